This is an optimization exercise on Yosys and OpenROAD, whose aim is small area, a short achievable clock period and few clock cycles, not a production implementation. At most, simulation tests tie the RTL to the original design; equivalence was not proved. Order is by start time. A run may have started before the one above it ended, and the first run may already hold edits. The series may have gaps, and a smaller design here may also do less where the tests do not look. No functional check of the RTL was part of run 4.

==> flow/design.v <==
module kmeans_distance_unit (
    input  [7:0] x1, y1, z1,
    input  [7:0] x2, y2, z2,
    output [17:0] dist2
);
    wire [8:0] dx = (x1 > x2) ? (x1 - x2) : (x2 - x1);
    wire [8:0] dy = (y1 > y2) ? (y1 - y2) : (y2 - y1);
    wire [8:0] dz = (z1 > z2) ? (z1 - z2) : (z2 - z1);
    assign dist2 = dx*dx + dy*dy + dz*dz;
endmodule
module kmeans_point_memory #(
    parameter N = 32
)(
    input clk,
    input  [4:0] raddr,
    output [7:0] x, y, z,
    output [1:0] label,
    input        pwe,
    input  [4:0] paddr,
    input  [7:0] px, py, pz,
    input        we,
    input  [4:0] waddr,
    input  [1:0] wlabel,
    output [2*N-1:0] labels
);
    reg [7:0] x_mem [0:N-1];
    reg [7:0] y_mem [0:N-1];
    reg [7:0] z_mem [0:N-1];
    reg [1:0] label_mem [0:N-1];
    assign x = x_mem[raddr];
    assign y = y_mem[raddr];
    assign z = z_mem[raddr];
    assign label = label_mem[raddr];
    genvar g;
    generate
        for (g = 0; g < N; g = g + 1) begin : g_lab
            assign labels[2*g+1:2*g] = label_mem[g];
        end
    endgenerate
    always @(posedge clk) begin
        if (pwe) begin
            x_mem[paddr] <= px;
            y_mem[paddr] <= py;
            z_mem[paddr] <= pz;
        end
        if (we)
            label_mem[waddr] <= wlabel;
    end
endmodule
module kmeans_fsm #(
    parameter N = 32,
    parameter ITER = 10
)(
    input clk,
    input rst,
    input start,
    input ld,
    input [17:0] d0, d1, d2,
    input [7:0]  x, y, z,
    input [1:0]  mem_label,
    output [4:0] idx,
    output        we,
    output [4:0]  waddr,
    output reg [1:0] wlabel,
    output reg [15:0] sumx0, sumx1, sumx2,
    output reg [15:0] sumy0, sumy1, sumy2,
    output reg [15:0] sumz0, sumz1, sumz2,
    output reg [5:0]  cnt0,  cnt1,  cnt2,
    output init_centroids,
    output update_centroids,
    output busy,
    output reg done
);
    localparam IDLE   = 2'd3,
               ASSIGN = 2'd0,
               ACCUM  = 2'd1,
               UPDATE = 2'd2;
    reg [1:0] phase;
    reg [4:0] i;
    reg [3:0] iter;
    assign busy = (phase != IDLE);
    assign idx = i;
    assign we = (phase == ASSIGN);
    assign waddr = i;
    assign init_centroids = (phase == IDLE) && start;
    assign update_centroids = (phase == UPDATE);
    always @(*) begin
        if (d0 <= d1 && d0 <= d2) wlabel = 2'd0;
        else if (d1 <= d2)        wlabel = 2'd1;
        else                      wlabel = 2'd2;
    end
    always @(posedge clk or posedge rst) begin
        if (rst) begin
            phase <= IDLE;
            i <= 0;
            iter <= 0;
            done <= 0;
            sumx0 <= 0; sumx1 <= 0; sumx2 <= 0;
            sumy0 <= 0; sumy1 <= 0; sumy2 <= 0;
            sumz0 <= 0; sumz1 <= 0; sumz2 <= 0;
            cnt0  <= 0; cnt1  <= 0; cnt2  <= 0;
        end else begin
            case (phase)
            IDLE: begin
                if (start) begin
                    phase <= ASSIGN;
                    i <= 0;
                    iter <= 0;
                    done <= 0;
                end else if (ld)
                    done <= 0;
            end
            ASSIGN: begin
                if (i == N-1) begin
                    i <= 0;
                    phase <= ACCUM;
                end else
                    i <= i + 1;
            end
            ACCUM: begin
                case (mem_label)
                    2'd0: begin
                        sumx0 <= sumx0 + x;
                        sumy0 <= sumy0 + y;
                        sumz0 <= sumz0 + z;
                        cnt0  <= cnt0 + 1;
                    end
                    2'd1: begin
                        sumx1 <= sumx1 + x;
                        sumy1 <= sumy1 + y;
                        sumz1 <= sumz1 + z;
                        cnt1  <= cnt1 + 1;
                    end
                    2'd2: begin
                        sumx2 <= sumx2 + x;
                        sumy2 <= sumy2 + y;
                        sumz2 <= sumz2 + z;
                        cnt2  <= cnt2 + 1;
                    end
                    default: ;
                endcase
                if (i == N-1) begin
                    i <= 0;
                    phase <= UPDATE;
                end else
                    i <= i + 1;
            end
            UPDATE: begin
                sumx0 <= 0; sumx1 <= 0; sumx2 <= 0;
                sumy0 <= 0; sumy1 <= 0; sumy2 <= 0;
                sumz0 <= 0; sumz1 <= 0; sumz2 <= 0;
                cnt0  <= 0; cnt1  <= 0; cnt2  <= 0;
                if (iter == ITER-1) begin
                    done <= 1;
                    phase <= IDLE;
                end else begin
                    iter <= iter + 1;
                    phase <= ASSIGN;
                end
            end
            endcase
        end
    end
endmodule
module kmeans_top #(
    parameter N    = 32,
    parameter ITER = 10
)(
    input clk,
    input rst,
    input        ld_valid,
    input  [4:0] ld_addr,
    input  [7:0] ld_x,
    input  [7:0] ld_y,
    input  [7:0] ld_z,
    input  start,
    output busy,
    output done,
    output [2*N-1:0] labels,
    output [71:0]    centroids
);
    wire [4:0] idx;
    wire [7:0] x, y, z;
    wire [1:0] mem_label;
    wire        we;
    wire [4:0]  waddr;
    wire [1:0]  wlabel;
    reg [7:0] cx0, cy0, cz0;
    reg [7:0] cx1, cy1, cz1;
    reg [7:0] cx2, cy2, cz2;
    wire [17:0] d0, d1, d2;
    wire [15:0] sumx0, sumx1, sumx2;
    wire [15:0] sumy0, sumy1, sumy2;
    wire [15:0] sumz0, sumz1, sumz2;
    wire [5:0]  cnt0,  cnt1,  cnt2;
    wire init_centroids;
    wire update_centroids;
    wire ld = ld_valid && !busy;
    assign centroids = {cz2, cy2, cx2, cz1, cy1, cx1, cz0, cy0, cx0};
    kmeans_point_memory #(N) PM (
        .clk(clk),
        .raddr(idx),
        .x(x), .y(y), .z(z),
        .label(mem_label),
        .pwe(ld),
        .paddr(ld_addr),
        .px(ld_x), .py(ld_y), .pz(ld_z),
        .we(we),
        .waddr(waddr),
        .wlabel(wlabel),
        .labels(labels)
    );
    kmeans_distance_unit DU0(x,y,z, cx0,cy0,cz0, d0);
    kmeans_distance_unit DU1(x,y,z, cx1,cy1,cz1, d1);
    kmeans_distance_unit DU2(x,y,z, cx2,cy2,cz2, d2);
    kmeans_fsm #(N,ITER) FSM (
        clk, rst,
        start, ld,
        d0,d1,d2,
        x,y,z,
        mem_label,
        idx,
        we, waddr, wlabel,
        sumx0,sumx1,sumx2,
        sumy0,sumy1,sumy2,
        sumz0,sumz1,sumz2,
        cnt0,cnt1,cnt2,
        init_centroids,
        update_centroids,
        busy,
        done
    );
    always @(posedge clk or posedge rst) begin
        if (rst) begin
            cx0 <= 12; cy0 <= 50; cz0 <= 10;
            cx1 <= 50; cy1 <= 50; cz1 <= 51;
            cx2 <= 90; cy2 <= 21; cz2 <= 71;
        end else if (init_centroids) begin
            cx0 <= 12; cy0 <= 50; cz0 <= 10;
            cx1 <= 50; cy1 <= 50; cz1 <= 51;
            cx2 <= 90; cy2 <= 21; cz2 <= 71;
        end else if (update_centroids) begin
            if (cnt0 != 0) begin
                cx0 <= sumx0 / cnt0;
                cy0 <= sumy0 / cnt0;
                cz0 <= sumz0 / cnt0;
            end
            if (cnt1 != 0) begin
                cx1 <= sumx1 / cnt1;
                cy1 <= sumy1 / cnt1;
                cz1 <= sumz1 / cnt1;
            end
            if (cnt2 != 0) begin
                cx2 <= sumx2 / cnt2;
                cy2 <= sumy2 / cnt2;
                cz2 <= sumz2 / cnt2;
            end
        end
    end
endmodule
==> flow/run.sh <==
#!/bin/bash
# synth_recipe.tcl (not shown) runs the flow's synth.tcl, then flattens the netlist and writes it again
# the make line also repeats each setting of config.mk as NAME=value (left out here)
make -C /OpenROAD-flow-scripts/flow DESIGN_CONFIG=/design/flow/config.mk WORK_HOME=/design/flow/orfs CLKGATE_MAP_FILE= SYNTH_SCRIPT=/design/flow/synth_recipe.tcl finish
==> flow/config.mk <==
export PLATFORM = sky130hd
export DESIGN_NAME = kmeans_top
export DESIGN_NICKNAME = kmeans_top
export VERILOG_FILES = /design/flow/design.v
export SDC_FILE = /design/flow/constraint.sdc
export NUM_CORES = 4
export LEC_CHECK = 0
export CAP_MARGIN = 20
export CORE_MARGIN = 2
export CORE_UTILIZATION = 40
export SLEW_MARGIN = 20
==> flow/constraint.sdc <==
create_clock -name core_clock -period 32.0 [get_ports {clk}]
set_input_delay 6.4000 -clock core_clock [delete_from_list [all_inputs] [get_ports {clk}]]
set_output_delay 6.4000 -clock core_clock [all_outputs]
set_load 0.01 [all_outputs]
==> results of run 1 <==
[layer usage]
metal  vias up  GRT usage
met5         -          0
met3       429     0.0348
met1     45400      0.305
li1      43200          -
met2      2241      0.387
met4         6     0.0710
[flip-flops by register name, summed over array words and instances, names as in the netlist, 16 cells and up]
| signal | flops |
|---|---|
| FSM.sumx0 | 16 |
| FSM.sumx1 | 16 |
| FSM.sumx2 | 16 |
| FSM.sumy0 | 16 |
| FSM.sumy1 | 16 |
| FSM.sumy2 | 16 |
| FSM.sumz0 | 16 |
| FSM.sumz1 | 16 |
| FSM.sumz2 | 16 |
| PM.label_mem | 64 |
| PM.x_mem | 256 |
| PM.y_mem | 256 |
| PM.z_mem | 256 |
[metrics by stage]
stage | cells | hold WS [ns] | setup WS, ns | util
6_report | 15800 | 0.542 | 1.96 | 0.451
5_1_grt | 15800 | 0.581 | -0.150 | 0.451
4_1_cts | 15700 | 0.534 | 0.0290 | 0.445
3_5_place_dp | 15500 | 0.511 | -0.587 | 0.428
3_3_place_gp | 15500 | 0.513 | 0.0417 | 0.428
2_1_floorplan | 11700 | 0.495 | 1.96 | -
[how the worst min path moves through the flow]
stage / startpoint / end / slack, ns
6_report: FSM.done / FSM.done / 0.54
3_3_place_gp: FSM.done / FSM.done / 0.51
5_1_grt: FSM.done / FSM.done / 0.58
3_5_place_dp: FSM.done / FSM.done / 0.51
2_1_floorplan: FSM.iter[1] / FSM.iter[1] / 0.50
4_1_cts: FSM.done / FSM.done / 0.53
[what timing repair did]
item                                   in CTS  in global routing
setup endpoints to repair                   4                 17
resized for setup                          18                285
cloned                                      0                  1
buffers inserted                            0                 77
pin swaps                                   0                 38
endpoints found under the hold margin       0                  0
[cells by family (layout without fill, tap and decap cells)]
logic type / count (synthesis) / after routing
mux: 574 / 574
flops: 1078 / 1078
buf+inv: 1489 / 1853
xor+xnor: 549 / 549
simple gates: 3435 / 3435
fa+ha+maj: 1762 / 1762
other cells: 0 / 7
compound gates: 2821 / 2822
[worst min-delay path, cell delays in order, from the launching register on]
cell and delay (ns):
dfrtp_1 0.38, nand2_1 0.06, o21ai_0 0.06
[placed cells by master (no fill, tap or decap), types with 151 or more instances in the layout]
master,instances
a21o_1,210
a21oi_1,542
buf_4,325
clkdlybuf4s50_1,164
dfrtp_1,210
edfxtp_1,832
fa_1,498
ha_1,1262
inv_1,1098
mux2_2,174
mux2i_1,171
mux4_2,208
nand2_1,664
nand3_1,255
nor2_1,1036
nor3_1,422
o21a_1,379
o21ai_0,455
or2_2,151
xnor2_1,373
xor2_1,174
[cell type report]
type	instances	area (um^2)
fillers	26300	153000
diodes	7	17.5
inverters	1116	4200
repair buffers	508	4370
clock buffers	140	3100
clock inverters	89	1370
multi-input cells	9142	77000
flip-flops and latches	1078	31200
well taps	3724	4660
==> run notes, run 1 <==
Critical R2R Launch FSM.cnt2[5]; sequential fraction of the synthesis area 0.278; later-pin clock latency in the skew report 0.86 ns; final instance area 126000 um^2; initial antenna violation count 13; R2R setup slack 1.96 ns; status finished clean; Synth Instances 11700; largest delay contributor family on the critical path compound AO/OA/AOI/OAI gates; FFs w/ async S/R, synth 0.228; most used flip-flop cell after synthesis edfxtp_1; syn_nets 13500; IO Count 171; WP data required 32.65 ns; Num CTS Buffers 120; Top cell by count, worst path o21a_1; worst hold stages 2; antenna-violating nets left 0; first-pass GRT wire length 521 mm; largest family of logic cells by synthesized area adder cells; R2R Path End cx2[0]; period utilisation layout 0.939; Worst setup startpoint FSM.cnt2[5]; Avg Cell Area, Syn 9.58 um^2; Placed Area 120000 um^2; GRT Util Overall 0.230; Hold Vio Cnt, Final 0; cell area after synthesis 112000 um^2; fin nets 13800; Setup crit start kind flop; layout cells sized above 1 0.129; CTS tree done; R2R depth 141; max capacitance violation total 0; Commonest cells post-synth 1262 x ha_1, 1114 x inv_1, 1089 x nor2_1, 832 x edfxtp_1, 677 x nand2_1; Bufs and invs on worst path 8; clk sink count 1078; crit path to cx2[0]; setup TNS after final layout 0 ns; Yosys top cell by area edfxtp_1; met1 wire length 148 mm; Pre-antenna DRT Iters 6; top layer in use met5; Detail Placement HPWL 250 mm; CTS Buffer Depth 3; Core Area 279000 um^2; Post-route DRC 0; Post-Synth XOR/XNOR Area 0.0431; most numerous cell in the Yosys netlist ha_1; post-synthesis mux area share 0.0766; wire per inst 21.3 um; vias per inst 5.77; Area Overhead vs Synth 12.3%; Rows 194; Synth cell types 132; PortBufs 170; Initial Util 0.402; Hold Path Class reg2reg; Worst-path clk slew 0.06 ns; CTS root buf clkbuf_16; slowest stage delay, CP 0.58 ns; Final Wtd Congestion 0.914; crit end category flop; Slew Limit Fails 0; Synth Area in Simple Gates 0.149; Synth Area in Adders 0.230; Synth top area share 0.223; number of enable flip-flop cells after synthesis 832; hold buffer count at cts 0; Max Clock Freq 33.3 MHz; CP max FO 14; Worst-Margin Slew 1.18 ns; metal3 WL 19.2 mm; DRT Wirelength 336 mm; die span in y 533 um; Die ar. 285000 um^2; total number of vias 91300; fin crit period 30.04 ns; Slew HR 0.205; final setup fails 0; Synth Warn # 3; largest net degree at the start of global routing 129; top cells by area, synth edfxtp_1 22%, ha_1 14%, fa_1 8.9%; DR iter-0 viols 6326; Die Width 533 um; Compound-Gate Fraction of Synth Area 0.173; Worst path slowest cell dfrtp_4; met2 wire length 158 mm; crit path DAT 30.69 ns; vias in the first global route 91200; Worst Skew 0.118 ns; CTS H-Tree Depth 3; Levels on crit path 141; Seq cells post-synth 1078; CP Class reg2reg; gr ovfl total 0
Testbench counts, summed over its fixed seeds: cycles 87,424.
Power of run 1 is left out: the tool's default activity adds up to more than one toggle a clock period on the data nets, which glitch-free logic cannot reach.
==> run 2, diff against run 1 <==
==> flow/design.v (replaced) <==
module kmeans_distance_unit (
    input  [7:0] px, py, pz,
    input  [7:0] qx, qy, qz,
    output [17:0] dist2
);
    wire [8:0] tx = {1'b0, px} - {1'b0, qx};
    wire [8:0] ty = {1'b0, py} - {1'b0, qy};
    wire [8:0] tz = {1'b0, pz} - {1'b0, qz};
    wire w1, w2, w3, w4, w5, w6, w7, w8, w9, w10, w11, w12, w13, w14, w15, w16, w17, w18, w19, w20, w21, w22, w23, w24, w25, w26, w27, w28, w29, w30, w31, w32, w33, w34, w35, w36, w37, w38, w39, w40, w41, w42, w43, w44, w45, w46, w47, w48, w49, w50, w51, w52, w53, w54, w55, w56, w57, w58, w59, w60, w61, w62, w63, w64, w65, w66, w67, w68, w69, w70, w71, w72, w73, w74, w75, w76, w77, w78, w79, w80, w81, w82, w83, w84, w85, w86, w87, w88, w89, w90, w91, w92, w93, w94, w95, w96, w97, w98, w99, w100, w101, w102, w103, w104, w105, w106, w107, w108, w109, w110, w111, w112, w113, w114, w115, w116, w117, w118, w119, w120, w121, w122, w123, w124, w125, w126, w127, w128, w129, w130, w131, w132, w133, w134, w135, w136, w137, w138, w139, w140, w141, w142, w143, w144, w145, w146, w147, w148, w149, w150, w151, w152, w153, w154, w155, w156, w157, w158, w159, w160, w161, w162, w163, w164, w165, w166, w167, w168, w169, w170, w171, w172, w173, w174, w175, w176, w177, w178, w179, w180, w181, w182, w183, w184, w185, w186, w187, w188, w189, w190, w191, w192, w193, w194, w195, w196, w197, w198, w199, w200, w201, w202, w203, w204, w205, w206, w207, w208, w209, w210, w211, w212, w213, w214, w215, w216, w217, w218, w219, w220, w221, w222, w223, w224;
    assign w1 = (tx[0] & tx[7]) ^ (tx[1] & tx[6]) ^ (tx[2] & tx[5]);
    assign w2 = ((tx[0] & tx[7]) & (tx[1] & tx[6])) | ((tx[0] & tx[7]) & (tx[2] & tx[5])) | ((tx[1] & tx[6]) & (tx[2] & tx[5]));
    assign w3 = (tx[1] & tx[7]) ^ (tx[2] & tx[6]);
    assign w4 = (tx[1] & tx[7]) & (tx[2] & tx[6]);
    assign w5 = (tx[2] & tx[7]) ^ (tx[3] & tx[6]) ^ (tx[4] & tx[5]);
    assign w6 = ((tx[2] & tx[7]) & (tx[3] & tx[6])) | ((tx[2] & tx[7]) & (tx[4] & tx[5])) | ((tx[3] & tx[6]) & (tx[4] & tx[5]));
    assign w7 = tx[5] ^ ~(tx[8] & tx[1]) ^ (ty[2] & ty[7]);
    assign w8 = (tx[5] & ~(tx[8] & tx[1])) | (tx[5] & (ty[2] & ty[7])) | (~(tx[8] & tx[1]) & (ty[2] & ty[7]));
    assign w9 = (tx[0] & tx[5]) ^ (tx[1] & tx[4]) ^ (tx[2] & tx[3]);
    assign w10 = ((tx[0] & tx[5]) & (tx[1] & tx[4])) | ((tx[0] & tx[5]) & (tx[2] & tx[3])) | ((tx[1] & tx[4]) & (tx[2] & tx[3]));
    assign w11 = tx[3] ^ (ty[0] & ty[5]);
    assign w12 = tx[3] & (ty[0] & ty[5]);
    assign w13 = (tx[0] & tx[6]) ^ (tx[1] & tx[5]) ^ (tx[2] & tx[4]);
    assign w14 = ((tx[0] & tx[6]) & (tx[1] & tx[5])) | ((tx[0] & tx[6]) & (tx[2] & tx[4])) | ((tx[1] & tx[5]) & (tx[2] & tx[4]));
    assign w15 = (tx[3] & tx[4]) ^ tx[4] ^ (ty[0] & ty[7]);
    assign w16 = ((tx[3] & tx[4]) & tx[4]) | ((tx[3] & tx[4]) & (ty[0] & ty[7])) | (tx[4] & (ty[0] & ty[7]));
    assign w17 = (ty[1] & ty[6]) ^ (ty[2] & ty[5]) ^ (ty[3] & ty[4]);
    assign w18 = ((ty[1] & ty[6]) & (ty[2] & ty[5])) | ((ty[1] & ty[6]) & (ty[3] & ty[4])) | ((ty[2] & ty[5]) & (ty[3] & ty[4]));
    assign w19 = ty[4] ^ (tz[0] & tz[7]);
    assign w20 = ty[4] & (tz[0] & tz[7]);
    assign w21 = (tx[3] & tx[5]) ^ ~(tx[8] & tx[0]) ^ (ty[1] & ty[7]);
    assign w22 = ((tx[3] & tx[5]) & ~(tx[8] & tx[0])) | ((tx[3] & tx[5]) & (ty[1] & ty[7])) | (~(tx[8] & tx[0]) & (ty[1] & ty[7]));
    assign w23 = (ty[2] & ty[6]) ^ (ty[3] & ty[5]) ^ ~(ty[8] & ty[0]);
    assign w24 = ((ty[2] & ty[6]) & (ty[3] & ty[5])) | ((ty[2] & ty[6]) & ~(ty[8] & ty[0])) | ((ty[3] & ty[5]) & ~(ty[8] & ty[0]));
    assign w25 = (tz[1] & tz[7]) ^ (tz[2] & tz[6]) ^ (tz[3] & tz[5]);
    assign w26 = ((tz[1] & tz[7]) & (tz[2] & tz[6])) | ((tz[1] & tz[7]) & (tz[3] & tz[5])) | ((tz[2] & tz[6]) & (tz[3] & tz[5]));
    assign w27 = ~(tz[8] & tz[0]) ^ 1'b1;
    assign w28 = ~(tz[8] & tz[0]) & 1'b1;
    assign w29 = (ty[3] & ty[6]) ^ (ty[4] & ty[5]) ^ ty[5];
    assign w30 = ((ty[3] & ty[6]) & (ty[4] & ty[5])) | ((ty[3] & ty[6]) & ty[5]) | ((ty[4] & ty[5]) & ty[5]);
    assign w31 = ~(ty[8] & ty[1]) ^ (tz[2] & tz[7]) ^ (tz[3] & tz[6]);
    assign w32 = (~(ty[8] & ty[1]) & (tz[2] & tz[7])) | (~(ty[8] & ty[1]) & (tz[3] & tz[6])) | ((tz[2] & tz[7]) & (tz[3] & tz[6]));
    assign w33 = (tz[4] & tz[5]) ^ tz[5] ^ ~(tz[8] & tz[1]);
    assign w34 = ((tz[4] & tz[5]) & tz[5]) | ((tz[4] & tz[5]) & ~(tz[8] & tz[1])) | (tz[5] & ~(tz[8] & tz[1]));
    assign w35 = 1'b1 ^ w5 ^ w7;
    assign w36 = (1'b1 & w5) | (1'b1 & w7) | (w5 & w7);
    assign w37 = (tx[3] & tx[7]) ^ (tx[4] & tx[6]) ^ ~(tx[8] & tx[2]);
    assign w38 = ((tx[3] & tx[7]) & (tx[4] & tx[6])) | ((tx[3] & tx[7]) & ~(tx[8] & tx[2])) | ((tx[4] & tx[6]) & ~(tx[8] & tx[2]));
    assign w39 = (ty[3] & ty[7]) ^ (ty[4] & ty[6]) ^ ~(ty[8] & ty[2]);
    assign w40 = ((ty[3] & ty[7]) & (ty[4] & ty[6])) | ((ty[3] & ty[7]) & ~(ty[8] & ty[2])) | ((ty[4] & ty[6]) & ~(ty[8] & ty[2]));
    assign w41 = (tz[3] & tz[7]) ^ (tz[4] & tz[6]) ^ ~(tz[8] & tz[2]);
    assign w42 = ((tz[3] & tz[7]) & (tz[4] & tz[6])) | ((tz[3] & tz[7]) & ~(tz[8] & tz[2])) | ((tz[4] & tz[6]) & ~(tz[8] & tz[2]));
    assign w43 = (tx[4] & tx[7]) ^ (tx[5] & tx[6]) ^ tx[6];
    assign w44 = ((tx[4] & tx[7]) & (tx[5] & tx[6])) | ((tx[4] & tx[7]) & tx[6]) | ((tx[5] & tx[6]) & tx[6]);
    assign w45 = ~(tx[8] & tx[3]) ^ (ty[4] & ty[7]) ^ (ty[5] & ty[6]);
    assign w46 = (~(tx[8] & tx[3]) & (ty[4] & ty[7])) | (~(tx[8] & tx[3]) & (ty[5] & ty[6])) | ((ty[4] & ty[7]) & (ty[5] & ty[6]));
    assign w47 = ty[6] ^ ~(ty[8] & ty[3]) ^ (tz[4] & tz[7]);
    assign w48 = (ty[6] & ~(ty[8] & ty[3])) | (ty[6] & (tz[4] & tz[7])) | (~(ty[8] & ty[3]) & (tz[4] & tz[7]));
    assign w49 = (tx[0] & tx[3]) ^ (tx[1] & tx[2]) ^ tx[2];
    assign w50 = ((tx[0] & tx[3]) & (tx[1] & tx[2])) | ((tx[0] & tx[3]) & tx[2]) | ((tx[1] & tx[2]) & tx[2]);
    assign w51 = (ty[0] & ty[3]) ^ (ty[1] & ty[2]);
    assign w52 = (ty[0] & ty[3]) & (ty[1] & ty[2]);
    assign w53 = (tx[0] & tx[4]) ^ (tx[1] & tx[3]) ^ (ty[0] & ty[4]);
    assign w54 = ((tx[0] & tx[4]) & (tx[1] & tx[3])) | ((tx[0] & tx[4]) & (ty[0] & ty[4])) | ((tx[1] & tx[3]) & (ty[0] & ty[4]));
    assign w55 = (ty[1] & ty[4]) ^ (ty[2] & ty[3]) ^ ty[3];
    assign w56 = ((ty[1] & ty[4]) & (ty[2] & ty[3])) | ((ty[1] & ty[4]) & ty[3]) | ((ty[2] & ty[3]) & ty[3]);
    assign w57 = (tz[0] & tz[5]) ^ (tz[1] & tz[4]) ^ (tz[2] & tz[3]);
    assign w58 = ((tz[0] & tz[5]) & (tz[1] & tz[4])) | ((tz[0] & tz[5]) & (tz[2] & tz[3])) | ((tz[1] & tz[4]) & (tz[2] & tz[3]));
    assign w59 = (ty[0] & ty[6]) ^ (ty[1] & ty[5]) ^ (ty[2] & ty[4]);
    assign w60 = ((ty[0] & ty[6]) & (ty[1] & ty[5])) | ((ty[0] & ty[6]) & (ty[2] & ty[4])) | ((ty[1] & ty[5]) & (ty[2] & ty[4]));
    assign w61 = (tz[0] & tz[6]) ^ (tz[1] & tz[5]) ^ (tz[2] & tz[4]);
    assign w62 = ((tz[0] & tz[6]) & (tz[1] & tz[5])) | ((tz[0] & tz[6]) & (tz[2] & tz[4])) | ((tz[1] & tz[5]) & (tz[2] & tz[4]));
    assign w63 = w13 ^ w10;
    assign w64 = w13 & w10;
    assign w65 = (tz[1] & tz[6]) ^ (tz[2] & tz[5]) ^ (tz[3] & tz[4]);
    assign w66 = ((tz[1] & tz[6]) & (tz[2] & tz[5])) | ((tz[1] & tz[6]) & (tz[3] & tz[4])) | ((tz[2] & tz[5]) & (tz[3] & tz[4]));
    assign w67 = tz[4] ^ w1 ^ w15;
    assign w68 = (tz[4] & w1) | (tz[4] & w15) | (w1 & w15);
    assign w69 = w17 ^ w19 ^ w14;
    assign w70 = (w17 & w19) | (w17 & w14) | (w19 & w14);
    assign w71 = w3 ^ w2 ^ w21;
    assign w72 = (w3 & w2) | (w3 & w21) | (w2 & w21);
    assign w73 = w23 ^ w25 ^ w27;
    assign w74 = (w23 & w25) | (w23 & w27) | (w25 & w27);
    assign w75 = w16 ^ w18 ^ w20;
    assign w76 = (w16 & w18) | (w16 & w20) | (w18 & w20);
    assign w77 = w4 ^ w29 ^ w31;
    assign w78 = (w4 & w29) | (w4 & w31) | (w29 & w31);
    assign w79 = w33 ^ w35 ^ w22;
    assign w80 = (w33 & w35) | (w33 & w22) | (w35 & w22);
    assign w81 = w24 ^ w26 ^ w28;
    assign w82 = (w24 & w26) | (w24 & w28) | (w26 & w28);
    assign w83 = w6 ^ w8 ^ w37;
    assign w84 = (w6 & w8) | (w6 & w37) | (w8 & w37);
    assign w85 = w39 ^ w41 ^ w30;
    assign w86 = (w39 & w41) | (w39 & w30) | (w41 & w30);
    assign w87 = w32 ^ w34 ^ w36;
    assign w88 = (w32 & w34) | (w32 & w36) | (w34 & w36);
    assign w89 = (tz[5] & tz[6]) ^ tz[6] ^ ~(tz[8] & tz[3]);
    assign w90 = ((tz[5] & tz[6]) & tz[6]) | ((tz[5] & tz[6]) & ~(tz[8] & tz[3])) | (tz[6] & ~(tz[8] & tz[3]));
    assign w91 = w43 ^ w45 ^ w47;
    assign w92 = (w43 & w45) | (w43 & w47) | (w45 & w47);
    assign w93 = w38 ^ w40 ^ w42;
    assign w94 = (w38 & w40) | (w38 & w42) | (w40 & w42);
    assign w95 = (tx[5] & tx[7]) ^ ~(tx[8] & tx[4]) ^ (ty[5] & ty[7]);
    assign w96 = ((tx[5] & tx[7]) & ~(tx[8] & tx[4])) | ((tx[5] & tx[7]) & (ty[5] & ty[7])) | (~(tx[8] & tx[4]) & (ty[5] & ty[7]));
    assign w97 = ~(ty[8] & ty[4]) ^ (tz[5] & tz[7]) ^ ~(tz[8] & tz[4]);
    assign w98 = (~(ty[8] & ty[4]) & (tz[5] & tz[7])) | (~(ty[8] & ty[4]) & ~(tz[8] & tz[4])) | ((tz[5] & tz[7]) & ~(tz[8] & tz[4]));
    assign w99 = w44 ^ w46 ^ w48;
    assign w100 = (w44 & w46) | (w44 & w48) | (w46 & w48);
    assign w101 = (tx[6] & tx[7]) ^ tx[7] ^ ~(tx[8] & tx[5]);
    assign w102 = ((tx[6] & tx[7]) & tx[7]) | ((tx[6] & tx[7]) & ~(tx[8] & tx[5])) | (tx[7] & ~(tx[8] & tx[5]));
    assign w103 = (ty[6] & ty[7]) ^ ty[7] ^ ~(ty[8] & ty[5]);
    assign w104 = ((ty[6] & ty[7]) & ty[7]) | ((ty[6] & ty[7]) & ~(ty[8] & ty[5])) | (ty[7] & ~(ty[8] & ty[5]));
    assign w105 = (tz[6] & tz[7]) ^ tz[7] ^ ~(tz[8] & tz[5]);
    assign w106 = ((tz[6] & tz[7]) & tz[7]) | ((tz[6] & tz[7]) & ~(tz[8] & tz[5])) | (tz[7] & ~(tz[8] & tz[5]));
    assign w107 = (tx[0] & tx[1]) ^ tx[1] ^ (ty[0] & ty[1]);
    assign w108 = ((tx[0] & tx[1]) & tx[1]) | ((tx[0] & tx[1]) & (ty[0] & ty[1])) | (tx[1] & (ty[0] & ty[1]));
    assign w109 = ty[2] ^ (tz[0] & tz[3]) ^ (tz[1] & tz[2]);
    assign w110 = (ty[2] & (tz[0] & tz[3])) | (ty[2] & (tz[1] & tz[2])) | ((tz[0] & tz[3]) & (tz[1] & tz[2]));
    assign w111 = (ty[1] & ty[3]) ^ (tz[0] & tz[4]) ^ (tz[1] & tz[3]);
    assign w112 = ((ty[1] & ty[3]) & (tz[0] & tz[4])) | ((ty[1] & ty[3]) & (tz[1] & tz[3])) | ((tz[0] & tz[4]) & (tz[1] & tz[3]));
    assign w113 = w53 ^ w50;
    assign w114 = w53 & w50;
    assign w115 = tz[3] ^ w9 ^ w11;
    assign w116 = (tz[3] & w9) | (tz[3] & w11) | (w9 & w11);
    assign w117 = w55 ^ w57 ^ w54;
    assign w118 = (w55 & w57) | (w55 & w54) | (w57 & w54);
    assign w119 = w12 ^ w59 ^ w61;
    assign w120 = (w12 & w59) | (w12 & w61) | (w59 & w61);
    assign w121 = w63 ^ w56 ^ w58;
    assign w122 = (w63 & w56) | (w63 & w58) | (w56 & w58);
    assign w123 = w65 ^ w67 ^ w69;
    assign w124 = (w65 & w67) | (w65 & w69) | (w67 & w69);
    assign w125 = w60 ^ w62 ^ w64;
    assign w126 = (w60 & w62) | (w60 & w64) | (w62 & w64);
    assign w127 = w71 ^ w73 ^ w75;
    assign w128 = (w71 & w73) | (w71 & w75) | (w73 & w75);
    assign w129 = w66 ^ w68 ^ w70;
    assign w130 = (w66 & w68) | (w66 & w70) | (w68 & w70);
    assign w131 = w77 ^ w79 ^ w81;
    assign w132 = (w77 & w79) | (w77 & w81) | (w79 & w81);
    assign w133 = w72 ^ w74 ^ w76;
    assign w134 = (w72 & w74) | (w72 & w76) | (w74 & w76);
    assign w135 = w83 ^ w85 ^ w87;
    assign w136 = (w83 & w85) | (w83 & w87) | (w85 & w87);
    assign w137 = w78 ^ w80 ^ w82;
    assign w138 = (w78 & w80) | (w78 & w82) | (w80 & w82);
    assign w139 = w89 ^ w91 ^ w93;
    assign w140 = (w89 & w91) | (w89 & w93) | (w91 & w93);
    assign w141 = w84 ^ w86 ^ w88;
    assign w142 = (w84 & w86) | (w84 & w88) | (w86 & w88);
    assign w143 = w95 ^ w97 ^ w99;
    assign w144 = (w95 & w97) | (w95 & w99) | (w97 & w99);
    assign w145 = w90 ^ w92 ^ w94;
    assign w146 = (w90 & w92) | (w90 & w94) | (w92 & w94);
    assign w147 = w101 ^ w103 ^ w105;
    assign w148 = (w101 & w103) | (w101 & w105) | (w103 & w105);
    assign w149 = w96 ^ w98 ^ w100;
    assign w150 = (w96 & w98) | (w96 & w100) | (w98 & w100);
    assign w151 = ~(tx[8] & tx[6]) ^ ~(ty[8] & ty[6]) ^ ~(tz[8] & tz[6]);
    assign w152 = (~(tx[8] & tx[6]) & ~(ty[8] & ty[6])) | (~(tx[8] & tx[6]) & ~(tz[8] & tz[6])) | (~(ty[8] & ty[6]) & ~(tz[8] & tz[6]));
    assign w153 = w102 ^ w104 ^ w106;
    assign w154 = (w102 & w104) | (w102 & w106) | (w104 & w106);
    assign w155 = tx[8] ^ ~(tx[8] & tx[7]) ^ ty[8];
    assign w156 = (tx[8] & ~(tx[8] & tx[7])) | (tx[8] & ty[8]) | (~(tx[8] & tx[7]) & ty[8]);
    assign w157 = ~(ty[8] & ty[7]) ^ tz[8] ^ ~(tz[8] & tz[7]);
    assign w158 = (~(ty[8] & ty[7]) & tz[8]) | (~(ty[8] & ty[7]) & ~(tz[8] & tz[7])) | (tz[8] & ~(tz[8] & tz[7]));
    assign w159 = ty[1] ^ (tz[0] & tz[1]);
    assign w160 = ty[1] & (tz[0] & tz[1]);
    assign w161 = (tx[0] & tx[2]) ^ (ty[0] & ty[2]) ^ (tz[0] & tz[2]);
    assign w162 = ((tx[0] & tx[2]) & (ty[0] & ty[2])) | ((tx[0] & tx[2]) & (tz[0] & tz[2])) | ((ty[0] & ty[2]) & (tz[0] & tz[2]));
    assign w163 = tz[2] ^ w49 ^ w51;
    assign w164 = (tz[2] & w49) | (tz[2] & w51) | (w49 & w51);
    assign w165 = w52 ^ w111 ^ w113;
    assign w166 = (w52 & w111) | (w52 & w113) | (w111 & w113);
    assign w167 = w115 ^ w117 ^ w112;
    assign w168 = (w115 & w117) | (w115 & w112) | (w117 & w112);
    assign w169 = w119 ^ w121 ^ w116;
    assign w170 = (w119 & w121) | (w119 & w116) | (w121 & w116);
    assign w171 = w123 ^ w125 ^ w120;
    assign w172 = (w123 & w125) | (w123 & w120) | (w125 & w120);
    assign w173 = w127 ^ w129 ^ w124;
    assign w174 = (w127 & w129) | (w127 & w124) | (w129 & w124);
    assign w175 = w131 ^ w133 ^ w128;
    assign w176 = (w131 & w133) | (w131 & w128) | (w133 & w128);
    assign w177 = w135 ^ w137 ^ w132;
    assign w178 = (w135 & w137) | (w135 & w132) | (w137 & w132);
    assign w179 = w139 ^ w141 ^ w136;
    assign w180 = (w139 & w141) | (w139 & w136) | (w141 & w136);
    assign w181 = w143 ^ w145 ^ w140;
    assign w182 = (w143 & w145) | (w143 & w140) | (w145 & w140);
    assign w183 = w147 ^ w149 ^ w144;
    assign w184 = (w147 & w149) | (w147 & w144) | (w149 & w144);
    assign w185 = w151 ^ w153 ^ w148;
    assign w186 = (w151 & w153) | (w151 & w148) | (w153 & w148);
    assign w187 = w155 ^ w157 ^ w152;
    assign w188 = (w155 & w157) | (w155 & w152) | (w157 & w152);
    assign w189 = 1'b1 ^ w156;
    assign w190 = 1'b1 & w156;
    assign w191 = tx[0] ^ ty[0];
    assign w192 = tx[0] & ty[0];
    assign w193 = tz[1] ^ w107;
    assign w194 = tz[1] & w107;
    assign w195 = w108 ^ w161 ^ w160;
    assign w196 = (w108 & w161) | (w108 & w160) | (w161 & w160);
    assign w197 = w109 ^ w163 ^ w162;
    assign w198 = (w109 & w163) | (w109 & w162) | (w163 & w162);
    assign w199 = w110 ^ w165 ^ w164;
    assign w200 = (w110 & w165) | (w110 & w164) | (w165 & w164);
    assign w201 = w114 ^ w167 ^ w166;
    assign w202 = (w114 & w167) | (w114 & w166) | (w167 & w166);
    assign w203 = w118 ^ w169 ^ w168;
    assign w204 = (w118 & w169) | (w118 & w168) | (w169 & w168);
    assign w205 = w122 ^ w171 ^ w170;
    assign w206 = (w122 & w171) | (w122 & w170) | (w171 & w170);
    assign w207 = w126 ^ w173 ^ w172;
    assign w208 = (w126 & w173) | (w126 & w172) | (w173 & w172);
    assign w209 = w130 ^ w175 ^ w174;
    assign w210 = (w130 & w175) | (w130 & w174) | (w175 & w174);
    assign w211 = w134 ^ w177 ^ w176;
    assign w212 = (w134 & w177) | (w134 & w176) | (w177 & w176);
    assign w213 = w138 ^ w179 ^ w178;
    assign w214 = (w138 & w179) | (w138 & w178) | (w179 & w178);
    assign w215 = w142 ^ w181 ^ w180;
    assign w216 = (w142 & w181) | (w142 & w180) | (w181 & w180);
    assign w217 = w146 ^ w183 ^ w182;
    assign w218 = (w146 & w183) | (w146 & w182) | (w183 & w182);
    assign w219 = w150 ^ w185 ^ w184;
    assign w220 = (w150 & w185) | (w150 & w184) | (w185 & w184);
    assign w221 = w154 ^ w187 ^ w186;
    assign w222 = (w154 & w187) | (w154 & w186) | (w187 & w186);
    assign w223 = w158 ^ w189 ^ w188;
    assign w224 = (w158 & w189) | (w158 & w188) | (w189 & w188);
    wire [17:0] ra = {w223, w221, w219, w217, w215, w213, w211, w209, w207, w205, w203, w201, w199, w197, w195, w159, w192, tz[0]};
    wire [17:0] rb = {w222, w220, w218, w216, w214, w212, w210, w208, w206, w204, w202, w200, w198, w196, w194, w193, 1'b0, w191};
    assign dist2 = ra + rb;
endmodule
module kmeans_dist3 (
    input  [23:0] p,
    input  [71:0] c,
    output [53:0] d
);
    kmeans_distance_unit DU0(p[7:0], p[15:8], p[23:16], c[7:0],   c[15:8],  c[23:16], d[17:0]);
    kmeans_distance_unit DU1(p[7:0], p[15:8], p[23:16], c[31:24], c[39:32], c[47:40], d[35:18]);
    kmeans_distance_unit DU2(p[7:0], p[15:8], p[23:16], c[55:48], c[63:56], c[71:64], d[53:36]);
endmodule
module kmeans_argmin3 (
    input  [53:0] d,
    output [1:0]  label
);
    wire [17:0] d0 = d[17:0], d1 = d[35:18], d2 = d[53:36];
    wire le01 = d0 <= d1;
    wire le02 = d0 <= d2;
    wire le12 = d1 <= d2;
    assign label = (le01 && le02) ? 2'd0 : (le12 ? 2'd1 : 2'd2);
endmodule
module kmeans_point_memory #(
    parameter P = 4,
    parameter R = 8
)(
    input clk,
    input shift,
    output [24*P-1:0] head,
    output [24*P-1:0] tail,
    input         pwe,
    input  [4:0]  paddr,
    input  [23:0] pdata
);
    genvar b, r;
    generate
        for (b = 0; b < P; b = b + 1) begin : g_bank
            wire [24*R-1:0] rows;
            for (r = 0; r < R; r = r + 1) begin : g_row
                reg [23:0] q;
                always @(posedge clk) begin
                    if (shift)
                        q <= rows[24*((r + 1) % R) +: 24];
                    else if (pwe && paddr == r * P + b)
                        q <= pdata;
                end
                assign rows[24*r +: 24] = q;
            end
            assign head[24*b +: 24] = rows[0 +: 24];
            assign tail[24*b +: 24] = rows[24*(R-1) +: 24];
        end
    endgenerate
endmodule
module kmeans_acc_div (
    input clk,
    input acc,
    input first,
    input [9:0] add,
    input div,
    input [5:0] n,
    output [3:0] q
);
    reg [12:0] sum;
    wire [12:0] r7 = sum;
    wire [6:0]  t7 = {1'b0, r7[12:7]} - {1'b0, n};
    wire [12:0] r6 = t7[6] ? r7 : {t7[5:0], r7[6:0]};
    wire [6:0]  t6 = {1'b0, r6[11:6]} - {1'b0, n};
    wire [12:0] r5 = t6[6] ? r6 : {1'b0, t6[5:0], r6[5:0]};
    wire [6:0]  t5 = {1'b0, r5[10:5]} - {1'b0, n};
    wire [12:0] r4 = t5[6] ? r5 : {2'b0, t5[5:0], r5[4:0]};
    wire [6:0]  t4 = {1'b0, r4[9:4]} - {1'b0, n};
    wire [12:0] r3 = t4[6] ? r4 : {3'b0, t4[5:0], r4[3:0]};
    assign q = {~t7[6], ~t6[6], ~t5[6], ~t4[6]};
    always @(posedge clk) begin
        if (acc)
            sum <= (first ? 13'd0 : sum) + {3'b0, add};
        else if (div)
            sum <= {r3[8:0], 4'b0};
    end
endmodule
module kmeans_top #(
    parameter N    = 32,
    parameter ITER = 10
)(
    input clk,
    input rst,
    input        ld_valid,
    input  [4:0] ld_addr,
    input  [7:0] ld_x,
    input  [7:0] ld_y,
    input  [7:0] ld_z,
    input  start,
    output busy,
    output done,
    output [2*N-1:0] labels,
    output [71:0]    centroids
);
    localparam P  = 4;           
    localparam R  = N / P;       
    reg busy_r, done_r;
    reg s1;                      
    reg [2:0] row;
    reg v2, first2, last2;       
    reg d1, d2;                  
    reg [3:0] iter;
    assign busy = busy_r;
    assign done = done_r;
    wire ld = ld_valid && !busy_r;
    wire go = start && !busy_r;
    reg        ldv_q;
    reg [4:0]  lda_q;
    reg [23:0] ldd_q;
    always @(posedge clk or posedge rst)
        if (rst) ldv_q <= 1'b0;
        else     ldv_q <= ld;
    always @(posedge clk)
        if (ld) begin
            lda_q <= ld_addr;
            ldd_q <= {ld_z, ld_y, ld_x};
        end
    wire [24*P-1:0] head, tail;
    kmeans_point_memory #(.P(P), .R(R)) PM (
        .clk(clk), .shift(s1), .head(head), .tail(tail),
        .pwe(ldv_q), .paddr(lda_q), .pdata(ldd_q)
    );
    wire [71:0] cvec;
    assign centroids = cvec;
    wire [2*P-1:0] lab;          
    wire [2*P-1:0] lab_prev;     
    genvar l, r;
    generate
        for (l = 0; l < P; l = l + 1) begin : g_lane
            wire [53:0] d;
            reg  [53:0] d_q;
            kmeans_dist3 DU (.p(head[24*l +: 24]), .c(cvec), .d(d));
            always @(posedge clk)
                if (s1) d_q <= d;
            kmeans_argmin3 AM (.d(d_q), .label(lab[2*l +: 2]));
            wire [2*R-1:0] lrows;
            for (r = 0; r < R; r = r + 1) begin : g_lrow
                reg [1:0] q;
                always @(posedge clk)
                    if (v2) q <= (r == R - 1) ? lab[2*l +: 2] : lrows[2*(r + 1) +: 2];
                assign lrows[2*r +: 2] = q;
                assign labels[2*(r*P + l) +: 2] = q;
            end
            assign lab_prev[2*l +: 2] = lrows[1:0];
        end
    endgenerate
    genvar k, c;
    wire [8:0] cdiff;
    generate
        for (k = 0; k < 3; k = k + 1) begin : g_cl
            wire [P-1:0] m;
            for (l = 0; l < P; l = l + 1) begin : g_m
                assign m[l] = (lab[2*l +: 2] == k);
            end
            reg [2:0] pc;
            integer j;
            always @(*) begin
                pc = 0;
                for (j = 0; j < P; j = j + 1) pc = pc + m[j];
            end
            reg [5:0] cnt;
            always @(posedge clk)
                if (v2) cnt <= (first2 ? 6'd0 : cnt) + pc;
            for (c = 0; c < 3; c = c + 1) begin : g_co
                reg [9:0] s;
                integer jj;
                always @(*) begin
                    s = 0;
                    for (jj = 0; jj < P; jj = jj + 1)
                        s = s + (m[jj] ? tail[24*jj + 8*c +: 8] : 8'd0);
                end
                wire [3:0] q;
                kmeans_acc_div AD (
                    .clk(clk), .acc(v2), .first(first2), .add(s),
                    .div(d1), .n(cnt), .q(q)
                );
                localparam [71:0] INIT = {8'd71, 8'd21, 8'd90, 8'd51, 8'd50, 8'd50, 8'd10, 8'd50, 8'd12};
                wire upd = (d1 || d2) && cnt != 0;
                reg [7:0] cr;
                always @(posedge clk) begin
                    if (go)
                        cr <= INIT[24*k + 8*c +: 8];
                    else if (upd) begin
                        if (d1) cr[7:4] <= q;
                        else    cr[3:0] <= q;
                    end
                end
                assign cvec[24*k + 8*c +: 8] = cr;
                assign cdiff[3*k + c] = upd && (q != (d1 ? cr[7:4] : cr[3:0]));
            end
        end
    endgenerate
    wire lab_chg_row = (lab != lab_prev);
    reg  lab_chg, cen_chg;
    wire lab_chg_all = lab_chg || lab_chg_row || iter == 0;
    wire pass_end = v2 && last2;
    wire fin_lab = pass_end && !lab_chg_all;
    wire cen_chg_all = cen_chg || (cdiff != 0);
    wire fin_div = d2 && (!cen_chg_all || iter == ITER - 1);
    always @(posedge clk) begin
        if (v2) lab_chg <= (first2 ? 1'b0 : lab_chg) || lab_chg_row;
        cen_chg <= d1 && (cdiff != 0);
    end
    always @(posedge clk or posedge rst) begin
        if (rst) begin
            busy_r <= 1'b0;
            done_r <= 1'b0;
            s1 <= 1'b0;
            row <= 0;
            v2 <= 1'b0;
            first2 <= 1'b0;
            last2 <= 1'b0;
            d1 <= 1'b0;
            d2 <= 1'b0;
            iter <= 4'd0;
        end else begin
            v2 <= s1;
            first2 <= (row == 0);
            last2 <= (row == R - 1);
            d1 <= pass_end && !fin_lab;
            d2 <= d1;
            if (go) begin
                busy_r <= 1'b1;
                done_r <= 1'b0;
                s1 <= 1'b1;
                row <= 0;
                iter <= 4'd0;
            end else if (ld) begin
                done_r <= 1'b0;
            end
            if (s1) begin
                row <= row + 1'b1;
                if (row == R - 1) s1 <= 1'b0;
            end
            if (fin_lab) begin
                busy_r <= 1'b0;
                done_r <= 1'b1;
            end
            if (d2) begin
                if (fin_div) begin
                    busy_r <= 1'b0;
                    done_r <= 1'b1;
                end else begin
                    iter <= iter + 1'b1;
                    s1 <= 1'b1;
                    row <= 0;
                end
            end
        end
    end
endmodule
==> run 2 against run 1 <==
  * Synthesized area is 15% higher
  * First-iteration DRC count is 60% higher
  * Sequential share of layout area is 2.2 points higher
  * Synthesized cell count is 15% higher
  * Count of clock-buffer cells in the layout is 57 higher
  * Non-clock buffer count is 132 lower
  * Global-route usage is 3.8 points higher
  * Fmax grew to 3.3 times the previous value
  * Highest routed layer unchanged
==> run notes, run 2 <==
cts repair resizes 0 (was 18); total number of vias 97200 (was 91300); hold buffer count at cts 0 (unchanged); CTS H-Tree Depth 4 (was 3); CP Class reg2reg (unchanged); setup TNS after final layout 0 ns (unchanged); Yosys top cell by area edfxtp_1 (unchanged); FFs w/ async S/R, synth 0.0123 (was 0.228); Die ar. 326000 um^2 (was 285000 um^2); die span in y 571 um (was 533 um); RSZ-0062 raised after global routing no; layout cells sized above 1 0.0524 (was 0.129); Num CTS Buffers 158 (was 120); wire per inst 24.3 um (was 21.3 um); Synth cell types 87 (was 132); WP data required 32.71 ns (was 32.65 ns); vias per inst 5.37 (was 5.77); Synth Warn # 3 (unchanged); largest net degree at the start of global routing 213 (was 129); period utilisation layout 0.288 (was 0.939); commonest non-fill, non-tap cell in the layout nand2_1 (was ha_1); CP max FO 14 (unchanged); fin nets 16200 (was 13800); Slew HR 0.210 (was 0.205); initial antenna violation count 33 (was 13); slowest stage delay, CP 0.56 ns (was 0.58 ns); Synth Instances 13400 (was 11700); PortBufs 170 (unchanged); Setup crit start kind flop (unchanged); first-pass GRT wire length 640 mm (was 521 mm); gr ovfl total 0 (unchanged); Setup Buffers After CTS 0 (unchanged); later-pin clock latency in the skew report 0.88 ns (was 0.86 ns); Pre-antenna DRT Iters 6 (unchanged); Core Area 321000 um^2 (was 279000 um^2); top cells by area, synth edfxtp_1 28%, fa_1 21%, ha_1 12% (was edfxtp_1 22%, ha_1 14%, fa_1 8.9%); most used flip-flop cell after synthesis edfxtp_1 (unchanged); Final Wtd Congestion 1.02 (was 0.914); most numerous cell in the Yosys netlist nand2_1 (was ha_1); Initial Util 0.401 (was 0.402); fin crit period 9.20 ns (was 30.04 ns); Die Width 571 um (was 533 um); clk sink count 1302 (was 1078); max reg flops 768; largest registers PM.g_bank.g_row.q (768), g_lane.d_q (216), g_cl.g_co.AD.sum (117) (was PM.x_mem (256), PM.y_mem (256), PM.z_mem (256)); vias in the first global route 94700 (was 91200); DR iter-0 viols 10100 (was 6326); Commonest cells post-synth 2305 x nand2_1, 1856 x inv_1, 1334 x nor2_1, 1332 x fa_1, 1238 x ha_1 (was 1262 x ha_1, 1114 x inv_1, 1089 x nor2_1, 832 x edfxtp_1, 677 x nand2_1); IO Count 171 (unchanged); Worst Skew 0.0724 ns (was 0.118 ns); Rows 208 (was 194); final instance area 142000 um^2 (was 126000 um^2); number of enable flip-flop cells after synthesis 1213 (was 832); max capacitance violation total 0 (unchanged); Post-route DRC 0 (unchanged); Slew Limit Fails 0 (unchanged); Worst path slowest cell inv_1 (was dfrtp_4); Area Overhead vs Synth 10.1% (was 12.3%); commonest non-fill, non-tap cells in the layout 2304 x nand2_1, 1856 x inv_1, 1332 x fa_1 (was 1262 x ha_1, 1098 x inv_1, 1036 x nor2_1); CTS tree done (unchanged); crit path DAT 9.91 ns (was 30.69 ns); Hold Path Class reg2reg (unchanged); final setup fails 0 (unchanged); crit end category flop (unchanged); Seq cells post-synth 1302 (was 1078); Hold Vio Cnt, Final 0 (unchanged); antenna-violating nets left 0 (unchanged); Synth top area share 0.283 (was 0.223); Max Clock Freq 109 MHz (was 33.3 MHz); DRT Wirelength 439 mm (was 336 mm); Placed Area 136000 um^2 (was 120000 um^2); Worst-Margin Slew 1.18 ns (about the same); Detail Placement HPWL 336 mm (was 250 mm); Worst-path clk slew 0.06 ns (about the same); Top reg by flops PM.g_bank.g_row.q; GRT Util Overall 0.269 (was 0.230); cell area after synthesis 129000 um^2 (was 112000 um^2); Avg Cell Area, Syn 9.59 um^2 (was 9.58 um^2); sequential fraction of the synthesis area 0.297 (was 0.278); syn_nets 16000 (was 13500); status finished clean (unchanged); CTS root buf clkbuf_16 (unchanged); CTS Buffer Depth 4 (was 3)
-- run 2: cell types whose count changed after synthesis, sizes merged, moves of 115 or more --
cell,before,now
nand2,679,2305
fa,498,1332
inv,1115,1859
edfxtp,832,1213
o21a,382,78
nor3,444,168
nor2,1092,1334
o21ai,502,264
mux4,208,0
dfrtp,216,16
nand3,266,93
xnor2,374,527
o31ai,148,25
xor2,175,290
-- run 2: worst paths after layout --
check / start / to / slack [ns] / depth (start not counted)
min: g_lane[0].g_lrow[7].q[0] / g_lane[0].g_lrow[6].q[0] / 0.44 / 0
max: g_cl[1].cnt[2] / iter[1] / 22.80 / 33
max in group asynchronous: rst / s1 / 25.23 / 2
min in group asynchronous: rst / ldv_q / 6.08 / 2
max reg2reg: g_cl[1].cnt[2] / iter[1] / 22.80 / 33
min reg2reg: g_lane[0].g_lrow[7].q[0] / g_lane[0].g_lrow[6].q[0] / 0.44 / 0
-- run 2: through the flow --
stage               utilization  hold WS [ns]  setup WS, ns  instances
finish                    0.442         0.442         22.80      18100
global placement          0.426         0.428         22.73      17800
detailed placement        0.426         0.431         22.80      17800
global route              0.442         0.450         21.99      18100
floorplan                     -         0.374         23.80      13400
CTS                       0.442         0.441         22.72      18100
-- run 2: cell type report --
type	instances	area (um^2)
Antenna cell	27	67.6
Fill cell	30900	179000
Clock buffer	197	4280
Sequential cell	1302	38300
Inverter	1861	6990
Timing Repair Buffer	376	3300
Multi-Input combinational cell	9945	82500
Clock inverter	86	896
Tap cell	4305	5390
-- run 2: per-layer routing --
| metal | wire [um] | GRT usage | vias up |
|---|---|---|---|
| li1 | - | - | 44400 |
| met1 | 183000 | 0.365 | 47800 |
| met5 | 25 | 0 | - |
| met2 | 185000 | 0.392 | 4149 |
| met3 | 45000 | 0.0703 | 817 |
| met4 | 26300 | 0.141 | 6 |
-- run 2: kinds of logic (layout without fill, tap and decap cells) --
family | count (synthesis) | after routing | synth area share
DFF | 1302 | 1302 | 0.297
xor gates and xnor gates | 817 | 817 | 0.0556
other | 0 | 27 | 0
and+or+nand+nor | 4696 | 4696 | 0.156
muxes | 189 | 189 | 0.0159
buffers and inverters | 2174 | 2520 | 0.0637
AOI/OAI and AO/OA | 1673 | 1673 | 0.0841
adders and majority gates | 2570 | 2570 | 0.328
-- run 2: worst max-delay path, delay by kind of cell, from the launching register on --
family / cells / cell delay, ns
xor gates and xnor gates: 1 / 0.20
adders and majority gates: 4 / 1.76
buffers and inverters: 3 / 0.88
AOI/OAI and AO/OA: 15 / 3.56
DFF: 1 / 0.42
and+or+nand+nor: 8 / 1.66
muxes: 2 / 0.59
Testbench counts for the RTL of run 2, summed over its fixed seeds: cycles 8,852.
Power of run 2 is left out for the same reason.
==> run 3, diff against run 2 <==
--- a/flow/design.v
+++ b/flow/design.v
@@ -338,2 +338,3 @@
     reg d1, d2;                  
+    reg pw;                      
     reg [3:0] iter;
@@ -354,2 +355,33 @@
         end
+    reg        pv2;              
+    reg [4:0]  lda_q2;
+    reg [23:0] ldd_q2;
+    reg        pre_first;        
+    reg [N-1:0] loaded;
+    reg        dup;
+    always @(posedge clk or posedge rst)
+        if (rst) pv2 <= 1'b0;
+        else     pv2 <= ldv_q;
+    always @(posedge clk)
+        if (ldv_q) begin
+            lda_q2 <= lda_q;
+            ldd_q2 <= ldd_q;
+        end
+    always @(posedge clk or posedge rst)
+        if (rst) begin
+            loaded <= 0;
+            dup <= 1'b0;
+            pre_first <= 1'b1;
+        end else begin
+            if (go) begin
+                loaded <= 0;
+                dup <= 1'b0;
+            end else if (ld) begin
+                loaded[ld_addr] <= 1'b1;
+                if (loaded[ld_addr]) dup <= 1'b1;
+            end
+            if (s1 || d1) pre_first <= 1'b1;
+            else if (pv2) pre_first <= 1'b0;
+        end
+    wire use_pre = (&loaded) && !dup;
     wire [24*P-1:0] head, tail;
@@ -368,5 +400,11 @@
             reg  [53:0] d_q;
-            kmeans_dist3 DU (.p(head[24*l +: 24]), .c(cvec), .d(d));
+            wire [23:0] pin;
+            if (l == 0) begin : g_pin
+                assign pin = busy_r ? head[23:0] : ldd_q;
+            end else begin : g_pin
+                assign pin = head[24*l +: 24];
+            end
+            kmeans_dist3 DU (.p(pin), .c(cvec), .d(d));
             always @(posedge clk)
-                if (s1) d_q <= d;
+                if (s1 || (l == 0 && ldv_q)) d_q <= d;
             kmeans_argmin3 AM (.d(d_q), .label(lab[2*l +: 2]));
@@ -377,2 +415,3 @@
                     if (v2) q <= (r == R - 1) ? lab[2*l +: 2] : lrows[2*(r + 1) +: 2];
+                    else if (pv2 && lda_q2 == r * P + l) q <= lab[1:0];
                 assign lrows[2*r +: 2] = q;
@@ -384,3 +423,4 @@
     genvar k, c;
-    wire [8:0] cdiff;
+    wire acc = v2 || pv2;
+    wire first = v2 ? first2 : pre_first;
     generate
@@ -389,3 +429,3 @@
             for (l = 0; l < P; l = l + 1) begin : g_m
-                assign m[l] = (lab[2*l +: 2] == k);
+                assign m[l] = (lab[2*l +: 2] == k) && (v2 || (l == 0 && pv2));
             end
@@ -399,3 +439,3 @@
             always @(posedge clk)
-                if (v2) cnt <= (first2 ? 6'd0 : cnt) + pc;
+                if (acc) cnt <= (first ? 6'd0 : cnt) + pc;
             for (c = 0; c < 3; c = c + 1) begin : g_co
@@ -406,3 +446,3 @@
                     for (jj = 0; jj < P; jj = jj + 1)
-                        s = s + (m[jj] ? tail[24*jj + 8*c +: 8] : 8'd0);
+                        s = s + (m[jj] ? ((jj == 0 && !v2) ? ldd_q2[8*c +: 8] : tail[24*jj + 8*c +: 8]) : 8'd0);
                 end
@@ -410,3 +450,3 @@
                 kmeans_acc_div AD (
-                    .clk(clk), .acc(v2), .first(first2), .add(s),
+                    .clk(clk), .acc(acc), .first(first), .add(s),
                     .div(d1), .n(cnt), .q(q)
@@ -417,3 +457,3 @@
                 always @(posedge clk) begin
-                    if (go)
+                    if (go || ld)
                         cr <= INIT[24*k + 8*c +: 8];
@@ -425,3 +465,2 @@
                 assign cvec[24*k + 8*c +: 8] = cr;
-                assign cdiff[3*k + c] = upd && (q != (d1 ? cr[7:4] : cr[3:0]));
             end
@@ -430,3 +469,3 @@
     wire lab_chg_row = (lab != lab_prev);
-    reg  lab_chg, cen_chg;
+    reg  lab_chg;
     wire lab_chg_all = lab_chg || lab_chg_row || iter == 0;
@@ -434,7 +473,5 @@
     wire fin_lab = pass_end && !lab_chg_all;
-    wire cen_chg_all = cen_chg || (cdiff != 0);
-    wire fin_div = d2 && (!cen_chg_all || iter == ITER - 1);
+    wire fin_div = d2 && iter == ITER - 1;
     always @(posedge clk) begin
         if (v2) lab_chg <= (first2 ? 1'b0 : lab_chg) || lab_chg_row;
-        cen_chg <= d1 && (cdiff != 0);
     end
@@ -451,2 +488,3 @@
             d2 <= 1'b0;
+            pw <= 1'b0;
             iter <= 4'd0;
@@ -456,3 +494,4 @@
             last2 <= (row == R - 1);
-            d1 <= pass_end && !fin_lab;
+            pw <= go && use_pre;
+            d1 <= (pass_end && !fin_lab) || pw;
             d2 <= d1;
@@ -461,3 +500,3 @@
                 done_r <= 1'b0;
-                s1 <= 1'b1;
+                s1 <= !use_pre;
                 row <= 0;
==> run 3 against run 2 <==
  * Still clean
  * Global-route usage is 1.4 points lower
  * Sequential cell count is 64 higher
  * Synthesized cell count is 3.6% higher
  * Synthesized area is 3.2% higher
  * Via count is 1.4% higher
  * Clock skew is 0.017 ns higher
  * Register-to-register slack better by 0.56 ns
  * Critical path depth is 32 lower
  * Worst hold slack better by 0.0098 ns
  * Sequential share of layout area is 0.43 points higher
  * Critical path type is now reg2out
  * Highest routed layer unchanged
==> run notes, run 3 <==
antenna-violating nets left 0 (unchanged); DRT Wirelength 431 mm (was 439 mm); WP data required 25.60 ns (was 32.71 ns); fin crit period 9.25 ns (was 9.20 ns); crit end category primary output (was flop); CTS H-Tree Depth 4 (unchanged); max capacitance violation total 0 (unchanged); vias in the first global route 97400 (was 94700); Area Overhead vs Synth 9.85% (was 10.1%); Hold Vio Cnt, Final 0 (unchanged); Hold Path Class reg2reg (unchanged); period utilisation layout 0.289 (was 0.288); clk sink count 1366 (was 1302); Pre-antenna DRT Iters 7 (was 6); CP Class reg2out (was reg2reg); crit path DAT 2.85 ns (was 9.91 ns); Synth Warn # 3 (unchanged); Setup Buffers After CTS 0 (unchanged); commonest non-fill, non-tap cell in the layout nand2_1 (unchanged); Yosys top cell by area edfxtp_1 (unchanged); Commonest cells post-synth 2441 x nand2_1, 1949 x inv_1, 1332 x fa_1, 1243 x ha_1, 1242 x edfxtp_1 (was 2305 x nand2_1, 1856 x inv_1, 1334 x nor2_1, 1332 x fa_1, 1238 x ha_1); commonest non-fill, non-tap cells in the layout 2441 x nand2_1, 1948 x inv_1, 1332 x fa_1 (was 2304 x nand2_1, 1856 x inv_1, 1332 x fa_1); fin nets 16700 (was 16200); Worst path slowest cell clkdlybuf4s50_1 (was inv_1); most used flip-flop cell after synthesis edfxtp_1 (unchanged); hold slack final 0.451 ns (was 0.442 ns); total number of vias 98500 (was 97200); Bufs and invs on worst path 1 (was 3); vias per inst 5.30 (was 5.37); Worst-Margin Slew 1.21 ns (was 1.18 ns); Setup crit start kind flop (unchanged); CP cell instances clkdlybuf4s50_1; Synth cell types 95 (was 87); sequential fraction of the synthesis area 0.301 (was 0.297); Worst Skew 0.0890 ns (was 0.0724 ns); pre-CTS setup slack 23.25 ns (was 22.80 ns); later-pin clock latency in the skew report 0.88 ns (about the same); syn_nets 16500 (was 16000); CP max FO 4 (was 14); CTS Buffer Depth 4 (unchanged); Top reg by flops PM.g_bank.g_row.q (unchanged); DR iter-0 viols 8317 (was 10100); slowest stage delay, CP 1.21 ns (was 0.56 ns); Post-route DRC 0 (unchanged); IO Count 171 (unchanged); Filler cells 31900 (was 30900); Die Width 580 um (was 571 um); setup TNS after final layout 0 ns (unchanged); gr ovfl total 0 (unchanged); GRT Util Overall 0.254 (was 0.269); Synth Instances 13900 (was 13400); Slew Limit Fails 0 (unchanged); layout cells sized above 1 0.0511 (was 0.0524); first-pass GRT wire length 639 mm (was 640 mm); largest delay contributor family on the critical path buffers and inverters (was compound AO/OA/AOI/OAI gates); FFs w/ async S/R, synth 0.0381 (was 0.0123); Die ar. 337000 um^2 (was 326000 um^2); PortBufs 170 (unchanged); cts repair resizes 0 (unchanged); Max Clock Freq 108 MHz (was 109 MHz); cell area after synthesis 133000 um^2 (was 129000 um^2); initial antenna violation count 24 (was 33); number of enable flip-flop cells after synthesis 1242 (was 1213); max reg flops 768 (unchanged); Worst-path clk slew 0.06 ns (about the same); Rows 211 (was 208); wire per inst 23.2 um (was 24.3 um); largest registers PM.g_bank.g_row.q (768), g_lane.d_q (216), g_cl.g_co.AD.sum (117) (unchanged); top cells by area, synth edfxtp_1 28%, fa_1 20%, ha_1 12% (was edfxtp_1 28%, fa_1 21%, ha_1 12%); Final WS setup 22.75 ns (was 22.80 ns); Core Area 331000 um^2 (was 321000 um^2); Slew HR 0.187 (was 0.210); CTS tree done (unchanged); die span in y 580 um (was 571 um); Num CTS Buffers 168 (was 158); CTS root buf clkbuf_16 (unchanged); Seq cells post-synth 1366 (was 1302); status finished clean (unchanged); most numerous cell in the Yosys netlist nand2_1 (unchanged); Initial Util 0.402 (was 0.401); Synth top area share 0.281 (was 0.283); hold buffer count at cts 0 (unchanged); largest net degree at the start of global routing 113 (was 213); Detail Placement HPWL 337 mm (was 336 mm); RSZ-0062 raised after global routing no (unchanged); Avg Cell Area, Syn 9.56 um^2 (was 9.59 um^2); Final Wtd Congestion 1.00 (was 1.02); final setup fails 0 (unchanged)
==> run 3: changes by cell type after synthesis, moves of 41 or more <==
cell,delta
o21ai_1,-41
o21ai_0,+82
nor2b_1,-43
nand3_1,+48
nor2_1,-116
and2_1,+253
inv_1,+93
nand2_1,+136
==> run 3: cells by family (layout without fill, tap and decap cells) <==
family                     after synthesis  count (layout)  share of synthesized area
and+or+nand+nor                       4926            4926                      0.161
adders and majority gates             2575            2575                      0.318
buffers and inverters                 2299            2602                     0.0650
AOI/OAI and AO/OA                     1734            1734                     0.0861
DFF                                   1366            1366                      0.301
xor gates and xnor gates               821             821                     0.0541
muxes                                  177             177                     0.0145
other                                    0              29                          0
==> run 3: path summary, 6_finish.rpt <==
path	end	depth (start not counted)	slack, ns	startpoint
worst max-delay path	centroids[25]	1	22.75	g_cl[1].g_co[0].cr[1]
worst min-delay path	PM.g_bank[1].g_row[0].q[22]	2	0.45	PM.g_bank[1].g_row[1].q[22]
worst max register to register	g_cl[2].g_co[0].AD.sum[11]	29	23.36	g_cl[2].cnt[1]
worst min register to register	PM.g_bank[1].g_row[0].q[22]	2	0.45	PM.g_bank[1].g_row[1].q[22]
max in group asynchronous	s1	3	25.29	rst
min in group asynchronous	dup	3	6.10	rst
==> run 3: through the flow <==
| step | instance area [um^2] | cells | utilization |
|---|---|---|---|
| after floorplan | 133000 | 13900 | - |
| after global placement | 140000 | 18300 | 0.425 |
| after detailed placement | 140000 | 18300 | 0.425 |
| after CTS | 146000 | 18600 | 0.441 |
| after global routing | 146000 | 18600 | 0.441 |
| final | 146000 | 18600 | 0.441 |
==> run 3: per-layer routing <==
layer	share of wire	track usage	routed length, um	vias to the layer above
met3	0.073	0.0419	31400	724
met2	0.45	0.401	193000	3391
met4	0.059	0.130	25200	4
met1	0.42	0.337	181000	48600
li1	-	-	-	45800
met5	0.000046	0	20	-
==> run 3: area by class of cell <==
type                       count  area [um^2]  area share
tap                         4366         5460      0.0374
clock inverter                82          848     0.00581
inverter                    1953         7340      0.0503
timing repair buffer         358         3120      0.0214
multi-input combinational  10200        84500       0.579
antenna                       29         72.6    0.000497
clock buffer                 209         4500      0.0309
sequential                  1366        40000       0.274
Testbench counts for the RTL of run 3, summed over its fixed seeds: cycles 7,828.
Power of run 3 is left out for the same reason.
==> run 4, diff against run 3 <==
--- a/flow/design.v
+++ b/flow/design.v
@@ -257,7 +257,8 @@
 module kmeans_point_memory #(
-    parameter P = 4,
-    parameter R = 8
+    parameter P  = 4,
+    parameter R  = 8,
+    parameter RW = 3
 )(
     input clk,
-    input shift,
+    input  [RW-1:0]   rot,
     output [24*P-1:0] head,
@@ -268,2 +269,4 @@
 );
+    wire [RW-1:0] prow = paddr / P;
+    wire [RW-1:0] tgt  = prow - rot - 1'b1;
     genvar b, r;
@@ -271,2 +274,3 @@
         for (b = 0; b < P; b = b + 1) begin : g_bank
+            wire bwe = pwe && (paddr % P) == b;
             wire [24*R-1:0] rows;
@@ -274,8 +278,4 @@
                 reg [23:0] q;
-                always @(posedge clk) begin
-                    if (shift)
-                        q <= rows[24*((r + 1) % R) +: 24];
-                    else if (pwe && paddr == r * P + b)
-                        q <= pdata;
-                end
+                always @(posedge clk)
+                    q <= (bwe && tgt == r) ? pdata : rows[24*((r + 1) % R) +: 24];
                 assign rows[24*r +: 24] = q;
@@ -331,7 +331,10 @@
 );
-    localparam P  = 4;           
+    localparam P  = 2;           
     localparam R  = N / P;       
+    localparam RW = $clog2(R);
     reg busy_r, done_r;
     reg s1;                      
-    reg [2:0] row;
+    reg [RW-1:0] row;            
+    reg [RW-1:0] rot;            
+    reg [RW-1:0] hrow2;          
     reg v2, first2, last2;       
@@ -350,7 +353,6 @@
         else     ldv_q <= ld;
-    always @(posedge clk)
-        if (ld) begin
-            lda_q <= ld_addr;
-            ldd_q <= {ld_z, ld_y, ld_x};
-        end
+    always @(posedge clk) begin
+        lda_q <= ld_addr;
+        ldd_q <= {ld_z, ld_y, ld_x};
+    end
     reg        pv2;              
@@ -364,7 +366,6 @@
         else     pv2 <= ldv_q;
-    always @(posedge clk)
-        if (ldv_q) begin
-            lda_q2 <= lda_q;
-            ldd_q2 <= ldd_q;
-        end
+    always @(posedge clk) begin
+        lda_q2 <= lda_q;
+        ldd_q2 <= ldd_q;
+    end
     always @(posedge clk or posedge rst)
@@ -378,5 +379,5 @@
                 dup <= 1'b0;
-            end else if (ld) begin
-                loaded[ld_addr] <= 1'b1;
-                if (loaded[ld_addr]) dup <= 1'b1;
+            end else if (ldv_q) begin
+                loaded[lda_q] <= 1'b1;
+                if (loaded[lda_q]) dup <= 1'b1;
             end
@@ -385,6 +386,7 @@
         end
-    wire use_pre = (&loaded) && !dup;
+    wire [N-1:0] loaded_now = loaded | ({{(N-1){1'b0}}, ldv_q} << lda_q);
+    wire use_pre = (&loaded_now) && !dup && !(ldv_q && loaded[lda_q]);
     wire [24*P-1:0] head, tail;
-    kmeans_point_memory #(.P(P), .R(R)) PM (
-        .clk(clk), .shift(s1), .head(head), .tail(tail),
+    kmeans_point_memory #(.P(P), .R(R), .RW(RW)) PM (
+        .clk(clk), .rot(rot), .head(head), .tail(tail),
         .pwe(ldv_q), .paddr(lda_q), .pdata(ldd_q)
@@ -394,3 +396,2 @@
     wire [2*P-1:0] lab;          
-    wire [2*P-1:0] lab_prev;     
     genvar l, r;
@@ -408,16 +409,20 @@
             always @(posedge clk)
-                if (s1 || (l == 0 && ldv_q)) d_q <= d;
+                d_q <= d;
             kmeans_argmin3 AM (.d(d_q), .label(lab[2*l +: 2]));
-            wire [2*R-1:0] lrows;
-            for (r = 0; r < R; r = r + 1) begin : g_lrow
+        end
+    endgenerate
+    wire [2*P-1:0] lrow [0:R-1];
+    generate
+        for (r = 0; r < R; r = r + 1) begin : g_lrow
+            for (l = 0; l < P; l = l + 1) begin : g_lcol
                 reg [1:0] q;
                 always @(posedge clk)
-                    if (v2) q <= (r == R - 1) ? lab[2*l +: 2] : lrows[2*(r + 1) +: 2];
+                    if (v2 && hrow2 == r) q <= lab[2*l +: 2];
                     else if (pv2 && lda_q2 == r * P + l) q <= lab[1:0];
-                assign lrows[2*r +: 2] = q;
+                assign lrow[r][2*l +: 2] = q;
                 assign labels[2*(r*P + l) +: 2] = q;
             end
-            assign lab_prev[2*l +: 2] = lrows[1:0];
         end
     endgenerate
+    wire [2*P-1:0] lab_prev = lrow[hrow2];    
     genvar k, c;
@@ -431,3 +436,3 @@
             end
-            reg [2:0] pc;
+            reg [$clog2(P+1)-1:0] pc;
             integer j;
@@ -474,5 +479,4 @@
     wire fin_div = d2 && iter == ITER - 1;
-    always @(posedge clk) begin
+    always @(posedge clk)
         if (v2) lab_chg <= (first2 ? 1'b0 : lab_chg) || lab_chg_row;
-    end
     always @(posedge clk or posedge rst) begin
@@ -483,2 +487,4 @@
             row <= 0;
+            rot <= 0;
+            hrow2 <= 0;
             v2 <= 1'b0;
@@ -491,2 +497,4 @@
         end else begin
+            rot <= rot + 1'b1;
+            hrow2 <= rot;
             v2 <= s1;
==> flow/flow/run.sh (new file) <==
#!/bin/bash
# Standard layout, with repair_timing asked for extra setup slack so that the
# resizer shortens paths well below the clock period.
set -euo pipefail
bash standard.sh SETUP_SLACK_MARGIN=24 finish > flow.log 2>&1
==> flow/standard.sh (new file) <==
#!/bin/bash
# synth_recipe.tcl (not shown) runs the flow's synth.tcl, then flattens the netlist and writes it again
# the make line also repeats each setting of config.mk as NAME=value (left out here)
make -C /OpenROAD-flow-scripts/flow DESIGN_CONFIG=/design/flow/config.mk WORK_HOME=/design/flow/orfs CLKGATE_MAP_FILE= SYNTH_SCRIPT=/design/flow/synth_recipe.tcl "${@:-finish}"
removed: flow/run.sh
==> run 4 against run 3 <==
  * Register-to-register slack improved by 0.94 ns
  * Count of clock-buffer cells in the layout fell by 20
  * Fmax rose by 16%
  * Via count is 34% lower
  * Design area fell by 31%
  * Die area shrank 33%
  * Non-clock buffer count is 45 higher
  * Wire length is 35% lower
  * Critical path depth grew 1
  * Synthesized area shrank 33%
  * Sequential cell count is 99 lower
  * Setup slack gained 1.3 ns
  * Critical endpoint is now busy
==> run notes, run 4 <==
status finished clean (unchanged); GRT Util Overall 0.248 (was 0.254); total number of vias 65000 (was 98500); largest net degree at the start of global routing 63 (was 113); CTS Buffer Depth 3 (was 4); Initial Util 0.402 (about the same); Slew HR 0.209 (was 0.187); Worst-Margin Slew 1.18 ns (was 1.21 ns); CTS tree done (unchanged); Seq cells post-synth 1267 (was 1366); clk sink count 1267 (was 1366); crit path DAT 1.58 ns (was 2.85 ns); Synth top area share 0.228 (was 0.281); most numerous cell in the Yosys netlist inv_1 (was nand2_1); max capacitance violation total 0 (unchanged); final setup fails 0 (unchanged); Final WS setup 24.02 ns (was 22.75 ns); largest registers PM.g_bank.g_row.q (768), g_cl.g_co.AD.sum (117), g_lane.d_q (108) (was PM.g_bank.g_row.q (768), g_lane.d_q (216), g_cl.g_co.AD.sum (117)); most used flip-flop cell after synthesis dfxtp_1 (was edfxtp_1); Avg Cell Area, Syn 9.93 um^2 (was 9.56 um^2); CP Class reg2out (unchanged); gr ovfl total 0 (unchanged); Die Width 474 um (was 580 um); vias per inst 5.31 (was 5.30); Synth Instances 8902 (was 13900); Setup crit start kind flop (unchanged); Worst-path clk slew 0.06 ns (about the same); initial antenna violation count 25 (was 24); PortBufs 170 (unchanged); Synth Warn # 3 (unchanged); Synth cell types 95 (unchanged); vias in the first global route 65800 (was 97400); commonest non-fill, non-tap cells in the layout 1045 x inv_1, 915 x dfxtp_1, 867 x mux2_2 (was 2441 x nand2_1, 1948 x inv_1, 1332 x fa_1); hold slack final 0.425 ns (was 0.451 ns); period utilisation layout 0.249 (was 0.289); antenna-violating nets left 0 (unchanged); Detail Placement HPWL 215 mm (was 337 mm); FFs w/ async S/R, synth 0.0481 (was 0.0381); sequential fraction of the synthesis area 0.313 (was 0.301); later-pin clock latency in the skew report 0.82 ns (was 0.88 ns); IO Count 171 (unchanged); max reg flops 768 (unchanged); crit end category primary output (unchanged); Die ar. 225000 um^2 (was 337000 um^2); Pre-antenna DRT Iters 6 (was 7); syn_nets 10400 (was 16500); CP max FO 4 (unchanged); wire per inst 23.0 um (was 23.2 um); first-pass GRT wire length 421 mm (was 639 mm); Final Wtd Congestion 0.948 (was 1.00); Hold Vio Cnt, Final 0 (unchanged); Hold Path Class reg2reg (unchanged); number of enable flip-flop cells after synthesis 200 (was 1242); die span in y 474 um (was 580 um); top cells by area, synth dfxtp_1 23%, fa_1 15%, mux2_2 11% (was edfxtp_1 28%, fa_1 20%, ha_1 12%); layout cells sized above 1 0.177 (was 0.0511); fin nets 10600 (was 16700); Area Overhead vs Synth 13.3% (was 9.85%); CTS root buf clkbuf_16 (unchanged); commonest non-fill, non-tap cell in the layout inv_1 (was nand2_1); RSZ-0062 raised after global routing yes (was no); Post-route DRC 0 (unchanged); CTS H-Tree Depth 4 (unchanged); DR iter-0 viols 5087 (was 8317); Rows 172 (was 211); setup TNS after final layout 0 ns (unchanged); fin crit period 7.98 ns (was 9.25 ns); DRT Wirelength 281 mm (was 431 mm); pre-CTS setup slack 23.09 ns (was 23.25 ns); WP data required 25.60 ns (about the same); cell area after synthesis 88400 um^2 (was 133000 um^2); Max Clock Freq 125 MHz (was 108 MHz); Yosys top cell by area dfxtp_1 (was edfxtp_1); Core Area 220000 um^2 (was 331000 um^2); Worst Skew 0.0757 ns (was 0.0890 ns); Top reg by flops PM.g_bank.g_row.q (unchanged); Commonest cells post-synth 1055 x inv_1, 1006 x dfxtp_1, 867 x mux2_2, 768 x nor2_1, 765 x ha_1 (was 2441 x nand2_1, 1949 x inv_1, 1332 x fa_1, 1243 x ha_1, 1242 x edfxtp_1); Num CTS Buffers 141 (was 168); hold buffer count at cts 0 (unchanged); Slew Limit Fails 0 (unchanged)
==> run 4: changes by cell type after synthesis, sizes merged, moves of 138 or more <==
cell	previous run	this run
dfxtp	72	1006
mux2	84	868
edfxtp	1242	200
ha	1243	765
nand2	2441	643
inv	1949	1057
nor2	1219	770
and2	380	137
fa	1332	659
a21o	277	139
xnor2	555	328
==> run 4: area by class of cell <==
type | instances | area (um^2)
inverters | 1059 | 4010
clock inverters | 71 | 1080
multi-input cells | 6280 | 56200
repair buffers | 403 | 3350
diodes | 10 | 25.0
fillers | 20800 | 120000
flip-flops and latches | 1267 | 27900
clock buffers | 189 | 3980
well taps | 2958 | 3700
==> run 4: final timing paths <==
kind	from	slack [ns]	cells after the start	end
worst max-delay path	busy_r	24.02	2	busy
max in group asynchronous	rst	25.31	3	busy_r
min in group asynchronous	rst	6.14	3	loaded[1]
worst min register to register	PM.g_bank[1].g_row[1].q[22]	0.43	1	PM.g_bank[1].g_row[0].q[22]
worst max register to register	PM.g_bank[1].g_row[0].q[8]	24.30	26	g_lane[1].d_q[52]
worst min-delay path	PM.g_bank[1].g_row[1].q[22]	0.43	1	PM.g_bank[1].g_row[0].q[22]
==> run 4: per-stage QoR <==
| step | instances | instance area [um^2] | utilization |
|---|---|---|---|
| 6_report | 12200 | 100000 | 0.456 |
| 5_1_grt | 12200 | 100000 | 0.456 |
| 4_1_cts | 12200 | 99400 | 0.452 |
| 3_5_place_dp | 11900 | 93800 | 0.427 |
| 3_3_place_gp | 11900 | 93800 | 0.427 |
| 2_1_floorplan | 8902 | 88400 | - |
==> run 4: routing by layer <==
metal,global-route usage,share of wire
met3,0.0410,0.064
met4,0.0848,0.036
met5,0,0.00031
met1,0.340,0.45
met2,0.397,0.45
==> run 4: repair_timing <==
item | in CTS | in global routing
setup buffers | 37 | 53
cloned | 0 | 2
gates resized for setup | 379 | 71
pin swaps | 0 | 9
endpoints found under the setup margin | 212 | 81
==> run 4: kinds of logic after synthesis <==
kind of cell | after synthesis | synth area share
simple gates | 2136 | 0.109
compound gates | 1294 | 0.0936
buf+inv | 1356 | 0.0588
mux | 955 | 0.121
flops | 1267 | 0.313
fa+ha+maj | 1424 | 0.257
xor+xnor | 470 | 0.0467
==> run 4: critical path, cell delays in order, from the launching register on <==
cell and delay (ns):
dfrtp_2 0.45, buf_4 0.16, buf_2 0.16
Power of run 4 is left out for the same reason.
==> run 5, diff against run 4 <==
--- a/flow/design.v
+++ b/flow/design.v
@@ -333,3 +333,3 @@
     localparam R  = N / P;       
-    localparam RW = $clog2(R);
+    localparam RW = (R <= 2) ? 1 : (R <= 4) ? 2 : (R <= 8) ? 3 : (R <= 16) ? 4 : 5;
     reg busy_r, done_r;
@@ -436,3 +436,3 @@
             end
-            reg [$clog2(P+1)-1:0] pc;
+            reg [2:0] pc;
             integer j;
==> flow/run.sh (new file) <==
#!/bin/bash
# synth_recipe.tcl (not shown) runs the flow's synth.tcl, then flattens the netlist and writes it again
# the make line also repeats each setting of config.mk as NAME=value (left out here)
make -C /OpenROAD-flow-scripts/flow DESIGN_CONFIG=/design/flow/config.mk WORK_HOME=/design/flow/orfs CLKGATE_MAP_FILE= SYNTH_SCRIPT=/design/flow/synth_recipe.tcl finish
removed: flow/flow/run.sh
removed: flow/standard.sh
==> run 5 against run 4 <==
  * Still clean on timing, DRC and antenna
  * Final cell count fell by 0.76%
  * Core utilization decreased by 0.56 points
  * Register-to-register slack worse by 1.4 ns
  * Synthesized cell count did not move
  * Clock skew is 0.0060 ns lower
  * Critical path depth rose by 29
  * First-iteration DRC count is 2.7% lower
  * Via count fell by 0.94%
  * Wire length fell by 0.95%
  * Synthesized area unchanged
  * Non-clock buffer count down 90
  * Critical path type is now reg2reg
  * Critical endpoint is now g_cl[1].g_co[0].AD.sum[10]
==> run notes, run 5 <==
Hold Vio Cnt, Final 0 (unchanged); Top reg by flops PM.g_bank.g_row.q (unchanged); CTS H-Tree Depth 4 (unchanged); Yosys top cell by area dfxtp_1 (unchanged); Setup Buffers After CTS 0 (was 37); largest net degree at the start of global routing 63 (unchanged); Worst-path clk slew 0.06 ns (about the same); cts repair resizes 0 (was 379); die span in y 474 um (unchanged); Initial Util 0.402 (unchanged); Slew HR 0.202 (was 0.209); area of the multi-input gates 55700 um^2 (was 56200 um^2); Rows 172 (unchanged); slowest stage delay, CP 0.77 ns (was 0.45 ns); Synth Warn # 3 (unchanged); Synth Instances 8902 (unchanged); max capacitance violation total 0 (unchanged); Commonest cells post-synth 1055 x inv_1, 1006 x dfxtp_1, 867 x mux2_2, 768 x nor2_1, 765 x ha_1 (unchanged); max reg flops 768 (unchanged); Area Overhead vs Synth 11.9% (was 13.3%); fin crit period 9.13 ns (was 7.98 ns); first-pass GRT wire length 418 mm (was 421 mm); crit path DAT 9.66 ns (was 1.58 ns); hold buffer count at cts 0 (unchanged); most used flip-flop cell after synthesis dfxtp_1 (unchanged); Hold Path Class reg2reg (unchanged); status finished clean (unchanged); Die Width 474 um (unchanged); RSZ-0062 raised after global routing no (was yes); FFs w/ async S/R, synth 0.0481 (unchanged); IO Count 171 (unchanged); most numerous cell in the Yosys netlist inv_1 (unchanged); Worst path slowest cell a21oi_1 (was dfrtp_2); wire per inst 23.0 um (about the same); largest registers PM.g_bank.g_row.q (768), g_cl.g_co.AD.sum (117), g_lane.d_q (108) (unchanged); setup TNS after final layout 0 ns (unchanged); vias per inst 5.30 (was 5.31); sequential fraction of the synthesis area 0.313 (unchanged); DRT Wirelength 279 mm (was 281 mm); Synth cell types 95 (unchanged); Setup crit start kind flop (unchanged); Slew Limit Fails 0 (unchanged); CTS tree done (unchanged); clk sink count 1267 (unchanged); syn_nets 10400 (unchanged); later-pin clock latency in the skew report 0.82 ns (about the same); Worst Skew 0.0697 ns (was 0.0757 ns); Max Clock Freq 110 MHz (was 125 MHz); CP max FO 14 (was 4); Num CTS Buffers 141 (unchanged); top cells by area, synth dfxtp_1 23%, fa_1 15%, mux2_2 11% (unchanged); layout cells sized above 1 0.150 (was 0.177); Die ar. 225000 um^2 (unchanged); fin nets 10500 (was 10600); CTS root buf clkbuf_16 (unchanged); cell area after synthesis 88400 um^2 (unchanged); CP Class reg2reg (was reg2out); antenna-violating nets left 0 (unchanged); Detail Placement HPWL 215 mm (unchanged); Filler cells 20800 (about the same); CTS Buffer Depth 3 (unchanged); Post-route DRC 0 (unchanged); crit end category flop (was primary output); commonest non-fill, non-tap cells in the layout 1054 x inv_1, 983 x dfxtp_1, 867 x mux2_2 (was 1045 x inv_1, 915 x dfxtp_1, 867 x mux2_2); initial antenna violation count 16 (was 25); GRT Util Overall 0.247 (was 0.248); DR iter-0 viols 4952 (was 5087); vias in the first global route 65400 (was 65800); WP data required 32.53 ns (was 25.60 ns); Seq cells post-synth 1267 (unchanged); final core utilization 0.450 (was 0.456); commonest non-fill, non-tap cell in the layout inv_1 (unchanged); Worst-Margin Slew 1.16 ns (was 1.18 ns); final setup fails 0 (unchanged); hold slack final 0.426 ns (was 0.425 ns); Sequential cell area 27700 um^2 (was 27900 um^2); Core Area 220000 um^2 (unchanged); total number of vias 64400 (was 65000); Avg Cell Area, Syn 9.93 um^2 (unchanged); gr ovfl total 0 (unchanged); period utilisation layout 0.285 (was 0.249); Final Wtd Congestion 0.948 (unchanged); Pre-antenna DRT Iters 6 (unchanged); Synth top area share 0.228 (unchanged); number of enable flip-flop cells after synthesis 200 (unchanged); PortBufs 170 (unchanged)
run 5: final cells by class:
type	count	share of cell area
Antenna cell	8	0.000202
Clock buffer	189	0.0402
Clock inverter	71	0.0109
Inverter	1059	0.0402
Multi-Input combinational cell	6279	0.563
Sequential cell	1267	0.280
Tap cell	2958	0.0374
Timing Repair Buffer	313	0.0285
run 5: worst max-delay path: cells and delay by family, from the launching register on:
kind                       cells  cell delay [ns]
AOI/OAI and AO/OA             18             4.21
adders and majority gates      5             1.92
DFF                            1             0.69
and+or+nand+nor                8             2.01
run 5: worst paths after layout:
kind	start	to	slack, ns	cells past startpoint
min	PM.g_bank[1].g_row[1].q[22]	PM.g_bank[1].g_row[0].q[22]	0.43	1
min in group asynchronous	rst	loaded[1]	6.14	3
max in group asynchronous	rst	v2	25.31	3
max reg2reg	g_cl[1].cnt[0]	g_cl[1].g_co[0].AD.sum[10]	22.87	31
min reg2reg	PM.g_bank[1].g_row[1].q[22]	PM.g_bank[1].g_row[0].q[22]	0.43	1
max	g_cl[1].cnt[0]	g_cl[1].g_co[0].AD.sum[10]	22.87	31
run 5: kinds of logic (layout without fill, tap and decap cells):
logic type | Yosys count | in the layout | synth area share
AOI/OAI and AO/OA | 1294 | 1294 | 0.0936
xor gates and xnor gates | 470 | 470 | 0.0467
adders and majority gates | 1424 | 1424 | 0.257
buffers and inverters | 1356 | 1632 | 0.0588
DFF | 1267 | 1267 | 0.313
muxes | 955 | 955 | 0.121
other | 0 | 8 | 0
and+or+nand+nor | 2136 | 2136 | 0.109
run 5: layer usage:
metal	routed length (um)	track usage
met1	126000	0.338
met2	125000	0.392
met3	17700	0.0417
met4	9830	0.0842
met5	90	0
run 5: per-stage QoR:
| stage | instances | cell area, um^2 | setup slack [ns] |
|---|---|---|---|
| 4_1_cts | 12100 | 98900 | 23.01 |
| 3_5_place_dp | 11900 | 93800 | 23.09 |
| 6_report | 12100 | 99000 | 22.87 |
| 3_3_place_gp | 11900 | 93800 | 23.09 |
| 5_1_grt | 12100 | 99000 | 22.30 |
| 2_1_floorplan | 8902 | 88400 | 24.09 |
Testbench counts for the RTL of run 5, summed over its fixed seeds: cycles 10,356.
Power of run 5 is left out for the same reason.
==> run 6, diff against run 5 <==
==> flow/flow/run.sh (new file) <==
#!/bin/bash
# Standard layout, with repair_timing asked for extra setup slack so that the
# resizer shortens paths well below the clock period.
set -euo pipefail
bash standard.sh SETUP_SLACK_MARGIN=24.5 finish > flow.log 2>&1
==> flow/standard.sh (new file) <==
#!/bin/bash
# synth_recipe.tcl (not shown) runs the flow's synth.tcl, then flattens the netlist and writes it again
# the make line also repeats each setting of config.mk as NAME=value (left out here)
make -C /OpenROAD-flow-scripts/flow DESIGN_CONFIG=/design/flow/config.mk WORK_HOME=/design/flow/orfs CLKGATE_MAP_FILE= SYNTH_SCRIPT=/design/flow/synth_recipe.tcl "${@:-finish}"
removed: flow/run.sh
==> run 6 against run 5 <==
  * Count of clock-buffer cells in the layout decreased by 1
  * Sequential cell count unchanged
  * Global-route usage grew 0.50 points
  * Sequential share of layout area fell by 0.84 points
  * Non-clock buffer count rose by 283
==> run notes, run 6 <==
Area Overhead vs Synth 16.5% (was 11.9%); CTS tree done (unchanged); initial antenna violation count 11 (was 16); FFs w/ async S/R, synth 0.0481 (unchanged); Filler cells 20500 (was 20800); PortBufs 170 (unchanged); slowest stage delay, CP 0.49 ns (was 0.77 ns); final core utilization 0.469 (was 0.450); Final Wtd Congestion 0.973 (was 0.948); Synth top area share 0.228 (unchanged); hold buffer count at cts 0 (unchanged); cell area after synthesis 88400 um^2 (unchanged); CTS root buf clkbuf_16 (unchanged); antenna-violating nets left 0 (unchanged); total number of vias 66400 (was 64400); IO Count 171 (unchanged); top cells by area, synth dfxtp_1 23%, fa_1 15%, mux2_2 11% (unchanged); sequential fraction of the synthesis area 0.313 (unchanged); WP data required 25.60 ns (was 32.53 ns); max capacitance violation total 0 (unchanged); later-pin clock latency in the skew report 0.83 ns (was 0.82 ns); layout cells sized above 1 0.222 (was 0.150); max reg flops 768 (unchanged); setup TNS after final layout 0 ns (unchanged); Core Area 220000 um^2 (unchanged); vias in the first global route 66900 (was 65400); wire per inst 23.2 um (was 23.0 um); Num CTS Buffers 143 (was 141); Slew Limit Fails 0 (unchanged); largest net degree at the start of global routing 76 (was 63); clk sink count 1267 (unchanged); CTS Buffer Depth 3 (unchanged); Initial Util 0.402 (unchanged); fin crit period 7.91 ns (was 9.13 ns); final setup fails 0 (unchanged); Die ar. 225000 um^2 (unchanged); gr ovfl total 0 (unchanged); Placed Area 93900 um^2 (was 93800 um^2); Worst Skew 0.0777 ns (was 0.0697 ns); status finished clean (unchanged); Seq cells post-synth 1267 (unchanged); Top reg by flops PM.g_bank.g_row.q (unchanged); vias per inst 5.34 (was 5.30); first-pass GRT wire length 426 mm (was 418 mm); Worst-Margin Slew 1.16 ns (about the same); Synth Instances 8902 (unchanged); hold slack final 0.424 ns (was 0.426 ns); CTS H-Tree Depth 4 (unchanged); Synth Warn # 3 (unchanged); most numerous cell in the Yosys netlist inv_1 (unchanged); crit path DAT 1.51 ns (was 9.66 ns); period utilisation layout 0.247 (was 0.285); Hold Path Class reg2reg (unchanged); Slew HR 0.220 (was 0.202); CP Class reg2out (was reg2reg); Die Width 474 um (unchanged); DRT Wirelength 289 mm (was 279 mm); Commonest cells post-synth 1055 x inv_1, 1006 x dfxtp_1, 867 x mux2_2, 768 x nor2_1, 765 x ha_1 (unchanged); Hold Vio Cnt, Final 0 (unchanged); most used flip-flop cell after synthesis dfxtp_1 (unchanged); largest registers PM.g_bank.g_row.q (768), g_cl.g_co.AD.sum (117), g_lane.d_q (108) (unchanged); Rows 172 (unchanged); crit end category primary output (was flop); commonest non-fill, non-tap cells in the layout 1035 x inv_1, 911 x dfxtp_1, 862 x mux2_2 (was 1054 x inv_1, 983 x dfxtp_1, 867 x mux2_2); Worst path slowest cell edfxtp_1 (was a21oi_1); die span in y 474 um (unchanged); Bufs and invs on worst path 1 (was 0); Pre-antenna DRT Iters 6 (unchanged); commonest non-fill, non-tap cell in the layout inv_1 (unchanged); Worst-path clk slew 0.06 ns (about the same); fin nets 10800 (was 10500); RSZ-0062 raised after global routing yes (was no); largest delay contributor family on the critical path flip-flops (was compound AO/OA/AOI/OAI gates); Avg Cell Area, Syn 9.93 um^2 (unchanged); Setup crit start kind flop (unchanged); Post-route DRC 0 (unchanged); CP max FO 2 (was 14); syn_nets 10400 (unchanged); Yosys top cell by area dfxtp_1 (unchanged); Synth cell types 95 (unchanged); Detail Placement HPWL 214 mm (was 215 mm); GRT Util Overall 0.252 (was 0.247); CP cell instances buf_2; Max Clock Freq 126 MHz (was 110 MHz); number of enable flip-flop cells after synthesis 200 (unchanged); DR iter-0 viols 4673 (was 4952); final instance area 103000 um^2 (was 99000 um^2)
-- run 6: cell counts after synthesis --
No cell type changed its count.
-- run 6: final timing paths --
kind / startpoint / end / slack (ns) / cells past startpoint
max: g_lrow[2].g_lcol[1].q[1] / labels[11] / 24.09 / 1
min: PM.g_bank[1].g_row[4].q[1] / PM.g_bank[1].g_row[3].q[1] / 0.42 / 1
max reg2reg: busy_r / g_lane[0].d_q[16] / 24.51 / 33
min reg2reg: PM.g_bank[1].g_row[4].q[1] / PM.g_bank[1].g_row[3].q[1] / 0.42 / 1
max in group asynchronous: rst / v2 / 25.21 / 3
min in group asynchronous: rst / loaded[10] / 6.18 / 3
-- run 6: area by class of cell --
cell class / count / area (um^2) / area share
clock buffer: 188 / 3910 / 0.0380
multi-input combinational: 6283 / 57200 / 0.556
timing repair buffer: 596 / 5090 / 0.0494
antenna: 2 / 5.00 / 0.0000486
inverter: 1059 / 4010 / 0.0390
clock inverter: 74 / 1080 / 0.0105
timing repair inverter: 1 / 5.00 / 0.0000486
tap: 2958 / 3700 / 0.0359
sequential: 1267 / 28000 / 0.272
-- run 6: metrics by stage --
stage / worst slack (ns) / instances
6_report: 24.09 / 12400
5_1_grt: 24.06 / 12400
4_1_cts: 24.06 / 12300
3_5_place_dp: 22.71 / 11900
3_3_place_gp: 22.62 / 11900
2_1_floorplan: 24.43 / 8902
-- run 6: cell families (layout without fill, tap and decap cells) --
kind of cell / Yosys count / after routing / synth area share
buffers and inverters: 1356 / 1918 / 0.0588
DFF: 1267 / 1267 / 0.313
and+or+nand+nor: 2136 / 2137 / 0.109
other: 0 / 2 / 0
adders and majority gates: 1424 / 1424 / 0.257
xor gates and xnor gates: 470 / 470 / 0.0467
muxes: 955 / 955 / 0.121
AOI/OAI and AO/OA: 1294 / 1297 / 0.0936
-- run 6: routing by layer --
layer  up-vias  track usage  share of wire
li1      30700            -              -
met1     33300        0.330           0.43
met2      1991        0.406           0.46
met3       472       0.0484          0.068
met4         0        0.103          0.044
met5         -            0              0
-- run 6: repair_timing --
| item | 4_1_cts | 5_1_grt |
|---|---|---|
| buffers inserted | 126 | 153 |
| pin swaps | 18 | 97 |
| setup endpoints to repair | 288 | 258 |
| cloned | 3 | 5 |
| gates resized for setup | 948 | 239 |
Power of run 6 is left out for the same reason.
==> run 7, diff against run 6 <==
--- a/flow/config.mk
+++ b/flow/config.mk
@@ -7,5 +7,7 @@
 export LEC_CHECK = 0
+export ABC_AREA = 1
 export CAP_MARGIN = 20
 export CORE_MARGIN = 2
-export CORE_UTILIZATION = 40
+export CORE_UTILIZATION = 55
+export CTS_CLUSTER_SIZE = 30
 export SLEW_MARGIN = 20
==> run 7 against run 6 <==
  * Still clean
  * Via count up 9.5%
  * Final cell count up 5.9%
  * First-iteration DRC count up 33%
  * Sequential cell count unchanged
  * Core utilization up 15 points
  * Critical path type unchanged
  * Highest routed layer is now met5
==> run notes, run 7 <==
R2R Path End g_lane[0].d_q[53] (was g_lane[0].d_q[16]); Sequential cell area 27900 um^2 (was 28000 um^2); Worst-path clk slew 0.06 ns (about the same); fin nets 12400 (was 10800); clk sink count 1267 (unchanged); R2R depth 24 (was 33); largest delay contributor family on the critical path flip-flops (unchanged); RSZ-0062 raised after global routing yes (unchanged); Placed Area 90500 um^2 (was 93900 um^2); CTS root buf clkbuf_16 (unchanged); CTS H-Tree Depth 4 (unchanged); vias per inst 5.52 (was 5.34); largest registers PM.g_bank.g_row.q (768), g_cl.g_co.AD.sum (117), g_lane.d_q (108) (unchanged); final setup fails 0 (unchanged); Slew Limit Fails 0 (unchanged); Detail Placement HPWL 211 mm (was 214 mm); initial antenna violation count 9 (was 11); Avg Cell Area, Syn 8.10 um^2 (was 9.93 um^2); number of enable flip-flop cells after synthesis 200 (unchanged); R2R setup slack 24.67 ns (was 24.51 ns); Top reg by flops PM.g_bank.g_row.q (unchanged); first-pass GRT wire length 418 mm (was 426 mm); Pre-antenna DRT Iters 6 (unchanged); hold slack final 0.343 ns (was 0.424 ns); Initial Util 0.555 (was 0.402); Synth cell types 60 (was 95); most numerous cell in the Yosys netlist nand2_1 (was inv_1); Worst path slowest cell edfxtp_1 (unchanged); WP data required 25.60 ns (about the same); Synth Warn # 3 (unchanged); commonest non-fill, non-tap cell in the layout nand2_1 (was inv_1); antenna-violating nets left 0 (unchanged); DR iter-0 viols 6210 (was 4673); FFs w/ async S/R, synth 0.0481 (unchanged); GRT Util Overall 0.338 (was 0.252); hold buffer count at cts 0 (unchanged); Max Clock Freq 127 MHz (was 126 MHz); max capacitance violation total 0 (unchanged); slowest stage delay, CP 0.50 ns (was 0.49 ns); Setup crit start kind flop (unchanged); area of the multi-input gates 52500 um^2 (was 57200 um^2); die span in y 402 um (was 474 um); Yosys top cell by area dfxtp_1 (unchanged); CTS tree done (unchanged); Worst Skew 0.0723 ns (was 0.0777 ns); Hold Vio Cnt, Final 0 (unchanged); total number of vias 72700 (was 66400); syn_nets 12200 (was 10400); CP max FO 2 (unchanged); wire per inst 21.0 um (was 23.2 um); gr ovfl total 0 (unchanged); Commonest cells post-synth 2428 x nand2_1, 1465 x inv_1, 1281 x o21ai_0, 1006 x dfxtp_1, 791 x nor2_1 (was 1055 x inv_1, 1006 x dfxtp_1, 867 x mux2_2, 768 x nor2_1, 765 x ha_1); Hold Path Class reg2reg (unchanged); sequential fraction of the synthesis area 0.318 (was 0.313); CP cell instances buf_2 (unchanged); cell area after synthesis 86900 um^2 (was 88400 um^2); setup TNS after final layout 0 ns (unchanged); CP Class reg2out (unchanged); Filler cells 13900 (was 20500); Rows 145 (was 172); Area Overhead vs Synth 12.2% (was 16.5%); most used flip-flop cell after synthesis dfxtp_1 (unchanged); IO Count 171 (unchanged); layout cells sized above 1 0.0837 (was 0.222); Bufs and invs on worst path 1 (unchanged); Num CTS Buffers 135 (was 143); Core Area 157000 um^2 (was 220000 um^2); final instance area 97500 um^2 (was 103000 um^2); status finished clean (unchanged); Post-route DRC 0 (unchanged); Synth Instances 10700 (was 8902); HP Start ldd_q[2] (was PM.g_bank[1].g_row[4].q[1]); Die ar. 161000 um^2 (was 225000 um^2); top cells by area, synth dfxtp_1 23%, fa_1 15%, ha_1 11% (was dfxtp_1 23%, fa_1 15%, mux2_2 11%); crit end category primary output (unchanged); fin crit period 7.85 ns (was 7.91 ns); period utilisation layout 0.245 (was 0.247); worst hold stages 0 (was 1); Seq cells post-synth 1267 (unchanged); vias in the first global route 69900 (was 66900); max reg flops 768 (unchanged); commonest non-fill, non-tap cells in the layout 2424 x nand2_1, 1449 x inv_1, 1248 x o21ai_0 (was 1035 x inv_1, 911 x dfxtp_1, 862 x mux2_2); DRT Wirelength 276 mm (was 289 mm); Worst-Margin Slew 1.14 ns (was 1.16 ns); Slew HR 0.235 (was 0.220); Die Width 402 um (was 474 um); WHS Endpoint ldd_q2[2] (was PM.g_bank[1].g_row[3].q[1]); crit path DAT 1.45 ns (was 1.51 ns); CTS Buffer Depth 3 (unchanged); Synth top area share 0.232 (was 0.228); later-pin clock latency in the skew report 0.81 ns (was 0.83 ns); PortBufs 170 (unchanged); Critical R2R Launch busy_r (unchanged); largest net degree at the start of global routing 80 (was 76); Final Wtd Congestion 0.988 (was 0.973)
run 7: cell count changes in the layout (fill, tap and decap cells not counted), sizes merged, moves of 104 or more:
cell / before / now
a21o: 139 / 35
nand2: 643 / 2428
inv: 1059 / 1476
buf: 562 / 453
nor2b: 129 / 1
a21oi: 413 / 587
xnor2: 328 / 155
o21ai: 257 / 1320
and2: 137 / 11
mux2: 868 / 0
nand3: 104 / 236
run 7: through the flow:
stage / setup slack [ns] / util / std cells
5_1_grt: 24.10 / 0.623 / 13200
4_1_cts: 24.03 / 0.614 / 13100
3_5_place_dp: 23.50 / 0.578 / 12700
3_3_place_gp: 23.52 / 0.578 / 12700
6_report: 24.15 / 0.623 / 13200
2_1_floorplan: 24.54 / - / 10700
run 7: layer usage:
layer  wire length [um]  GRT usage
met1             117000      0.450
met2             123000      0.533
met3              22200     0.0693
met4              13600      0.145
met5                 13          0
run 7: final cells by class:
class	count	area share
antenna	2	0.0000513
timing repair inverter	1	0.0000770
inverter	1492	0.0578
clock inverter	56	0.00734
clock buffer	191	0.0409
timing repair buffer	490	0.0425
tap	2058	0.0264
multi-input combinational	7605	0.539
sequential	1267	0.286
run 7: cell families (layout without fill, tap and decap cells):
| kind of cell | after synthesis | after routing | synth area share |
|---|---|---|---|
| compound gates | 2144 | 2144 | 0.130 |
| fa+ha+maj | 1424 | 1424 | 0.262 |
| simple gates | 3636 | 3636 | 0.165 |
| flops | 1267 | 1267 | 0.318 |
| other cells | 0 | 2 | 0 |
| xor+xnor | 395 | 395 | 0.0402 |
| buf+inv | 1856 | 2230 | 0.0831 |
| mux | 6 | 6 | 0.000691 |
run 7: how the worst max path moves through the flow:
stage / from / cells past startpoint / endpoint
5_1_grt: g_lrow[0].g_lcol[0].q[1] / 1 / labels[1]
2_1_floorplan: start / 6 / g_cl[0].g_co[0].cr[3]
4_1_cts: busy_r / 2 / busy
3_5_place_dp: start / 8 / g_cl[1].g_co[1].cr[3]
3_3_place_gp: start / 8 / g_cl[2].g_co[1].cr[7]
6_report: g_lrow[0].g_lcol[0].q[1] / 1 / labels[1]
run 7: timing repair:
| item | in CTS | in global routing |
|---|---|---|
| endpoints found under the setup margin | 283 | 228 |
| gates resized for setup | 841 | 106 |
| cloned | 1 | 4 |
| pin swaps | 0 | 8 |
| buffers inserted | 100 | 105 |
Power of run 7 is left out for the same reason.
==> run 8, diff against run 7 <==
--- a/flow/design.v
+++ b/flow/design.v
@@ -289,3 +289,2 @@
     input clk,
-    input acc,
     input first,
@@ -308,6 +307,6 @@
     always @(posedge clk) begin
-        if (acc)
-            sum <= (first ? 13'd0 : sum) + {3'b0, add};
-        else if (div)
+        if (div)
             sum <= {r3[8:0], 4'b0};
+        else
+            sum <= (first ? 13'd0 : sum) + {3'b0, add};
     end
@@ -418,4 +417,5 @@
                 reg [1:0] q;
-                always @(posedge clk)
-                    if (v2 && hrow2 == r) q <= lab[2*l +: 2];
+                always @(posedge clk or posedge rst)
+                    if (rst) q <= 2'd0;
+                    else if (v2 && hrow2 == r) q <= lab[2*l +: 2];
                     else if (pv2 && lda_q2 == r * P + l) q <= lab[1:0];
@@ -428,4 +428,3 @@
     genvar k, c;
-    wire acc = v2 || pv2;
-    wire first = v2 ? first2 : pre_first;
+    wire first = v2 ? first2 : (pv2 && pre_first);
     generate
@@ -444,3 +443,3 @@
             always @(posedge clk)
-                if (acc) cnt <= (first ? 6'd0 : cnt) + pc;
+                cnt <= (first ? 6'd0 : cnt) + pc;
             for (c = 0; c < 3; c = c + 1) begin : g_co
@@ -455,3 +454,3 @@
                 kmeans_acc_div AD (
-                    .clk(clk), .acc(acc), .first(first), .add(s),
+                    .clk(clk), .first(first), .add(s),
                     .div(d1), .n(cnt), .q(q)
--- a/flow/config.mk
+++ b/flow/config.mk
@@ -10,4 +10,6 @@
 export CORE_MARGIN = 2
-export CORE_UTILIZATION = 55
-export CTS_CLUSTER_SIZE = 30
+export CORE_UTILIZATION = 62
+export CTS_CLUSTER_DIAMETER = 120
+export CTS_CLUSTER_SIZE = 24
+export PLACE_DENSITY = 0.7
 export SLEW_MARGIN = 20
==> run 8 against run 7 <==
  * Still clean
  * Via count increased by 2.7%
  * Wire length is 2.1% lower
  * Core utilization up 5.6 points
  * Synthesized cell count grew 1.5%
  * Sequential cell count is the same
  * Critical path type unchanged
  * Largest cell class unchanged
==> run notes, run 8 <==
Slew HR 0.238 (was 0.235); wire per inst 21.0 um (about the same); Avg Cell Area, Syn 7.93 um^2 (was 8.10 um^2); Post-route DRC 0 (unchanged); setup TNS after final layout 0 ns (unchanged); pre-CTS setup slack 23.14 ns (was 23.50 ns); Pre-antenna DRT Iters 7 (was 6); crit end category primary output (unchanged); max reg flops 768 (unchanged); vias per inst 5.80 (was 5.52); most used flip-flop cell after synthesis dfxtp_1 (unchanged); # diodes 0 (was 2); DR iter-0 viols 7017 (was 6210); Synth Warn # 3 (unchanged); Area Overhead vs Synth 8.36% (was 12.2%); layout cells sized above 1 0.0733 (was 0.0837); slowest stage delay, CP 0.46 ns (was 0.50 ns); Detail Placement HPWL 206 mm (was 211 mm); FFs w/ async S/R, synth 0.0987 (was 0.0481); syn_nets 12400 (was 12200); Die Width 377 um (was 402 um); hold buffer count at cts 0 (unchanged); Critical R2R Launch busy_r (unchanged); Core Area 138000 um^2 (was 157000 um^2); CP max FO 2 (unchanged); Filler cells 11700 (was 13900); hold slack final 0.344 ns (was 0.343 ns); Num CTS Buffers 66 (was 135); CP Class reg2out (unchanged); Synth top area share 0.264 (was 0.232); antenna-violating nets left 0 (unchanged); crit path DAT 1.36 ns (was 1.45 ns); Worst-Margin Slew 1.13 ns (was 1.14 ns); largest delay contributor family on the critical path flip-flops (unchanged); top cells by area, synth dfxtp_1 26%, fa_1 15%, ha_1 11% (was dfxtp_1 23%, fa_1 15%, ha_1 11%); total number of vias 74700 (was 72700); cell area after synthesis 86400 um^2 (was 86900 um^2); Bufs and invs on worst path 1 (unchanged); CP cell instances buf_2 (unchanged); Seq cells post-synth 1267 (unchanged); CTS H-Tree Depth 3 (was 4); Synth Instances 10900 (was 10700); Die ar. 142000 um^2 (was 161000 um^2); fin crit period 7.76 ns (was 7.85 ns); sequential fraction of the synthesis area 0.301 (was 0.318); CTS root buf clkbuf_16 (unchanged); RSZ-0062 raised after global routing yes (unchanged); Synth cell types 60 (unchanged); Hold Path Class reg2reg (unchanged); WP data required 25.60 ns (about the same); status finished clean (unchanged); Worst-path clk slew 0.11 ns (was 0.06 ns); # placed instances 12600 (was 12700); GRT Util Overall 0.377 (was 0.338); number of enable flip-flop cells after synthesis 1 (was 200); Commonest cells post-synth 2494 x nand2_1, 1489 x inv_1, 1141 x dfxtp_1, 1135 x o21ai_0, 802 x nor2_1 (was 2428 x nand2_1, 1465 x inv_1, 1281 x o21ai_0, 1006 x dfxtp_1, 791 x nor2_1); Initial Util 0.627 (was 0.555); Yosys top cell by area dfxtp_1 (unchanged); DRT Wirelength 270 mm (was 276 mm); initial antenna violation count 7 (was 9); vias in the first global route 72700 (was 69900); Hold Vio Cnt, Final 0 (unchanged); R2R Path End g_lane[0].d_q[17] (was g_lane[0].d_q[53]); HP Start ldd_q[15] (was ldd_q[2]); fin nets 12500 (was 12400); first-pass GRT wire length 412 mm (was 418 mm); Worst path slowest cell dfrtp_1 (was edfxtp_1); Top reg by flops PM.g_bank.g_row.q (unchanged); R2R depth 32 (was 24); clk sink count 1267 (unchanged); max capacitance violation total 0 (unchanged); PortBufs 170 (unchanged); later-pin clock latency in the skew report 0.74 ns (was 0.81 ns); period utilisation layout 0.243 (was 0.245); Post-Layout Cell Count 12900 (was 13200); Slew Limit Fails 0 (unchanged); die span in y 377 um (was 402 um); worst hold stages 0 (unchanged); IO Count 171 (unchanged); R2R setup slack 24.62 ns (was 24.67 ns); CTS tree done (unchanged); final setup fails 0 (unchanged); WHS Endpoint ldd_q2[15] (was ldd_q2[2]); Final Wtd Congestion 1.02 (was 0.988); commonest non-fill, non-tap cell in the layout nand2_1 (unchanged); CTS Buffer Depth 3 (unchanged); gr ovfl total 0 (unchanged); Max Clock Freq 129 MHz (was 127 MHz); Rows 136 (was 145); largest registers PM.g_bank.g_row.q (768), g_cl.g_co.AD.sum (117), g_lane.d_q (108) (unchanged); most numerous cell in the Yosys netlist nand2_1 (unchanged); Worst Skew 0.0600 ns (was 0.0723 ns); commonest non-fill, non-tap cells in the layout 2486 x nand2_1, 1476 x inv_1, 1112 x o21ai_0 (was 2424 x nand2_1, 1449 x inv_1, 1248 x o21ai_0); Setup crit start kind flop (unchanged); Final WS setup 24.24 ns (was 24.15 ns); largest net degree at the start of global routing 82 (was 80)
run 8: cell count changes after synthesis, moves of 13 or more:
cell | before | now
buf_6 | 10 | 42
dfxtp_1 | 1006 | 1141
buf_2 | 109 | 81
o221ai_1 | 2 | 20
inv_1 | 1465 | 1489
o21a_1 | 4 | 22
dfrtp_1 | 60 | 124
edfxtp_1 | 200 | 1
nand3_2 | 3 | 16
nand2_1 | 2428 | 2494
o21ai_1 | 31 | 182
o21ai_0 | 1281 | 1135
run 8: stage by stage:
stage | cell area (um^2) | util
3_5_place_dp | 89300 | 0.648
3_3_place_gp | 89300 | 0.648
6_report | 93600 | 0.679
5_1_grt | 93600 | 0.679
4_1_cts | 92400 | 0.670
2_1_floorplan | 86400 | -
run 8: worst reg2reg max path, delay by kind of cell (launching register included):
kind                       cells  cell delay, ns
adders and majority gates      8            3.33
AOI/OAI and AO/OA              6            0.91
DFF                            1            0.38
and+or+nand+nor               10            1.67
buffers and inverters          8            0.93
run 8: final cells by class:
cell class,count,area [um^2],area share
Clock buffer,74,1680,0.0180
Clock inverter,19,389,0.00416
Inverter,1511,5700,0.0609
Multi-Input combinational cell,7739,53500,0.571
Sequential cell,1267,26200,0.280
Tap cell,1794,2240,0.0240
Timing Repair Buffer,470,3890,0.0416
Timing Repair inverter,1,7.51,0.0000802
run 8: how the worst max path moves through the flow:
stage / cells past startpoint / endpoint / from / slack [ns]
floorplan: 1 / busy_r / rst / 24.06
global placement: 8 / loaded[16] / start / 23.22
detailed placement: 8 / loaded[8] / start / 23.14
CTS: 1 / labels[35] / g_lrow[8].g_lcol[1].q[1] / 24.23
global route: 1 / labels[34] / g_lrow[8].g_lcol[1].q[0] / 24.22
finish: 1 / labels[42] / g_lrow[10].g_lcol[1].q[0] / 24.24
run 8: metal layers:
| metal | track usage | part of all wire |
|---|---|---|
| met5 | 0 | 0.00026 |
| met4 | 0.210 | 0.066 |
| met3 | 0.0776 | 0.091 |
| met2 | 0.604 | 0.45 |
| met1 | 0.475 | 0.40 |
run 8: cell families (layout without fill, tap and decap cells):
kind of cell    count (synthesis)  count (layout)  share of synthesized area
mux                             7               7                   0.000811
xor+xnor                      380             380                     0.0392
simple gates                 3731            3731                      0.172
buf+inv                      1884            2075                     0.0868
fa+ha+maj                    1427            1427                      0.264
compound gates               2194            2194                      0.136
flops                        1267            1267                      0.301
run 8: what timing repair did:
item | CTS | global route
endpoints found under the setup margin | 368 | 262
cloned | 1 | 3
gates resized for setup | 778 | 138
pin swaps | 0 | 17
setup buffers | 121 | 70
Testbench counts for the RTL of run 8, summed over its fixed seeds: cycles 10,356.
Power of run 8 is left out for the same reason.
==> run 9, diff against run 8 <==
==> flow/flow/run.sh (replaced) <==
#!/bin/bash
# Standard layout, except:
#  - yosys's synth runs with -noabc, so its early "abc -fast" does not remap
#    the explicit adder trees before the full adders are extracted (the
#    registers, their names and cell types are those of the standard synthesis);
#  - repair_timing is asked for extra setup slack so that the resizer shortens
#    paths well below the clock period.
# make's output goes to flow.log; each tool's own log is under orfs/logs/.
set -euo pipefail
bash standard.sh SYNTH_ARGS=-noabc SETUP_SLACK_MARGIN=24.3 finish > flow.log 2>&1
==> run 9 against run 8 <==
  * Clock skew decreased by 0.0019 ns
  * Still clean on timing, DRC and antenna
  * Global-route usage shrank 0.49 points
  * Worst hold slack gained 0.011 ns
  * Count of clock-buffer cells in the layout shrank 5
  * Via count shrank 5.1%
  * Critical path depth stayed put
  * Design area decreased by 2.9%
  * Final cell count fell by 5.2%
  * First-iteration DRC count up 0.37%
  * Sequential share of layout area grew 0.88 points
  * Synthesized area fell by 1.6%
==> run notes, run 9 <==
wire per inst 21.6 um (was 21.0 um); max capacitance violation total 0 (unchanged); Detail Placement HPWL 202 mm (was 206 mm); fin nets 11900 (was 12500); final setup fails 0 (unchanged); gr ovfl total 0 (unchanged); FFs w/ async S/R, synth 0.0987 (unchanged); CP max FO 3 (was 2); Max Clock Freq 129 MHz (about the same); CTS tree done (unchanged); vias per inst 5.80 (about the same); commonest non-fill, non-tap cell in the layout nand2_1 (unchanged); Bufs and invs on worst path 1 (unchanged); CP Class reg2out (unchanged); Post-route DRC 0 (unchanged); CTS root buf clkbuf_16 (unchanged); initial antenna violation count 11 (was 7); RSZ-0062 raised after global routing yes (unchanged); sequential fraction of the synthesis area 0.306 (was 0.301); CTS Buffer Depth 3 (unchanged); GRT Util Overall 0.372 (was 0.377); Commonest cells post-synth 2047 x nand2_1, 1197 x inv_1, 1141 x dfxtp_1, 1132 x o21ai_0, 1039 x nor2_1 (was 2494 x nand2_1, 1489 x inv_1, 1141 x dfxtp_1, 1135 x o21ai_0, 802 x nor2_1); top cells by area, synth dfxtp_1 27%, fa_1 17%, ha_1 11% (was dfxtp_1 26%, fa_1 15%, ha_1 11%); DR iter-0 viols 7043 (was 7017); worst hold stages 0 (unchanged); Worst path slowest cell dfrtp_1 (unchanged); cell area after synthesis 85000 um^2 (was 86400 um^2); syn_nets 11900 (was 12400); Pre-antenna DRT Iters 7 (unchanged); antenna-violating nets left 0 (unchanged); hold buffer count at cts 0 (unchanged); first-pass GRT wire length 401 mm (was 412 mm); Worst-Margin Slew 1.21 ns (was 1.13 ns); Hold Path Class reg2reg (unchanged); WP data required 25.60 ns (about the same); slowest stage delay, CP 0.44 ns (was 0.46 ns); Slew HR 0.172 (was 0.238); Filler cells 11500 (was 11700); clk sink count 1267 (unchanged); Synth top area share 0.269 (was 0.264); vias in the first global route 69000 (was 72700); fin crit period 7.76 ns (about the same); largest net degree at the start of global routing 89 (was 82); DRT Wirelength 263 mm (was 270 mm); Rows 135 (was 136); Initial Util 0.626 (was 0.627); CP cell instances buf_2 (unchanged); Die Width 374 um (was 377 um); Worst-path clk slew 0.10 ns (was 0.11 ns); crit path DAT 1.36 ns (about the same); Synth Instances 10300 (was 10900); Avg Cell Area, Syn 8.24 um^2 (was 7.93 um^2); most numerous cell in the Yosys netlist nand2_1 (unchanged); Num CTS Buffers 61 (was 66); later-pin clock latency in the skew report 0.77 ns (was 0.74 ns); Hold Vio Cnt, Final 0 (unchanged); Synth cell types 60 (unchanged); Area Overhead vs Synth 6.92% (was 8.36%); die span in y 374 um (was 377 um); IO Count 171 (unchanged); largest registers PM.g_bank.g_row.q (768), g_cl.g_co.AD.sum (117), g_lane.d_q (108) (unchanged); Levels on crit path 1 (unchanged); Final Wtd Congestion 1.01 (was 1.02); R2R depth 24 (was 32); CTS H-Tree Depth 2 (was 3); PortBufs 170 (unchanged); most used flip-flop cell after synthesis dfxtp_1 (unchanged); status finished clean (unchanged); Yosys top cell by area dfxtp_1 (unchanged); layout cells sized above 1 0.0621 (was 0.0733); commonest non-fill, non-tap cells in the layout 2046 x nand2_1, 1187 x inv_1, 1120 x o21ai_0 (was 2486 x nand2_1, 1476 x inv_1, 1112 x o21ai_0); Die ar. 140000 um^2 (was 142000 um^2); setup TNS after final layout 0 ns (unchanged); period utilisation layout 0.242 (was 0.243); max reg flops 768 (unchanged); total number of vias 70800 (was 74700); Seq cells post-synth 1267 (unchanged); Slew Limit Fails 0 (unchanged); number of enable flip-flop cells after synthesis 1 (unchanged); largest delay contributor family on the critical path flip-flops (unchanged); Core Area 136000 um^2 (was 138000 um^2); Setup crit start kind flop (unchanged); Synth Warn # 3 (unchanged); crit end category primary output (unchanged); Top reg by flops PM.g_bank.g_row.q (unchanged); Worst Skew 0.0581 ns (was 0.0600 ns)
run 9: what timing repair did:
action,in CTS,in global routing
buffers inserted,101,34
hold endpoints to repair,0,0
gates cloned,0,2
gates resized for setup,742,75
pin swaps,0,4
endpoints found under the setup margin,269,212
run 9: worst paths after layout:
kind                                           from                  endpoint  slack [ns]
setup / recovery           g_lrow[4].g_lcol[1].q[1]                labels[19]       24.24
hold / removal                             ldd_q[6]                 ldd_q2[6]        0.35
setup reg to reg                             busy_r         g_lane[0].d_q[35]       24.51
hold reg to reg                            ldd_q[6]                 ldd_q2[6]        0.35
max in group asynchronous                       rst  g_lrow[1].g_lcol[0].q[1]       24.72
min in group asynchronous                       rst                loaded[15]        6.17
run 9: cells by family (layout without fill, tap and decap cells):
logic type,Yosys count,after routing,share of synthesized area
DFF,1267,1267,0.306
buffers and inverters,1611,1710,0.0746
and+or+nand+nor,3405,3405,0.158
adders and majority gates,1509,1509,0.287
xor gates and xnor gates,349,349,0.0363
other,0,4,0
AOI/OAI and AO/OA,2153,2153,0.135
muxes,25,25,0.00294
run 9: area by class of cell:
type                    instances  area, um^2  share of cell area
multi-input cells            7441       52900               0.583
flip-flops and latches       1267       26200               0.289
inverters                    1224        4620              0.0508
repair buffers                406        3060              0.0336
well taps                    1781        2230              0.0245
clock buffers                  69        1580              0.0174
clock inverters                10         179             0.00197
diodes                          4        10.0            0.000110
repair inverters                1        5.00           0.0000551
run 9: per-stage QoR:
stage                     worst slack [ns]  instances  hold slack, ns   util  area [um^2]
after floorplan                      24.06      10300           0.331      -        85000
after global placement               23.29      12000           0.335  0.648        87900
after detailed placement             23.22      12000           0.336  0.648        88000
after CTS                            23.97      12200           0.354  0.664        90200
after global routing                 24.14      12200           0.358  0.669        90900
final                                24.24      12200           0.355  0.669        90900
run 9: routing by layer:
layer	wire (um)	vias up	track usage
li1	-	33100	-
met1	108000	34100	0.500
met2	115000	3017	0.570
met3	25600	607	0.0805
met4	15000	4	0.183
met5	26	-	0
Power of run 9 is left out for the same reason.
==> run 10, diff against run 9 <==
==> flow/flow/run.sh (replaced) <==
#!/bin/bash
# Standard layout, with repair_timing asked for extra setup slack so that the
# resizer shortens paths well below the clock period.
set -euo pipefail
bash standard.sh SETUP_SLACK_MARGIN=24.3 finish > flow.log 2>&1
==> run 10 against run 9 <==
  * Worst hold slack got worse by 0.011 ns
  * Sequential cell count stayed put
  * Final cell count rose by 5.0%
  * Design area is 1.8% higher
  * Register-to-register slack lost 0.04 ns
==> run notes, run 10 <==
status finished clean (unchanged); Commonest cells post-synth 2494 x nand2_1, 1489 x inv_1, 1141 x dfxtp_1, 1135 x o21ai_0, 802 x nor2_1 (was 2047 x nand2_1, 1197 x inv_1, 1141 x dfxtp_1, 1132 x o21ai_0, 1039 x nor2_1); max reg flops 768 (unchanged); PortBufs 170 (unchanged); Worst-path clk slew 0.11 ns (was 0.10 ns); largest net degree at the start of global routing 74 (was 89); Bufs and invs on worst path 1 (unchanged); setup TNS after final layout 0 ns (unchanged); hold slack final 0.344 ns (was 0.355 ns); commonest non-fill, non-tap cells in the layout 2490 x nand2_1, 1480 x inv_1, 1112 x o21ai_0 (was 2046 x nand2_1, 1187 x inv_1, 1120 x o21ai_0); Synth Warn # 3 (unchanged); R2R depth 31 (was 24); crit path to labels[62] (was labels[19]); crit path DAT 1.38 ns (was 1.36 ns); hold buffer count at cts 0 (unchanged); initial antenna violation count 6 (was 11); sequential fraction of the synthesis area 0.301 (was 0.306); IO Count 171 (unchanged); top cells by area, synth dfxtp_1 26%, fa_1 15%, ha_1 11% (was dfxtp_1 27%, fa_1 17%, ha_1 11%); fin crit period 7.78 ns (was 7.76 ns); CTS H-Tree Depth 2 (unchanged); Core Area 138000 um^2 (was 136000 um^2); DRT Wirelength 268 mm (was 263 mm); Die Width 377 um (was 374 um); Setup crit start kind flop (unchanged); R2R Path End g_lane[0].d_q[14] (was g_lane[0].d_q[35]); Post-route DRC 0 (unchanged); GRT busiest layer met2 (unchanged); CP Class reg2out (unchanged); Synth cell types 60 (unchanged); Top reg by flops PM.g_bank.g_row.q (unchanged); Num CTS Buffers 61 (unchanged); crit end category primary output (unchanged); R2R setup slack 24.47 ns (was 24.51 ns); Worst-Margin Slew 1.13 ns (was 1.21 ns); largest delay contributor family on the critical path flip-flops (unchanged); Synth top area share 0.264 (was 0.269); vias in the first global route 71400 (was 69000); Hold Path Class reg2reg (unchanged); Synth Instances 10900 (was 10300); CP cell instances buf_6 (was buf_2); WP data required 25.60 ns (about the same); Worst Skew 0.0466 ns (was 0.0581 ns); Area Overhead vs Synth 7.06% (was 6.92%); Worst setup startpoint g_lrow[15].g_lcol[1].q[0] (was g_lrow[4].g_lcol[1].q[1]); first-pass GRT wire length 410 mm (was 401 mm); commonest non-fill, non-tap cell in the layout nand2_1 (unchanged); max capacitance violation total 0 (unchanged); final setup fails 0 (unchanged); met2 usage 0.593 (was 0.570); most used flip-flop cell after synthesis dfxtp_1 (unchanged); antenna-violating nets left 0 (unchanged); CTS tree done (unchanged); vias per inst 5.77 (was 5.80); Max Clock Freq 129 MHz (about the same); Detail Placement HPWL 206 mm (was 202 mm); Levels on crit path 1 (unchanged); Slew Limit Fails 0 (unchanged); wire per inst 20.9 um (was 21.6 um); fin nets 12500 (was 11900); period utilisation layout 0.243 (was 0.242); Yosys top cell by area dfxtp_1 (unchanged); Avg Cell Area, Syn 7.93 um^2 (was 8.24 um^2); Pre-antenna DRT Iters 6 (was 7); CTS Buffer Depth 3 (unchanged); GR Layer Usage met3 0.0702 (was 0.0805); Die ar. 142000 um^2 (was 140000 um^2); Seq cells post-synth 1267 (unchanged); met1 usage 0.492 (was 0.500); GRT Util Overall 0.374 (was 0.372); Hold Vio Cnt, Final 0 (unchanged); syn_nets 12400 (was 11900); Initial Util 0.627 (was 0.626); total number of vias 74000 (was 70800); RSZ-0062 raised after global routing yes (unchanged); DR iter-0 viols 6907 (was 7043); layout cells sized above 1 0.0657 (was 0.0621); clk sink count 1267 (unchanged); FFs w/ async S/R, synth 0.0987 (unchanged); Slew HR 0.235 (was 0.172); CTS root buf clkbuf_16 (unchanged); cell area after synthesis 86400 um^2 (was 85000 um^2); CP max FO 3 (unchanged); largest registers PM.g_bank.g_row.q (768), g_cl.g_co.AD.sum (117), g_lane.d_q (108) (unchanged); Rows 136 (was 135); number of enable flip-flop cells after synthesis 1 (unchanged); most numerous cell in the Yosys netlist nand2_1 (unchanged); die span in y 377 um (was 374 um); HP Start ldd_q[16] (was ldd_q[6]); Final Wtd Congestion 1.01 (about the same); Critical R2R Launch busy_r (unchanged); slowest stage delay, CP 0.48 ns (was 0.44 ns); gr ovfl total 0 (unchanged); Worst path slowest cell dfrtp_2 (was dfrtp_1); later-pin clock latency in the skew report 0.76 ns (was 0.77 ns)
## run 10: cell count changes after synthesis, sizes merged, moves of 18 or more
cell,before,now
nand2,2050,2494
inv,1212,1505
nor2,1044,807
fa,739,658
nand3,183,260
a21oi,531,592
o21bai,54,5
or2,21,59
o21ai,1359,1331
xor2,205,230
nand4,56,36
mux2i,25,7
## run 10: routing by layer
metal | wire (um) | up-vias | share of wire
met2 | 118000 | 3034 | 0.44
met3 | 23900 | 648 | 0.089
met5 | 41 | - | 0.00015
li1 | - | 34800 | -
met1 | 110000 | 35400 | 0.41
met4 | 15600 | 6 | 0.058
## run 10: kinds of logic (layout without fill, tap and decap cells)
family	after synthesis	after routing	synth area share
AND/OR/NAND/NOR	3731	3731	0.172
AO/OA/AOI/OAI	2194	2194	0.136
buffers and inverters	1884	2006	0.0868
adder cells (fa/ha/maj)	1427	1427	0.264
flip-flops	1267	1267	0.301
XOR/XNOR	380	380	0.0392
multiplexers	7	7	0.000811
other	0	2	0
## run 10: worst min-delay path by stage
stage               cells past startpoint          to  slack (ns)
CTS                                     0  ldd_q2[16]        0.35
finish                                  0  ldd_q2[16]        0.34
global placement                        0   ldd_q2[3]        0.34
floorplan                               0   ldd_q2[0]        0.33
global route                            0  ldd_q2[14]        0.36
detailed placement                      0  ldd_q2[14]        0.34
## run 10: layout make-up
cell class                 instances  area (um^2)
multi-input combinational       7739        53300
fill                           11800        45400
sequential                      1267        26200
inverter                        1511         5690
timing repair buffer             414         3180
tap                             1794         2240
clock buffer                      71         1580
clock inverter                    10          196
antenna                            2         5.00
## run 10: per-stage QoR
step                worst slack, ns   util  cell area [um^2]  cells
finish                        24.22  0.671             92500  12800
global route                  24.20  0.671             92500  12800
CTS                           24.16  0.666             91700  12800
detailed placement            23.18  0.648             89300  12600
global placement              23.18  0.647             89200  12600
floorplan                     24.06      -             86400  10900
## run 10: repair_timing
action,4_1_cts,5_1_grt
buffers inserted,116,28
resized for setup,744,101
setup endpoints to repair,201,160
hold endpoints to repair,0,0
pin swaps,0,5
Power of run 10 is left out for the same reason.
==> run 11, diff against run 10 <==
==> flow/flow/run.sh (replaced) <==
#!/bin/bash
# Standard layout, except:
#  - yosys's synth runs with -noabc, so its early "abc -fast" does not remap
#    the explicit adder trees before the full adders are extracted (the
#    registers, their names and cell types are those of the standard synthesis);
#  - repair_timing is asked for extra setup slack so that the resizer shortens
#    paths well below the clock period.
# make's output goes to flow.log; each tool's own log is under orfs/logs/.
set -euo pipefail
bash standard.sh SYNTH_ARGS=-noabc SETUP_SLACK_MARGIN=24.2 finish > flow.log 2>&1
==> run 11 against run 10 <==
  * First-iteration DRC count is 2.9% lower
  * Worst hold slack better by 0.011 ns
  * Synthesized area decreased by 1.6%
  * Sequential share of layout area increased by 0.60 points
  * Core utilization fell by 0.50 points
  * Clock skew grew 0.014 ns
  * Sequential cell count unchanged
  * Via count shrank 4.7%
  * Design area decreased by 2.2%
  * Die area decreased by 1.6%
  * Register-to-register slack improved by 0.06 ns
  * Final cell count is 5.1% lower
  * Largest cell class unchanged
  * Highest routed layer unchanged
==> run notes, run 11 <==
status finished clean (unchanged); Yosys top cell by area dfxtp_1 (unchanged); syn_nets 11900 (was 12400); first-pass GRT wire length 399 mm (was 410 mm); cell area after synthesis 85000 um^2 (was 86400 um^2); Placed Area 88000 um^2 (was 89300 um^2); Hold Path Class reg2reg (unchanged); top cells by area, synth dfxtp_1 27%, fa_1 17%, ha_1 11% (was dfxtp_1 26%, fa_1 15%, ha_1 11%); setup TNS after final layout 0 ns (unchanged); Synth Instances 10300 (was 10900); Final Wtd Congestion 1.01 (about the same); CTS H-Tree Depth 2 (unchanged); antenna-violating nets left 0 (unchanged); number of enable flip-flop cells after synthesis 1 (unchanged); CTS tree done (unchanged); Slew Limit Fails 0 (unchanged); Worst path slowest cell dfrtp_2 (unchanged); CTS root buf clkbuf_16 (unchanged); Seq cells post-synth 1267 (unchanged); Post-route DRC 0 (unchanged); Rows 135 (was 136); Core Area 136000 um^2 (was 138000 um^2); CP cell instances buf_6 > buf_6 (was buf_6); area of the multi-input gates 52900 um^2 (was 53300 um^2); CTS Buffer Depth 3 (unchanged); fin crit period 7.84 ns (was 7.78 ns); die span in y 374 um (was 377 um); FFs w/ async S/R, synth 0.0987 (unchanged); Worst-Margin Slew 1.20 ns (was 1.13 ns); crit end category primary output (unchanged); max reg flops 768 (unchanged); Setup crit start kind flop (unchanged); final setup fails 0 (unchanged); commonest non-fill, non-tap cells in the layout 2046 x nand2_1, 1191 x inv_1, 1122 x o21ai_0 (was 2490 x nand2_1, 1480 x inv_1, 1112 x o21ai_0); final instance area 90400 um^2 (was 92500 um^2); Hold Vio Cnt, Final 0 (unchanged); WP data required 25.60 ns (about the same); Synth top area share 0.269 (was 0.264); gr ovfl total 0 (unchanged); Bufs and invs on worst path 2 (was 1); largest registers PM.g_bank.g_row.q (768), g_cl.g_co.AD.sum (117), g_lane.d_q (108) (unchanged); DR iter-0 viols 6706 (was 6907); Max Clock Freq 128 MHz (was 129 MHz); Commonest cells post-synth 2047 x nand2_1, 1197 x inv_1, 1141 x dfxtp_1, 1132 x o21ai_0, 1039 x nor2_1 (was 2494 x nand2_1, 1489 x inv_1, 1141 x dfxtp_1, 1135 x o21ai_0, 802 x nor2_1); Top cell by count, worst path buf_6; IO Count 171 (unchanged); Post-Layout Cell Count 12200 (was 12800); vias in the first global route 68900 (was 71400); Worst-path clk slew 0.10 ns (was 0.11 ns); largest delay contributor family on the critical path flip-flops (unchanged); slowest stage delay, CP 0.45 ns (was 0.48 ns); max capacitance violation total 0 (unchanged); layout cells sized above 1 0.0547 (was 0.0657); Detail Placement HPWL 202 mm (was 206 mm); later-pin clock latency in the skew report 0.77 ns (was 0.76 ns); Top reg by flops PM.g_bank.g_row.q (unchanged); PortBufs 170 (unchanged); Slew HR 0.178 (was 0.235); # placed instances 12000 (was 12600); sequential fraction of the synthesis area 0.306 (was 0.301); GRT Util Overall 0.370 (was 0.374); total number of vias 70500 (was 74000); Worst Skew 0.0611 ns (was 0.0466 ns); Synth cell types 60 (unchanged); Sequential cell area 26200 um^2 (about the same); Die ar. 140000 um^2 (was 142000 um^2); Avg Cell Area, Syn 8.24 um^2 (was 7.93 um^2); most used flip-flop cell after synthesis dfxtp_1 (unchanged); largest net degree at the start of global routing 89 (was 74); CP max FO 2 (was 3); most numerous cell in the Yosys netlist nand2_1 (unchanged); clk sink count 1267 (unchanged); crit path DAT 1.44 ns (was 1.38 ns); Initial Util 0.626 (was 0.627); fin nets 11900 (was 12500); CP Class reg2out (unchanged); Pre-antenna DRT Iters 8 (was 6); Filler cells 11600 (was 11800); Area Overhead vs Synth 6.40% (was 7.06%); initial antenna violation count 12 (was 6); DRT Wirelength 262 mm (was 268 mm); Synth Warn # 3 (unchanged); wire per inst 21.5 um (was 20.9 um); Num CTS Buffers 61 (unchanged); period utilisation layout 0.245 (was 0.243); RSZ-0062 raised after global routing yes (unchanged); commonest non-fill, non-tap cell in the layout nand2_1 (unchanged); vias per inst 5.80 (was 5.77); Die Width 374 um (was 377 um)
==> run 11: per-layer routing <==
| layer | GRT usage | vias up | share of wire |
|---|---|---|---|
| li1 | - | 33000 | - |
| met1 | 0.497 | 34000 | 0.41 |
| met2 | 0.570 | 2887 | 0.44 |
| met3 | 0.0804 | 575 | 0.093 |
| met4 | 0.178 | 6 | 0.057 |
| met5 | 0 | - | 0.00013 |
==> run 11: path summary, 6_finish.rpt <==
path                                             from           endpoint  slack [ns]  cells past startpoint
setup / recovery                               busy_r               busy       24.16                      2
hold / removal                               ldd_q[6]          ldd_q2[6]        0.36                      0
setup reg to reg           PM.g_bank[1].g_row[0].q[8]  g_lane[1].d_q[15]       24.53                     24
hold reg to reg                              ldd_q[6]          ldd_q2[6]        0.36                      0
max in group asynchronous                         rst                 d1       24.55                      3
min in group asynchronous                         rst             row[2]        6.17                      2
==> run 11: cells by family after synthesis <==
group | share of synthesized area
xor gates and xnor gates | 0.0363
and+or+nand+nor | 0.158
muxes | 0.00294
AOI/OAI and AO/OA | 0.135
DFF | 0.306
adders and majority gates | 0.287
buffers and inverters | 0.0746
==> run 11: area by class of cell <==
cell class	count	area share
inverter	1224	0.0510
antenna	4	0.000111
sequential	1267	0.290
timing repair buffer	356	0.0302
clock buffer	69	0.0174
tap	1781	0.0246
clock inverter	10	0.00198
multi-input combinational	7441	0.585
==> run 11: per-stage QoR <==
stage,setup WS [ns],hold WS [ns],utilization
after global placement,23.29,0.335,0.648
after global routing,24.12,0.358,0.666
after CTS,23.95,0.354,0.663
after floorplan,24.06,0.331,-
after detailed placement,23.22,0.336,0.648
final,24.16,0.355,0.666
==> run 11: timing repair <==
action | CTS | global route
resized for setup | 610 | 56
pin swaps | 0 | 3
hold buffers | 0 | 0
endpoints found under the hold margin | 0 | 0
buffers inserted | 75 | 11
endpoints found under the setup margin | 252 | 92
Power of run 11 is left out for the same reason.

## what the ideal ports hide
The results above use ideal ports. As a check the final layouts listed here were re-extracted and re-timed, cells and wires unchanged. Step 1: set_driving_cell puts a clkbuf_16 on clk and a buf_2 on each other input, an assumption about the parent block. Step 2, shift: input delay + t, output delay - t, t = (earliest + latest rising clock arrival at the registers) / 2. This alone moves slack from input paths to output paths. Three values: ideal, step 1, step 2; two values: the first two.
| run | t, ns | slack for setup (ns) | worst setup path at the end | pins driven straight from the clock port |
|---|---|---|---|---|
| run 1 | 0.891 | 1.958 / 1.958 / 1.958 | register to register | 1 |
| run 2 | 0.961 | 22.798 / 22.798 / 22.798 | register to register | 1 |
| run 3 | 0.935 | 22.747 / 22.647 / 23.199 | input to register | 1 |
| run 4 | 0.877 | 24.023 / 23.936 / 23.424 | input to register | 1 |
| run 5 | 0.879 | 22.870 / 22.870 / 22.870 | register to register | 1 |
| run 6 | 0.881 | 24.090 / 24.004 / 23.732 | input to register | 1 |
| run 7 | 0.872 | 24.146 / 24.051 / 23.770 | input to register | 1 |
| run 8 | 0.798 | 24.238 / 24.152 / 23.878 | input to register | 1 |
| run 9 | 0.824 | 24.241 / 24.155 / 23.717 | input to register | 1 |
| run 10 | 0.826 | 24.220 / 24.136 / 23.625 | input to register | 1 |
| run 11 | 0.823 | 24.161 / 24.076 / 23.638 | input to register | 1 |
After both steps setup and hold are still met in every run listed. The setup slack of run 4, which loses most, moves by -0.087 ns with the drivers and by -0.599 ns with both steps.
